This design comes from an exercise in tuning for small area and a short achievable clock period on the open sky130 flow, not from production work.
Where RTL was checked, it was by simulation tests only, not by an equivalence proof against the original.
The runs stand in the order in which they began. Some may have run side by side, so a run need not build on the results above it, and the first need not be the original design.
Not every run is shown, and edits may drop behaviour that the tests do not exercise.
No functional check of the RTL was part of run 4.

**flow/config.mk**
```make
export PLATFORM = sky130hd
export DESIGN_NAME = QR_decomposition_v2
export DESIGN_NICKNAME = QR_decomposition_v2
export VERILOG_FILES = /design/flow/design.v
export SDC_FILE = /design/flow/constraint.sdc
export NUM_CORES = 4
export LEC_CHECK = 0
export ABC_CLOCK_PERIOD_IN_PS = 18000
export CAP_MARGIN = 20
export CORE_MARGIN = 2
export CORE_UTILIZATION = 35
export SETUP_SLACK_MARGIN = 0.5
export SLEW_MARGIN = 20
```
**flow/constraint.sdc**
```tcl
create_clock -name core_clock -period 27.0 [get_ports {clk}]
set_input_delay 5.4000 -clock core_clock [delete_from_list [all_inputs] [get_ports {clk}]]
set_output_delay 5.4000 -clock core_clock [all_outputs]
set_load 0.01 [all_outputs]
```
**flow/design.v**
```verilog
module QR_decomposition_v2(clk, rst_n,valid, in_1, in_2, in_3, in_4, out_1, out_2, out_3, out_4);
	parameter HOLD = 4;  
	input clk;
	input rst_n;
	input valid;  
	input signed [17-1:0] in_1, in_2, in_3, in_4;
	output signed [17-1:0] out_1, out_2, out_3, out_4;
	reg [2:0] counter;
	always @(posedge clk, negedge rst_n)begin
		if(!rst_n)begin
			counter <= 0;
		end
		else begin
			counter <= (valid)? (counter==3'd7)? 6'd0 : counter+1'b1 : counter;
		end
	end
	reg signed [17-1:0] in_skew_3[1*HOLD-1:0], in_skew_4[2*HOLD-1:0];
	reg signed [17-1:0] DU2[HOLD-1:0], DU3[HOLD-1:0];
	always @(posedge clk, negedge rst_n)begin
		if(!rst_n)begin
			in_skew_3[0] <= 17'd0;
			in_skew_4[0] <= 17'd0;
		end
		else begin
			in_skew_3[0] <= in_3;
			in_skew_4[0] <= in_4;
		end
	end
	generate
		genvar idx;
		for(idx=1; idx<1*HOLD; idx=idx+1)begin : in_skew_3_save
			always @(posedge clk, negedge rst_n)begin
				if(!rst_n)begin
					in_skew_3[idx] <= 17'd0;
				end
				else begin
					in_skew_3[idx] <= in_skew_3[idx-1];
				end
			end
		end
		for(idx=1; idx<2*HOLD; idx=idx+1)begin : in_skew_4_save
			always @(posedge clk, negedge rst_n)begin
				if(!rst_n)begin
					in_skew_4[idx] <= 17'd0;
				end
				else begin
					in_skew_4[idx] <= in_skew_4[idx-1];
				end
			end
		end
	endgenerate
	wire signed [17-1:0] xin_PE[6:1], yin_PE[6:1];
	wire signed [17-1:0] xout_PE[6:1], yout_PE[6:1];
	wire signed [16-1:0] angle_in_PE[6:1], angle_out_PE[6:1];
	reg signed [16-1:0] angle_dff_PE[6:1];
	wire map_flag_in_PE[6:1], map_flag_out_PE[6:1];
	reg map_flag_dff_PE[6:1];
	wire mode_in_PE[6:1], mode_out_PE[6:1];
	wire rote_zero_PE[6:1];
	assign xin_PE[1] = in_1;
	assign yin_PE[1] = in_2;
	assign xin_PE[2] = xout_PE[1];
	assign yin_PE[2] = in_skew_3[1*HOLD-1];
	assign xin_PE[3] = xout_PE[2];
	assign yin_PE[3] = in_skew_4[2*HOLD-1];
	assign mode_in_PE[1] = (counter ==         1'b0)? 1'b0: 1'b1;
	assign mode_in_PE[2] = (counter == ((1*HOLD)%8))? 1'b0: 1'b1;
	assign mode_in_PE[3] = (counter == ((2*HOLD)%8))? 1'b0: 1'b1;
	generate
		for(idx=1;idx<=3;idx=idx+1)begin : first_row_PE
			CORDIC_PE first_row_PE (.clk(clk), .rst_n(rst_n), .mode(mode_in_PE[idx]), .x(xin_PE[idx]), .y(yin_PE[idx]),
				 .angle(angle_in_PE[idx]), .map_flag(map_flag_in_PE[idx]), .rote_zero_in(1'b0),
				 .x_out(xout_PE[idx]), .y_out(yout_PE[idx]), 
				 .angle_out(angle_out_PE[idx]), .map_flag_out(map_flag_out_PE[idx]), .mode_out(mode_out_PE[idx]));
		end
		for (idx=1;idx<=3;idx=idx+1)begin : first_row_angle
			assign angle_in_PE[idx] = (mode_in_PE[idx])? angle_dff_PE[idx] : $signed(0);
		end
		for (idx=1;idx<=3;idx=idx+1)begin : first_row_flag
			assign map_flag_in_PE[idx] = (mode_in_PE[idx])? map_flag_dff_PE[idx] : $signed(0);
		end
		for (idx=1;idx<=3;idx=idx+1)begin : first_row_angle_dff
			always@(posedge clk, negedge rst_n)begin
				if(!rst_n) begin
					angle_dff_PE[idx] <= 16'd0;
				end
				else begin
					angle_dff_PE[idx] <= (mode_out_PE[idx]==1'b1)? angle_dff_PE[idx] : angle_out_PE[idx];
				end
			end
		end
		for (idx=1;idx<=3;idx=idx+1)begin : first_row_flag_dff
			always@(posedge clk, negedge rst_n)begin
				if(!rst_n) begin
				 map_flag_dff_PE[idx] <= 16'd0;
				end
				else begin
				 map_flag_dff_PE[idx] <= (mode_out_PE[idx]==1'b1)? map_flag_dff_PE[idx] : map_flag_out_PE[idx];
				end
			end
		end
	endgenerate
	assign xin_PE[4] = DU2[HOLD-1];
	assign yin_PE[4] = yout_PE[2];
	assign xin_PE[5] = xout_PE[4];
	assign yin_PE[5] = yout_PE[3];
	assign mode_in_PE[4] = (counter == (((2*HOLD+1)%8)))? 1'b0: 1'b1;
	assign mode_in_PE[5] = (counter == (((3*HOLD+1)%8)))? 1'b0: 1'b1;
	assign rote_zero_PE[4] = (counter == ((2*HOLD)%8))? 1'b1: 1'b0;
	assign rote_zero_PE[5] = (counter == ((3*HOLD)%8))? 1'b1: 1'b0;
	always @(posedge clk, negedge rst_n)begin
		if(!rst_n)begin
			DU2[0] <= 17'd0;
		end
		else begin
			DU2[0] <= yout_PE[1];
		end
	end
	generate 
		for(idx=1; idx<HOLD; idx=idx+1)begin : DU2_save
			always @(posedge clk, negedge rst_n)begin
				if(!rst_n)begin
					DU2[idx] <= 17'd0;
				end
				else begin
					DU2[idx] <= DU2[idx-1];
				end
			end
		end
		for(idx=4;idx<=5;idx=idx+1)begin : second_row_PE
			CORDIC_PE second_row_PE (.clk(clk), .rst_n(rst_n), .mode(mode_in_PE[idx]), .x(xin_PE[idx]), .y(yin_PE[idx]),
				 .angle(angle_in_PE[idx]), .map_flag(map_flag_in_PE[idx]), .rote_zero_in(rote_zero_PE[idx]),
				 .x_out(xout_PE[idx]), .y_out(yout_PE[idx]), 
				 .angle_out(angle_out_PE[idx]), .map_flag_out(map_flag_out_PE[idx]), .mode_out(mode_out_PE[idx]));
		end
		for (idx=4;idx<=5;idx=idx+1)begin : second_row_angle
			assign angle_in_PE[idx] = (mode_in_PE[idx])? angle_dff_PE[idx] : $signed(0);
		end
		for (idx=4;idx<=5;idx=idx+1)begin : second_row_flag
			assign map_flag_in_PE[idx] = (mode_in_PE[idx])? map_flag_dff_PE[idx] : $signed(0);
		end
		for (idx=4;idx<=5;idx=idx+1)begin : second_row_angle_dff
			always@(posedge clk, negedge rst_n)begin
				if(!rst_n) begin
					angle_dff_PE[idx] <= 16'd0;
				end
				else begin
					angle_dff_PE[idx] <= (mode_out_PE[idx]==1'b1)? angle_dff_PE[idx] : angle_out_PE[idx];
				end
			end
		end
		for (idx=4;idx<=5;idx=idx+1)begin : second_row_flag_dff
			always@(posedge clk, negedge rst_n)begin
				if(!rst_n) begin
				 map_flag_dff_PE[idx] <= 16'd0;
				end
				else begin
				 map_flag_dff_PE[idx] <= (mode_out_PE[idx]==1'b1)? map_flag_dff_PE[idx] : map_flag_out_PE[idx];
				end
			end
		end
	endgenerate
	assign xin_PE[6] = DU3[HOLD-1];
	assign yin_PE[6] = yout_PE[5];
	assign mode_in_PE[6] =  (counter == ((4*HOLD+2)%8))? 1'b0: 1'b1;
	assign rote_zero_PE[6] = (counter ==  ((4*HOLD+1)%8) || counter == ((4*HOLD)%8))? 1'b1: 1'b0;
	always @(posedge clk, negedge rst_n)begin
		if(!rst_n)begin
			DU3[0] <= 17'd0;
		end
		else begin
			DU3[0] <= yout_PE[4];
		end
	end
	generate 
		for(idx=1; idx<HOLD; idx=idx+1)begin : DU3_save
			always @(posedge clk, negedge rst_n)begin
				if(!rst_n)begin
					DU3[idx] <= 17'd0;
				end
				else begin
					DU3[idx] <= DU3[idx-1];
				end
			end
		end
		for(idx=6;idx<=6;idx=idx+1)begin : third_row_PE
			CORDIC_PE third_row_PE (.clk(clk), .rst_n(rst_n), .mode(mode_in_PE[idx]), .x(xin_PE[idx]), .y(yin_PE[idx]),
				 .angle(angle_in_PE[idx]), .map_flag(map_flag_in_PE[idx]), .rote_zero_in(rote_zero_PE[idx]),
				 .x_out(xout_PE[idx]), .y_out(yout_PE[idx]), 
				 .angle_out(angle_out_PE[idx]), .map_flag_out(map_flag_out_PE[idx]), .mode_out(mode_out_PE[idx]));
		end
		for (idx=6;idx<=6;idx=idx+1)begin : third_row_angle
			assign angle_in_PE[idx] = (mode_in_PE[idx])? angle_dff_PE[idx] : $signed(0);
		end
		for (idx=6;idx<=6;idx=idx+1)begin : third_row_flag
			assign map_flag_in_PE[idx] = (mode_in_PE[idx])? map_flag_dff_PE[idx] : $signed(0);
		end
		for (idx=6;idx<=6;idx=idx+1)begin : third_row_angle_dff
			always@(posedge clk, negedge rst_n)begin
				if(!rst_n) begin
					angle_dff_PE[idx] <= 16'd0;
				end
				else begin
					angle_dff_PE[idx] <= (mode_out_PE[idx]==1'b1)? angle_dff_PE[idx] : angle_out_PE[idx];
				end
			end
		end
		for (idx=6;idx<=6;idx=idx+1)begin : third_row_flag_dff
			always@(posedge clk, negedge rst_n)begin
				if(!rst_n) begin
				 map_flag_dff_PE[idx] <= 16'd0;
				end
				else begin
				 map_flag_dff_PE[idx] <= (mode_out_PE[idx]==1'b1)? map_flag_dff_PE[idx] : map_flag_out_PE[idx];
				end
			end
		end
	endgenerate
	reg signed [17-1:0] out_skew_2[1*HOLD-1:0], out_skew_1[2*HOLD-1:0];
	always @(posedge clk, negedge rst_n)begin
		if(!rst_n)begin
			out_skew_1[0] <= 17'd0;
			out_skew_2[0] <= 17'd0;
		end
		else begin
			out_skew_1[0] <= xout_PE[3];
			out_skew_2[0] <= xout_PE[5];
		end
	end	
	generate 
		for(idx=1; idx<1*HOLD; idx=idx+1)begin : out_skew_2_save
			always @(posedge clk, negedge rst_n)begin
				if(!rst_n)begin
					out_skew_2[idx] <= 17'd0;
				end
				else begin
					out_skew_2[idx] <= out_skew_2[idx-1];
				end
			end
		end
		for(idx=1; idx<2*HOLD; idx=idx+1)begin : out_skew_1_save
			always @(posedge clk, negedge rst_n)begin
				if(!rst_n)begin
					out_skew_1[idx] <= 17'd0;
				end
				else begin
					out_skew_1[idx] <= out_skew_1[idx-1];
				end
			end
		end
	endgenerate
	assign out_1 = out_skew_1[2*HOLD-1];
	assign out_2 = out_skew_2[1*HOLD-1];
	assign out_3 = xout_PE[6]; 
	assign out_4 = yout_PE[6];
endmodule
module CSD(in, out);
input signed [17-1:0] in;
output signed [17-1:0] out;
wire signed [17-1:0] xbuff1, xbuff3, xbuff6, xbuff9, xbuff12, xbuff14;
wire signed [17-1:0] add_buff1, add_buff2, add_buff3, add_buff4;
assign xbuff1 = in >>> 1;
assign xbuff3 = in >>> 3;
assign xbuff6 = in >>> 6;
assign xbuff9 = in >>> 9;
assign xbuff12= in >>> 12;
assign xbuff14= in >>> 14;
assign add_buff1 = xbuff1+xbuff3;
assign add_buff2 = xbuff6+xbuff9;
assign add_buff3 = xbuff12-xbuff14;
assign out = add_buff1 - add_buff2 -add_buff3 ;
endmodule
module CORDIC_PE_Acc(x, y, ang, mode, mu_in, map_in, rote_zero, x_out, y_out, ang_out, mu_out);
parameter SHIFT_STAGE = 0;
parameter signed ELEMENTARY_ANGLE = 16'b0011001001000011;
input signed [17-1:0] x, y;
input signed [16-1:0] ang;
input mode, mu_in, map_in, rote_zero;
output signed [17-1:0] x_out, y_out;
output signed [16-1:0] ang_out;
output mu_out;
wire mu;
assign mu = (rote_zero==1'b0) ? (mode==1'b0)? ((y<0)? 1'b1 : 1'b0) : ((map_in==1'b0)? mu_in : ~mu_in): ((ang<0)? 1'b0:1'b1);
assign mu_out = (rote_zero==1'b0) ? (mode==1'b0)? mu : mu_in : mu;
wire signed [17-1:0] Y_SHIFT, X_SHIFT;
assign X_SHIFT = (x>>>SHIFT_STAGE);
assign Y_SHIFT = (y>>>SHIFT_STAGE);
wire signed [17-1:0] Y_pre_add, X_pre_add;
assign X_pre_add = (mu==1'b1)? X_SHIFT : -(X_SHIFT);
assign Y_pre_add = (mu==1'b0)? Y_SHIFT : -(Y_SHIFT);
wire signed [16-1:0] ang_pre_add;
assign ang_pre_add = (mu==1'b0) ? ELEMENTARY_ANGLE : -(ELEMENTARY_ANGLE);
assign x_out = x + Y_pre_add;
assign y_out = X_pre_add + y;
assign ang_out = (rote_zero==1'b0)? (x|y)? ang + ang_pre_add : $signed(0) : ang+ang_pre_add;
endmodule
module CORDIC_PE(clk, rst_n, mode, x, y, angle, map_flag, rote_zero_in, x_out, y_out, angle_out, map_flag_out, mode_out);
	parameter DISTANCE = 7;  
	parameter DIVIDE = 6; 	 
	input clk, rst_n;
	input mode, map_flag, rote_zero_in;
	input signed [17-1:0] x, y;
	input signed [16-1:0] angle;
	output reg signed [17-1:0] x_out, y_out;
	output reg signed [16-1:0] angle_out;
	output reg map_flag_out;
	output reg mode_out;
		wire mode_in [13-1:0];
		wire map_in [13-1:0];
		wire rote_zero [13-1:0];
		reg mu_data[13-1:0];
		wire mu_in [13-1:0], mu_out[13-1:0];
		reg mode_data [2:0];
		reg map_data [2:0];
		reg rote_zero_data[2:0];
		reg signed [17-1:0] x_data [2:0], y_data [2:0];
		reg signed [16-1:0] angle_data [2:0];
	always @(posedge clk, negedge rst_n)begin
		if(!rst_n) begin
			mode_data[0] <= 1'b0;
			map_data[0] <= 1'b0;
			rote_zero_data[0] <= 1'b0;
			x_data[0] <= 17'd0;
			y_data[0] <= 17'd0;
			angle_data[0] <= 16'd0;
		end
		else begin
			mode_data[0] <= mode;
			map_data[0] <= (mode==1'b0)? (x<0)? 1'b1: 1'b0: map_data[0];
			rote_zero_data[0] <= rote_zero_in;
			x_data[0] <= (!rote_zero_in)? (mode==1'b0)? ((x<0)? -x: x): ((map_data[0]==1'b1)? -x: x): x;
			y_data[0] <= (!rote_zero_in)? (mode==1'b0)? y : ((map_data[0]==1'b1)? -y: y): y;
			angle_data[0] <= (!rote_zero_in)? (mode==1'b0)? 16'd0 : angle : 16'd0;
		end
	end
	always @(posedge clk, negedge rst_n) begin
		if(!rst_n) begin
			mode_data[2] <= 1'b0;
			map_data[2] <= 1'b0;
			rote_zero_data[2] <= 1'b0;
			x_data[2] <= 17'd0;
			y_data[2] <= 17'd0;
			angle_data[2] <= 16'd0;
		end
		else begin
			mode_data[2] <= mode_data[2-1];
			map_data[2] <= map_data[2-1];
			rote_zero_data[2] <= rote_zero_data[2-1];
			x_data[2] <= acc_stage[13-1].x_acc_out;
			y_data[2] <= acc_stage[13-1].y_acc_out;
			angle_data[2] <= acc_stage[13-1].ang_acc_out;
		end
	end
	wire signed [17-1:0] origin_x, origin_y, mapped_x, mapped_y;
	assign origin_x = x_data[2];
	assign origin_y = y_data[2];
	CSD scaling_x(.in(origin_x), .out(mapped_x));
	CSD scaling_y(.in(origin_y), .out(mapped_y));
	always @(posedge clk, negedge rst_n)begin
		if(!rst_n)begin
			x_out <= 17'd0;
			y_out <= 17'd0;
			angle_out <= 16'd0;
			map_flag_out <= 1'b0;
			mode_out <= 1'b1;
		end
		else begin
			x_out <= mapped_x; 
			y_out <= mapped_y;
			angle_out <= (mode_data[2]==1'b0)? (map_data[2])? -angle_data[2] : angle_data[2] : angle_data[2] ;
			map_flag_out <= map_data[2];
			mode_out <= mode_data[2];
		end
	end
	assign mode_in[0] = mode_data[0];
	assign map_in[0] = map_data[0];
	assign rote_zero[0] = rote_zero_data[0];
	parameter [16*13-1:0] elementary_angle = {
	16'b0011001001000011,
	16'b0001110110101100,
	16'b0000111110101101,
	16'b0000011111110101,
	16'b0000001111111110,
	16'b0000000111111111,
	16'b0000000011111111,
	16'b0000000001111111,
	16'b0000000000111111,
	16'b0000000000011111,
	16'b0000000000001111,
	16'b0000000000000111,
	16'b0000000000000011};
		genvar idx;
		generate
			for(idx=0; idx<13; idx=idx+1)begin : acc_stage
				wire signed [17-1:0] x_acc_in, y_acc_in, x_acc_out, y_acc_out;
				wire signed [16-1:0] ang_acc_in, ang_acc_out;
				if(idx == 0) begin : first
					assign x_acc_in = x_data[0];
					assign y_acc_in = y_data[0];
					assign ang_acc_in = angle_data[0];
				end
				else if(((idx%DISTANCE) == 0)) begin : from_reg
					assign x_acc_in = x_data[(idx/DISTANCE)];
					assign y_acc_in = y_data[(idx/DISTANCE)];
					assign ang_acc_in = angle_data[(idx/DISTANCE)];
				end
				else begin : from_prev
					assign x_acc_in = acc_stage[idx-1].x_acc_out;
					assign y_acc_in = acc_stage[idx-1].y_acc_out;
					assign ang_acc_in = acc_stage[idx-1].ang_acc_out;
				end
				CORDIC_PE_Acc #(.ELEMENTARY_ANGLE(elementary_angle[16*(13-idx-1) +: 16]), .SHIFT_STAGE(idx)) 
				  Stage_(.x(x_acc_in), .y(y_acc_in), .ang(ang_acc_in), .mode(mode_in[idx]), .mu_in(mu_in[idx]), .map_in(map_in[idx]), .rote_zero(rote_zero[idx]),
				         .x_out(x_acc_out), .y_out(y_acc_out),.ang_out(ang_acc_out),.mu_out(mu_out[idx]));
			end
			for(idx=0;idx<13;idx=idx+1)begin : mu_data_save
				always @(posedge clk, negedge rst_n)begin
					if(!rst_n) begin
						mu_data[idx] <= 1'b0;
					end
					else begin
						mu_data[idx] <= mu_out[idx];
					end
				end
				assign mu_in[idx] = mu_data[idx];
			end
			for(idx=1; idx<13; idx=idx+1)begin
				if(((idx%DISTANCE) == 0)) begin
					assign mode_in[idx] = mode_data[(idx/DISTANCE)];
					assign map_in[idx] = map_data[(idx/DISTANCE)];
					assign rote_zero[idx] = rote_zero_data[(idx/DISTANCE)];
				end
				else begin
					assign mode_in[idx] = mode_data[((idx-(idx%DISTANCE))/DISTANCE)];
					assign map_in[idx] = map_data[((idx-(idx%DISTANCE))/DISTANCE)];
					assign rote_zero[idx] = rote_zero_data[((idx-(idx%DISTANCE))/DISTANCE)];
				end
			end
			for(idx=0; idx<13; idx=idx+1)begin
				if(!((idx==13-1)&&(DIVIDE==0)))begin
					if((idx)%DISTANCE== (DISTANCE-1)) begin
						always @(posedge clk, negedge rst_n)begin
							if(!rst_n)begin
								mode_data[(idx+1)/DISTANCE] <= 1'b0;
								map_data[(idx+1)/DISTANCE] <= 1'b0;
								rote_zero_data[(idx+1)/DISTANCE] <= 1'b0;
								x_data[(idx+1)/DISTANCE] <= 17'd0;		
								y_data[(idx+1)/DISTANCE] <= 17'd0;		
								angle_data[(idx+1)/DISTANCE] <= 16'd0;		
							end
							else begin
								mode_data[(idx+1)/DISTANCE] <= mode_data[(idx+1)/DISTANCE-1];
								map_data[(idx+1)/DISTANCE] <= map_data[(idx+1)/DISTANCE-1];
								rote_zero_data[(idx+1)/DISTANCE] <= rote_zero_data[(idx+1)/DISTANCE-1];
								x_data[(idx+1)/DISTANCE] <= acc_stage[idx].x_acc_out;
								y_data[(idx+1)/DISTANCE] <= acc_stage[idx].y_acc_out;
								angle_data[(idx+1)/DISTANCE] <= acc_stage[idx].ang_acc_out;
							end
						end
					end
				end
			end
		endgenerate
endmodule
```
**flow/run.sh**
```bash
#!/bin/bash
# synth_recipe.tcl (not shown) runs the flow's synth.tcl, then flattens the netlist and writes it again
# the make line also repeats each setting of config.mk as NAME=value (left out here)
make -C /OpenROAD-flow-scripts/flow DESIGN_CONFIG=/design/flow/config.mk WORK_HOME=/design/flow/orfs CLKGATE_MAP_FILE= SYNTH_SCRIPT=/design/flow/synth_recipe.tcl finish
```
==> results of run 1 <==
final cells by class:
cell class	count	area, µm²
Tap cell	9516	11900
Multi-Input combinational cell	25300	194000
Antenna cell	5	12.5
Timing Repair Buffer	516	4360
Clock buffer	256	5670
Timing Repair inverter	1	5.00
Inverter	3080	11600
Fill cell	72700	439000
Clock inverter	125	1600
Sequential cell	1706	42700
synth_stat cells (57+ instances only):
master / number / area share [%]
inv_1: 3052 / 4.6
a211oi_1: 144 / 0.43
a211o_1: 74 / 0.26
a21oi_1: 2786 / 5.6
a21boi_0: 131 / 0.39
nor3_1: 595 / 1.2
nand2b_1: 345 / 0.87
nor2_1: 2491 / 3.7
or3_1: 324 / 0.81
nor4_1: 191 / 0.48
o21a_1: 211 / 0.64
and3_1: 161 / 0.40
o211ai_1: 121 / 0.36
xor2_1: 1436 / 5.0
nor3b_1: 74 / 0.22
fa_1: 645 / 5.2
ha_1: 3810 / 19
mux2i_1: 102 / 0.41
nand3b_1: 88 / 0.26
a31oi_1: 154 / 0.39
nor2b_1: 280 / 0.70
nand3_1: 368 / 0.74
nand2_1: 1797 / 2.7
mux2_2: 136 / 0.61
clkbuf_1: 423 / 0.64
xnor2_1: 3166 / 11
or4_1: 170 / 0.51
a21o_1: 1011 / 3.0
buf_1: 57 / 0.086
a2111oi_0: 65 / 0.23
dfrtp_1: 1703 / 17
o31ai_1: 281 / 0.85
and2_1: 180 / 0.45
o21bai_1: 1099 / 3.3
or2_2: 141 / 0.35
o21ai_0: 1679 / 3.4
o41ai_1: 76 / 0.27
nand4_1: 104 / 0.26
flip-flops by register name, indices dropped and copies added (netlist names), 26 cells and up:
register and cells:
first_row_PE.first_row_PE.x_out 51, in_skew_4 136, angle_dff_PE 48, second_row_PE.second_row_PE.mu_data 26
second_row_PE.second_row_PE.x_out 34, first_row_PE.first_row_PE.x_data 150, first_row_PE.first_row_PE.y_out 51, out_skew_1 136
third_row_PE.third_row_PE.angle_data 48, DU3 68, third_row_PE.third_row_PE.x_data 50, first_row_PE.first_row_PE.mu_data 39
in_skew_3 68, out_skew_2 68, second_row_PE.second_row_PE.y_out 34, second_row_PE.second_row_PE.angle_data 96
second_row_PE.second_row_PE.y_data 100, third_row_PE.third_row_PE.y_data 50, first_row_PE.first_row_PE.y_data 150, second_row_PE.second_row_PE.angle_out 32
DU2 68, second_row_PE.second_row_PE.x_data 100
metrics by stage:
step / instances / setup slack, ns
finish: 40500 / 2.21
global route: 40500 / 0.481
CTS: 40400 / 0.713
detailed placement: 40000 / 0.554
global placement: 40000 / 0.894
floorplan: 30600 / 0.859
critical path: cells and delay by family, from the launching register on:
| family | cells | cell delay, ns |
|---|---|---|
| AOI/OAI and AO/OA | 71 | 13.48 |
| DFF | 1 | 0.43 |
| xor gates and xnor gates | 12 | 1.91 |
| muxes | 2 | 0.64 |
| adders and majority gates | 7 | 2.75 |
| buffers and inverters | 4 | 0.54 |
| and+or+nand+nor | 23 | 4.83 |
layer usage:
layer	routed length, µm	up-vias
met3	23700	779
met4	14600	4
met2	322000	3747
li1	-	107000
met5	21	-
met1	317000	102000
path summary, 6_finish.rpt:
check / cells after the start / end / slack, ns
hold reg to reg: 0 / in_skew_4[4][6]$_DFF_PN0_ / 0.32
min in group asynchronous: 1 / third_row_PE[6].third_row_PE.y_out[12]$_DFF_PN0_ / 4.35
hold / removal: 0 / in_skew_4[4][6]$_DFF_PN0_ / 0.32
max in group asynchronous: 6 / first_row_PE[3].first_row_PE.mode_data[0]$_DFF_PN0_ / 18.33
setup / recovery: 119 / second_row_PE[5].second_row_PE.y_data[1][16]$_DFF_PN0_ / 2.21
setup reg to reg: 119 / second_row_PE[5].second_row_PE.y_data[1][16]$_DFF_PN0_ / 2.21
kinds of logic after synthesis:
kind of cell               synth area share, %
AOI/OAI and AO/OA                         21.2
xor gates and xnor gates                  16.4
adders and majority gates                 24.3
buffers and inverters                     5.44
DFF                                       17.1
muxes                                     1.06
and+or+nand+nor                           14.5
repair_timing:
action | 4_1_cts | 5_1_grt
buffers inserted | 0 | 64
pin swaps | 0 | 32
gates resized for setup | 1 | 294
gates cloned | 0 | 5
setup endpoints to repair | 1 | 275
endpoints found under the hold margin | 0 | 0
==> results.yml, run 1 <==
synthesis:
  syn_area_per_cell_um2: 8.16
  ys_warn_count: 32
  synth_nets: 35100
  synth-edff-count: 0
  synth_top_flop_cell: "dfrtp_1"
  syn_area_um2: 249000
  synth-seq-cells: 1706
  synth_cell_type_count: 127
  netlist_instances: 30600
  yosysSeqAreaShare_pct: 17.1
  async_flop_share_pct: 100
placement:
  io_buffers: 138
  gp_congestion: 0.909
  hpwl_um: 560000
  placed_cell_area_um2: 263000
timing:
  worst_slew_pin_slew_ns: 1.21
  max_slew_margin_pct: 18.2
  finalMaxSlewViolations: 0
  final-hold-violation-count: 0
  hold_ws_ns: 0.317
  fmax_mhz: 40.3
  rsz0062_at_grt: "no"
  final.setup_skew_ns: 0.114
  min_period_ns: 24.79
  min_period_over_period_pct: 91.8
  fin_setup_tns_ns: 0
  setup_viol: 0
worst_setup_path:
  arrival_ns: 25.55
  end_kind: "flip-flop"
  worst-path-max-fanout: 14
  r2r_start: "second_row_PE[5].second_row_PE.x_data[0][6]$_DFF_PN0_"
  cpPeakStageDelay_ns: 0.59
  cp-start-kind: "flip-flop"
  cp-startpoint: "second_row_PE[5].second_row_PE.x_data[0][6]$_DFF_PN0_"
  path_class: "flip-flop to flip-flop"
  cp_slowest_cell: "or4_4"
  crit_top_cell: "a21oi_1"
  cp.required_ns: 27.76
global_route:
  use_met1_pct: 24.5
  grt_pass1_wl_um: 1090000
  antenna_found_initial: 18
  gr-total-overflow: 0
  top_usage_layer: "met2"
  grt_util_met3_pct: 1.35
  grt_pass1_vias: 208000
  grt_usage_pct: 18.2
  grt_util_met2_pct: 31.8
  grt_max_degree: 156
route:
  drc_errors: 0
  wl_per_cell_um: 16.7
  dr.pass1.iters: 7
  num_vias: 213000
  ant_nets: 0
  drtIter0Drc: 13300
  drt_wl_total_um: 677000
  vias_per_cell: 5.26
clocking:
  path_clk_slew_ns: 0.06
  cts_hold_buf: 0
  cts_buffers: 210
  cts-root-buf: "clkbuf_16"
  cts_buffer_depth: 4
  cts_tree: "yes"
  cts_htree_levels: 4
  clock_latency_ns: 0.98
  clock_sinks: 1706
final_layout:
  layout_commonest_cell: "ha_1"
  drive_gt1_share_pct: 4.49
  area_growth_pct: 9.08
  design_area_um2: 272000
  fin_nets: 35300
  mostFrequentLayoutCells: "ha_1, xnor2_1, inv_1"
  post-route-util_pct: 38.2
floorplan:
  die_w_um: 848
  start_util_pct: 35.1
  core.rowCount: 310
  die_h_um: 848
  placeableCoreArea_um2: 711000
  boundaryPins: 139
  die-area_um2: 719000
job:
  cap_violations: 0
worst_hold_path:
  hp-start: "in_skew_4[3][6]$_DFF_PN0_"
  hold_class: "flip-flop to flip-flop"
run_status:
  outcome: "finished clean"
Power of run 1 is not shown: default switching activity piles up to over one toggle a cycle in this logic, so the estimate is an artifact.
==> inputs of run 2 (changes only) <==
==> flow/design.v (replaced) <==
module QR_decomposition_v2(clk, rst_n,valid, in_1, in_2, in_3, in_4, out_1, out_2, out_3, out_4);
	parameter HOLD = 4;
	input clk;
	input rst_n;
	input valid;
	input signed [17-1:0] in_1, in_2, in_3, in_4;
	output signed [17-1:0] out_1, out_2, out_3, out_4;
	reg [2:0] counter;
	always @(posedge clk, negedge rst_n) begin
		if (!rst_n) counter <= 3'd0;
		else if (valid) counter <= counter + 3'd1;
	end
	reg signed [17-1:0] in_skew_3[1*HOLD-1:0], in_skew_4[2*HOLD-1:0];
	reg signed [17-1:0] DU2[HOLD-1:0], DU3[HOLD-1:0];
	reg signed [17-1:0] out_skew_2[1*HOLD-1:0], out_skew_1[2*HOLD-1:0];
	wire signed [17-1:0] xin_PE[6:1], yin_PE[6:1];
	wire signed [17-1:0] xout_PE[6:1], yout_PE[6:1];
	wire mode_PE[6:1], rz_PE[6:1];
	wire signed [17-1:0] DU2_c, DU3_c, out_skew_1_c, out_skew_2_c;
	CSD csd_du2(.in(DU2[0]), .out(DU2_c));
	CSD csd_du3(.in(DU3[0]), .out(DU3_c));
	CSD csd_os1(.in(out_skew_1[0]), .out(out_skew_1_c));
	CSD csd_os2(.in(out_skew_2[0]), .out(out_skew_2_c));
	integer i;
	always @(posedge clk, negedge rst_n) begin
		if (!rst_n) begin
			for (i = 0; i < HOLD; i = i + 1) begin
				in_skew_3[i] <= 0; DU2[i] <= 0; DU3[i] <= 0; out_skew_2[i] <= 0;
			end
			for (i = 0; i < 2*HOLD; i = i + 1) begin
				in_skew_4[i] <= 0; out_skew_1[i] <= 0;
			end
		end else begin
			in_skew_3[0] <= in_3;
			in_skew_4[0] <= in_4;
			DU2[0] <= yout_PE[1];
			DU3[0] <= yout_PE[4];
			out_skew_1[0] <= xout_PE[3];
			out_skew_2[0] <= xout_PE[5];
			DU2[1] <= DU2_c;
			DU3[1] <= DU3_c;
			out_skew_1[1] <= out_skew_1_c;
			out_skew_2[1] <= out_skew_2_c;
			for (i = 1; i < HOLD; i = i + 1) in_skew_3[i] <= in_skew_3[i-1];
			for (i = 2; i < HOLD; i = i + 1) begin
				DU2[i] <= DU2[i-1]; DU3[i] <= DU3[i-1]; out_skew_2[i] <= out_skew_2[i-1];
			end
			for (i = 1; i < 2*HOLD; i = i + 1) in_skew_4[i] <= in_skew_4[i-1];
			for (i = 2; i < 2*HOLD; i = i + 1) out_skew_1[i] <= out_skew_1[i-1];
		end
	end
	assign xin_PE[1] = in_1;           assign yin_PE[1] = in_2;
	assign xin_PE[2] = xout_PE[1];     assign yin_PE[2] = in_skew_3[HOLD-1];
	assign xin_PE[3] = xout_PE[2];     assign yin_PE[3] = in_skew_4[2*HOLD-1];
	assign xin_PE[4] = DU2[HOLD-1];    assign yin_PE[4] = yout_PE[2];
	assign xin_PE[5] = xout_PE[4];     assign yin_PE[5] = yout_PE[3];
	assign xin_PE[6] = DU3[HOLD-1];    assign yin_PE[6] = yout_PE[5];
	assign mode_PE[1] = (counter != 3'd0);
	assign mode_PE[2] = (counter != 3'd4);
	assign mode_PE[3] = (counter != 3'd0);
	assign mode_PE[4] = (counter != 3'd1);
	assign mode_PE[5] = (counter != 3'd5);
	assign mode_PE[6] = (counter != 3'd2);
	assign rz_PE[1] = 1'b0;
	assign rz_PE[2] = 1'b0;
	assign rz_PE[3] = 1'b0;
	assign rz_PE[4] = (counter == 3'd0);
	assign rz_PE[5] = (counter == 3'd4);
	assign rz_PE[6] = (counter == 3'd0) | (counter == 3'd1);
	localparam [15:0] CUTS_FIRST = 16'b0100010001000010;  
	localparam [15:0] CUTS_MID   = 16'b0100100010001000;  
	localparam [15:0] CUTS_LAST  = 16'b1000100010001000;  
	CORDIC_PE #(.CUTS(CUTS_FIRST), .CSD_X(0), .CSD_Y(0), .CSD_OUT(0)) pe1 (.clk(clk), .rst_n(rst_n),
		.mode(mode_PE[1]), .rz(rz_PE[1]), .x(xin_PE[1]), .y(yin_PE[1]), .x_out(xout_PE[1]), .y_out(yout_PE[1]));
	CORDIC_PE #(.CUTS(CUTS_MID), .CSD_X(1), .CSD_Y(0), .CSD_OUT(0)) pe2 (.clk(clk), .rst_n(rst_n),
		.mode(mode_PE[2]), .rz(rz_PE[2]), .x(xin_PE[2]), .y(yin_PE[2]), .x_out(xout_PE[2]), .y_out(yout_PE[2]));
	CORDIC_PE #(.CUTS(CUTS_MID), .CSD_X(1), .CSD_Y(0), .CSD_OUT(0)) pe3 (.clk(clk), .rst_n(rst_n),
		.mode(mode_PE[3]), .rz(rz_PE[3]), .x(xin_PE[3]), .y(yin_PE[3]), .x_out(xout_PE[3]), .y_out(yout_PE[3]));
	CORDIC_PE #(.CUTS(CUTS_MID), .CSD_X(0), .CSD_Y(1), .CSD_OUT(0)) pe4 (.clk(clk), .rst_n(rst_n),
		.mode(mode_PE[4]), .rz(rz_PE[4]), .x(xin_PE[4]), .y(yin_PE[4]), .x_out(xout_PE[4]), .y_out(yout_PE[4]));
	CORDIC_PE #(.CUTS(CUTS_MID), .CSD_X(1), .CSD_Y(1), .CSD_OUT(0)) pe5 (.clk(clk), .rst_n(rst_n),
		.mode(mode_PE[5]), .rz(rz_PE[5]), .x(xin_PE[5]), .y(yin_PE[5]), .x_out(xout_PE[5]), .y_out(yout_PE[5]));
	CORDIC_PE #(.CUTS(CUTS_LAST), .CSD_X(0), .CSD_Y(1), .CSD_OUT(1)) pe6 (.clk(clk), .rst_n(rst_n),
		.mode(mode_PE[6]), .rz(rz_PE[6]), .x(xin_PE[6]), .y(yin_PE[6]), .x_out(xout_PE[6]), .y_out(yout_PE[6]));
	assign out_1 = out_skew_1[2*HOLD-1];
	assign out_2 = out_skew_2[HOLD-1];
	assign out_3 = xout_PE[6];
	assign out_4 = yout_PE[6];
endmodule
module CSD(in, out);
input signed [17-1:0] in;
output signed [17-1:0] out;
wire signed [17-1:0] xbuff1, xbuff3, xbuff6, xbuff9, xbuff12, xbuff14;
wire signed [17-1:0] add_buff1, add_buff2, add_buff3, add_buff4;
assign xbuff1 = in >>> 1;
assign xbuff3 = in >>> 3;
assign xbuff6 = in >>> 6;
assign xbuff9 = in >>> 9;
assign xbuff12= in >>> 12;
assign xbuff14= in >>> 14;
assign add_buff1 = xbuff1+xbuff3;
assign add_buff2 = xbuff6+xbuff9;
assign add_buff3 = xbuff12-xbuff14;
assign out = add_buff1 - add_buff2 -add_buff3 ;
endmodule
module CORDIC_PE_Acc(x, y, mu, x_out, y_out);
parameter SHIFT_STAGE = 0;
input signed [17-1:0] x, y;
input mu;
output signed [17-1:0] x_out, y_out;
wire signed [17-1:0] X_SHIFT = x >>> SHIFT_STAGE;
wire signed [17-1:0] Y_SHIFT = y >>> SHIFT_STAGE;
CSA_add add_x(.a(x), .b(Y_SHIFT ^ {17{mu}}), .ci(mu), .s(x_out));
CSA_add add_y(.a(y), .b(X_SHIFT ^ {17{!mu}}), .ci(!mu), .s(y_out));
endmodule
module CSA_add(a, b, ci, s);
input [17-1:0] a, b;
input ci;
output [17-1:0] s;
wire [17-1:0] p0 = a ^ b;
wire [17-1:0] g0 = a & b;
genvar l, j;
generate
	for (l = 0; l <= 5; l = l + 1) begin : lv
		wire [17-1:0] g, p;
		if (l == 0) begin : init
			assign g = {g0[17-1:1], g0[0] | (p0[0] & ci)};
			assign p = p0;
		end else begin : tree
			for (j = 0; j < 17; j = j + 1) begin : b
				if ((j >> (l-1)) & 1) begin : comb
					assign g[j] = lv[l-1].g[j] | (lv[l-1].p[j] & lv[l-1].g[((j >> (l-1)) << (l-1)) - 1]);
					assign p[j] = lv[l-1].p[j] & lv[l-1].p[((j >> (l-1)) << (l-1)) - 1];
				end else begin : keep
					assign g[j] = lv[l-1].g[j];
					assign p[j] = lv[l-1].p[j];
				end
			end
		end
	end
endgenerate
assign s = p0 ^ {lv[5].g[17-2:0], ci};
endmodule
module CORDIC_PE(clk, rst_n, mode, rz, x, y, x_out, y_out);
	parameter [15:0] CUTS = 16'b0100100010001000;
	parameter CSD_X = 0;    
	parameter CSD_Y = 0;    
	parameter CSD_OUT = 0;  
	localparam [12:0] RZ_MU = 13'b1000011010001;
	input clk, rst_n;
	input mode, rz;
	input signed [17-1:0] x, y;
	output signed [17-1:0] x_out, y_out;
	reg map_s;
	reg [12:0] mu_s;
	genvar e;
	generate
		for (e = 0; e < 16; e = e + 1) begin : el
			wire signed [17-1:0] xi, yi;
			wire mi, ri, pi;
			wire signed [17-1:0] xo, yo;
			if (e == 0) begin : head
				assign xi = x;
				assign yi = y;
				assign mi = mode;
				assign ri = rz;
				assign pi = map_s;
			end else begin : link
				assign xi = el[e-1].xq;
				assign yi = el[e-1].yq;
				assign mi = el[e-1].mq;
				assign ri = el[e-1].rq;
				assign pi = el[e-1].pq;
			end
			if (e == 0 || e == 15) begin : csd
				if ((e == 0) ? CSD_X : CSD_OUT) begin : cx
					CSD scaling_x(.in(xi), .out(xo));
				end else begin : nx
					assign xo = xi;
				end
				if ((e == 0) ? CSD_Y : CSD_OUT) begin : cy
					CSD scaling_y(.in(yi), .out(yo));
				end else begin : ny
					assign yo = yi;
				end
			end else if (e == 1) begin : entry
				wire nx = !ri & (mi ? pi : xi[17-1]);
				wire ny = !ri & mi & pi;
				assign xo = (xi ^ {17{nx}}) + nx;
				assign yo = (yi ^ {17{ny}}) + ny;
				always @(posedge clk, negedge rst_n) begin
					if (!rst_n) map_s <= 1'b0;
					else if (!mi) map_s <= xi[17-1];
				end
			end else begin : rot
				wire mu = ri ? RZ_MU[e-2] : (!mi ? yi[17-1] : (pi ^ mu_s[e-2]));
				CORDIC_PE_Acc #(.SHIFT_STAGE(e-2)) stage_(.x(xi), .y(yi), .mu(mu), .x_out(xo), .y_out(yo));
				always @(posedge clk, negedge rst_n) begin
					if (!rst_n) mu_s[e-2] <= 1'b0;
					else if (ri | !mi) mu_s[e-2] <= mu;
				end
			end
			wire signed [17-1:0] xq, yq;
			wire mq, rq, pq;
			if (CUTS[e]) begin : cut
				reg signed [17-1:0] xr, yr;
				reg mr, rr, pr;
				always @(posedge clk, negedge rst_n) begin
					if (!rst_n) begin
						xr <= 0; yr <= 0; mr <= 1'b0; rr <= 1'b0; pr <= 1'b0;
					end else begin
						xr <= xo; yr <= yo; mr <= mi; rr <= ri; pr <= pi;
					end
				end
				assign xq = xr; assign yq = yr; assign mq = mr; assign rq = rr; assign pq = pr;
			end else begin : pass
				assign xq = xo; assign yq = yo; assign mq = mi; assign rq = ri; assign pq = pi;
			end
		end
	endgenerate
	assign x_out = el[15].xq;
	assign y_out = el[15].yq;
endmodule
==> flow/flow/run.sh (new file) <==
#!/bin/bash
# Layout flow: the standard flow, except that Yosys does not extract
# full/half adder cells before ABC, so ABC maps each register-to-register
# cone of the CORDIC adder chains as a whole. Registers are unchanged.
set -euo pipefail
sed 's/CLKGATE_MAP_FILE= /CLKGATE_MAP_FILE= ADDER_MAP_FILE= /' standard.sh > standard_noadders.sh
grep -q 'ADDER_MAP_FILE= ' standard_noadders.sh
bash standard_noadders.sh > flow_make.log 2>&1
==> flow/standard.sh (new file) <==
#!/bin/bash
# synth_recipe.tcl (not shown) runs the flow's synth.tcl, then flattens the netlist and writes it again
# the make line also repeats each setting of config.mk as NAME=value (left out here)
make -C /OpenROAD-flow-scripts/flow DESIGN_CONFIG=/design/flow/config.mk WORK_HOME=/design/flow/orfs CLKGATE_MAP_FILE= SYNTH_SCRIPT=/design/flow/synth_recipe.tcl "${@:-finish}"
--- a/flow/config.mk
+++ b/flow/config.mk
@@ -7,2 +7,3 @@
 export LEC_CHECK = 0
+export ABC_AREA = 1
 export ABC_CLOCK_PERIOD_IN_PS = 18000
removed: flow/run.sh
==> run 2 against run 1 <==
Effect of this change:
- setup slack better by 14 ns
- sequential share of layout area is 1.1 points higher
- area after synthesis is 18% lower
- synthesized cell count up 24%
- global-route usage rose by 1.1 points
- maximum frequency rose by 120%
- register-to-register slack better by 14 ns
- hold slack got worse by 0.0043 ns
- non-clock buffer count is 302 lower
- clock skew is 0.021 ns lower
- largest cell class unchanged
==> results.yml, run 2 <==
global_route:
  grt_pass1_wl_um: 971000
  grt_max_degree: 136
  grt_pass1_vias: 199000
  gr-total-overflow: 0
  grt_usage_pct: 19.2
  antenna_found_initial: 9
worst_hold_path:
  hold_class: "flip-flop to flip-flop"
placement:
  place_ws_ns: 15.97
  hpwl_um: 485000
  io_buffers: 138
  gp_congestion: 0.893
clocking:
  cts-root-buf: "clkbuf_16"
  cts_resized: 0
  postCtsSetupRepairBufs: 0
  cts_htree_levels: 4
  cts_buffers: 189
  cts_buffer_depth: 4
  cts_hold_buf: 0
  clock_sinks: 1475
  cts_tree: "yes"
  clock_latency_ns: 0.97
  path_clk_slew_ns: 0.07
synthesis:
  synth-edff-count: 0
  synth_compound_area_share_pct: 7.42
  synth_mux_area_share_pct: 0.0220
  syn_area_per_cell_um2: 5.42
  synth_area_leaders: "nand2_1, dfrtp_1, inv_1"
  synth_cell_type_count: 82
  yosysTopAreaCellShare_pct: 29.6
  synth-simple-area-share_pct: 50.4
  synth-xor-area-share_pct: 12.4
  yosys.area_share.adder_pct: 0.139
  ys_warn_count: 18
  netlist_top_cells_count: "nand2_1, inv_1, nand3_1"
  yosysTopAreaCell: "nand2_1"
  syn_area_um2: 205000
  synth_most_common_cell: "nand2_1"
  yosysSeqAreaShare_pct: 18.0
  synth-seq-cells: 1475
  synth_top_family_by_area: "simple AND/OR/NAND/NOR gates"
  synth_nets: 37900
  async_flop_share_pct: 100
  netlist_instances: 37800
  synth_top_flop_cell: "dfrtp_1"
timing:
  finalMaxSlewViolations: 0
  min_period_over_period_pct: 41.0
  max_slew_margin_pct: 32.8
  final-hold-violation-count: 0
  rsz0062_at_grt: "no"
  fin_setup_tns_ns: 0
  setup_ws_ns: 15.93
  setup_viol: 0
  worst_slew_pin_slew_ns: 1.00
  fmax_mhz: 90.3
  final.setup_skew_ns: 0.0933
  min_period_ns: 11.07
run_status:
  outcome: "finished clean"
route:
  drtIter0Drc: 13500
  vias_per_cell: 4.78
  num_vias: 218000
  ant_nets: 0
  drt_wl_total_um: 590000
  drc_errors: 0
  wl_per_cell_um: 12.9
  dr.pass1.iters: 7
final_layout:
  drive_gt1_share_pct: 3.83
  multi_input_area_um2: 144000
  largest-register: "in_skew_4"
  layout_commonest_cell: "nand2_1"
  mostFrequentLayoutCells: "nand2_1, inv_1, nand3_1"
  fin_nets: 37800
  regArea_um2: 36900
  area_growth_pct: 7.50
  reg_top3: "in_skew_4 x136, out_skew_1 x135"
  largest_reg_flops: 136
  n_fill_cell: 64300
job:
  cap_violations: 0
floorplan:
  die-area_um2: 591000
  die_h_um: 769
  die_w_um: 769
  boundaryPins: 139
  placeableCoreArea_um2: 582000
  start_util_pct: 35.2
  core.rowCount: 280
worst_setup_path:
  cp-start-kind: "flip-flop"
  end_kind: "flip-flop"
  cp.required_ns: 27.85
  crit_top_cell: "nand2_1"
  worst-path-max-fanout: 37
  cpPeakStageDelay_ns: 0.65
  arrival_ns: 11.92
  path_class: "flip-flop to flip-flop"
  cp_slowest_cell: "dfrtp_1"
## run 2: cell count changes after synthesis, sizes merged, moves of 645 or more
cell / before / now
a21o: 1011 / 53
a21oi: 2786 / 979
fa: 645 / 0
ha: 3810 / 0
inv: 3070 / 5519
nand2: 1798 / 16341
nand3: 369 / 4047
o21ai: 1699 / 874
o21bai: 1099 / 57
xnor2: 3174 / 603
xor2: 1438 / 2297
## run 2: final timing paths
path	slack, ns	depth (start not counted)	endpoint	start
worst max register to register	15.93	70	pe1.el[6].cut.yr[15]$_DFF_PN0_	pe3.el[3].cut.mr$_DFF_PN0_
worst max-delay path	15.93	70	pe1.el[6].cut.yr[15]$_DFF_PN0_	pe3.el[3].cut.mr$_DFF_PN0_
max in group asynchronous	17.83	7	pe3.el[14].cut.xr[2]$_DFF_PN0_	rst_n
worst min-delay path	0.31	0	DU2[0][8]$_DFF_PN0_	pe1.el[14].cut.yr[8]$_DFF_PN0_
min in group asynchronous	4.48	1	pe5.el[11].cut.yr[6]$_DFF_PN0_	rst_n
worst min register to register	0.31	0	DU2[0][8]$_DFF_PN0_	pe1.el[14].cut.yr[8]$_DFF_PN0_
## run 2: layout make-up
type	count	area share, %
antenna	2	0.00227
clock buffer	227	2.32
clock inverter	118	0.638
inverter	5537	9.44
multi-input combinational	30300	65.5
sequential	1475	16.8
tap	7755	4.41
timing repair buffer	214	0.904
## run 2: metrics by stage
stage	utilization (%)	hold slack, ns	instance area, µm²	cells
6_report	37.8	0.313	220000	45600
5_1_grt	37.8	0.303	220000	45600
4_1_cts	37.8	0.305	220000	45600
3_3_place_gp	36.7	0.332	214000	45300
3_5_place_dp	36.7	0.335	214000	45300
2_1_floorplan	-	0.331	205000	37800
## run 2: cell families (layout without fill, tap and decap cells)
logic type | after synthesis | in the layout
flip-flops | 1475 | 1475
XOR/XNOR | 2900 | 2900
adder cells (fa/ha/maj) | 28 | 28
AND/OR/NAND/NOR | 24800 | 24800
buffers and inverters | 6001 | 6096
multiplexers | 4 | 4
other | 0 | 2
AO/OA/AOI/OAI | 2612 | 2612
## run 2: layer usage
| metal | wire (µm) | share of wire [%] | vias to the layer above | track usage (%) |
|---|---|---|---|---|
| met2 | 277000 | 47 | 3376 | 34.3 |
| met5 | 12 | 0.0020 | - | 0 |
| li1 | - | - | 117000 | - |
| met3 | 18500 | 3.1 | 653 | 1.24 |
| met4 | 13100 | 2.2 | 2 | 4.13 |
| met1 | 281000 | 48 | 97600 | 25.5 |
## run 2: worst max-delay path, delay by kind of cell, from the launching register on
family / cells / cell delay [ns]
AO/OA/AOI/OAI: 4 / 0.82
AND/OR/NAND/NOR: 61 / 8.41
flip-flops: 1 / 0.65
buffers and inverters: 5 / 0.98
Power of run 2 is left out for the same reason.
==> inputs of run 3 (changes only) <==
==> flow/run.sh (new file) <==
#!/bin/bash
# synth_recipe.tcl (not shown) runs the flow's synth.tcl, then flattens the netlist and writes it again
# the make line also repeats each setting of config.mk as NAME=value (left out here)
make -C /OpenROAD-flow-scripts/flow DESIGN_CONFIG=/design/flow/config.mk WORK_HOME=/design/flow/orfs CLKGATE_MAP_FILE= SYNTH_SCRIPT=/design/flow/synth_recipe.tcl finish
removed: flow/flow/run.sh
removed: flow/standard.sh
==> run 3 against run 2 <==
Effect of this change:
- still clean
- flip-flop and latch count unchanged
- wire length decreased by 39%
- global-route usage decreased by 4.7 points
- core utilization rose by 0.48 points
- first-iteration DRC count is 67% lower
- count of clock-buffer cells in the layout decreased by 4
- critical endpoint is now pe1.el[6].cut.xr[16]$_DFF_PN0_
==> results.yml, run 3 <==
timing:
  final.setup_skew_ns: 0.0757
  fmax_mhz: 66.4
  setup_ws_ns: 11.93
  min_period_ns: 15.07
  min_period_over_period_pct: 55.8
  hold_ws_ns: 0.320
  finalMaxSlewViolations: 0
  setup_viol: 0
  worst_slew_pin_slew_ns: 1.09
  rsz0062_at_grt: "no"
  final-hold-violation-count: 0
  max_slew_margin_pct: 27.0
  fin_setup_tns_ns: 0
worst_hold_path:
  hp-start: "pe3.el[14].cut.xr[14]$_DFF_PN0_"
  hold_end: "out_skew_1[0][14]$_DFF_PN0_"
  hold_class: "flip-flop to flip-flop"
  holdPathStages: 0
final_layout:
  area_growth_pct: 8.97
  largest-register: "in_skew_4"
  largest_reg_flops: 136
  multi_input_area_um2: 121000
  layout_commonest_cell: "inv_1"
  mostFrequentLayoutCells: "inv_1, xor2_1, nand2_1"
  n_fill_cell: 49600
  drive_gt1_share_pct: 3.00
  reg_top3: "in_skew_4 x136, out_skew_1 x135"
  fin_nets: 23900
  regArea_um2: 36900
route:
  num_vias: 123000
  drc_errors: 0
  drtIter0Drc: 4464
  vias_per_cell: 4.58
  wl_per_cell_um: 13.4
  ant_nets: 0
  drt_wl_total_um: 361000
  dr.pass1.iters: 7
synthesis:
  yosys.area_share.adder_pct: 30.9
  synth_compound_area_share_pct: 8.88
  synth-xor-area-share_pct: 19.4
  synth_most_common_cell: "inv_1"
  synth-edff-count: 0
  yosysTopAreaCellShare_pct: 21.3
  synth_top_family_by_area: "adder cells"
  yosysTopAreaCell: "dfrtp_1"
  ys_warn_count: 18
  synth-seq-cells: 1475
  synth_cell_type_count: 65
  synth_nets: 23700
  syn_area_um2: 173000
  synth-simple-area-share_pct: 10.7
  netlist_instances: 20000
  synth_top_flop_cell: "dfrtp_1"
  synth_mux_area_share_pct: 0.127
  async_flop_share_pct: 100
  syn_area_per_cell_um2: 8.68
  synth_area_leaders: "dfrtp_1, ha_1, xor2_1"
  netlist_top_cells_count: "inv_1, xor2_1, nand2_1"
  yosysSeqAreaShare_pct: 21.3
floorplan:
  die_h_um: 708
  start_util_pct: 35.1
  placeableCoreArea_um2: 494000
  die-area_um2: 501000
  boundaryPins: 139
  core.rowCount: 258
  die_w_um: 708
worst_setup_path:
  r2r_start: "pe1.el[1].cut.pr$_DFF_PN0_"
  cp.required_ns: 27.82
  arrival_ns: 15.89
  cpPeakStageDelay_ns: 0.58
  cp_slowest_cell: "nand2_2"
  reg2reg_depth: 91
  rrSetupSlack_ns: 11.93
  path_class: "flip-flop to flip-flop"
  timing.rr.end: "pe1.el[6].cut.xr[16]$_DFF_PN0_"
  end_kind: "flip-flop"
  crit_top_cell: "nand2_1"
  cp-start-kind: "flip-flop"
  worst-path-max-fanout: 32
clocking:
  clock_latency_ns: 0.93
  cts_htree_levels: 4
  path_clk_slew_ns: 0.06
  postCtsSetupRepairBufs: 0
  cts_hold_buf: 0
  cts-root-buf: "clkbuf_16"
  clock_sinks: 1475
  cts_resized: 0
  cts_tree: "yes"
  cts_buffers: 176
  cts_buffer_depth: 4
job:
  cap_violations: 0
placement:
  gp_congestion: 0.857
  io_buffers: 138
  hpwl_um: 307000
  place_ws_ns: 11.98
global_route:
  grt_pass1_vias: 126000
  grt_max_degree: 143
  antenna_found_initial: 3
  grt_pass1_wl_um: 613000
  grt_usage_pct: 14.5
  gr-total-overflow: 0
run_status:
  outcome: "finished clean"
==> run 3: worst max-delay path by stage <==
stage	from	end	cells after the start
final	pe1.el[1].cut.pr$_DFF_PN0_	pe1.el[6].cut.xr[16]$_DFF_PN0_	91
after global routing	pe1.el[1].cut.pr$_DFF_PN0_	pe1.el[6].cut.yr[16]$_DFF_PN0_	93
after CTS	pe1.el[1].cut.pr$_DFF_PN0_	pe1.el[6].cut.xr[16]$_DFF_PN0_	93
after global placement	pe1.el[1].cut.pr$_DFF_PN0_	pe1.el[6].cut.yr[16]$_DFF_PN0_	93
after floorplan	pe3.el[3].cut.mr$_DFF_PN0_	pe1.el[6].cut.yr[16]$_DFF_PN0_	87
after detailed placement	pe6.el[11].cut.pr$_DFF_PN0_	pe6.el[15].cut.yr[15]$_DFF_PN0_	72
==> run 3: cell families after synthesis <==
group / after synthesis
DFF: 1475
adders and majority gates: 3639
AOI/OAI and AO/OA: 2710
buffers and inverters: 3957
and+or+nand+nor: 4347
muxes: 21
xor gates and xnor gates: 3833
==> run 3: critical path, delay by kind of cell, from the launching register on <==
kind                       cells  cell delay, ns
xor gates and xnor gates       1            0.15
adders and majority gates      5            2.42
DFF                            1            0.39
AOI/OAI and AO/OA             22            4.40
buffers and inverters         11            2.20
and+or+nand+nor               52            5.26
==> run 3: cell type report <==
class                           instances  area share (%)
Multi-Input combinational cell      14600            64.2
Sequential cell                      1475            19.5
Inverter                             3795            7.54
Tap cell                             6500            4.30
Clock buffer                          223            2.55
Timing Repair Buffer                  227            1.11
Clock inverter                         96           0.715
Antenna cell                            2         0.00265
==> run 3: through the flow <==
stage          std cells  area [µm²]  util, %
4_1_cts            26900      189000     38.3
3_5_place_dp       26500      183000     37.0
2_1_floorplan      20000      173000        -
6_report           26900      189000     38.3
5_1_grt            26900      189000     38.3
3_3_place_gp       26500      183000     37.0
==> run 3: per-layer routing <==
layer | wire, µm | track usage [%] | vias up
met3 | 8510 | 1.32 | 415
met1 | 163000 | 18.2 | 57800
met2 | 181000 | 26.8 | 1040
li1 | - | - | 63800
met4 | 7840 | 3.15 | 2
met5 | 11 | 0 | -
Power of run 3 is left out for the same reason.
==> inputs of run 4 (changes only) <==
--- a/flow/design.v
+++ b/flow/design.v
@@ -69,3 +69,3 @@
 	assign rz_PE[6] = (counter == 3'd0) | (counter == 3'd1);
-	localparam [15:0] CUTS_FIRST = 16'b0100010001000010;  
+	localparam [15:0] CUTS_FIRST = 16'b0100010001000100;  
 	localparam [15:0] CUTS_MID   = 16'b0100100010001000;  
@@ -119,21 +119,46 @@
 output [17-1:0] s;
-wire [17-1:0] p0 = a ^ b;
-wire [17-1:0] g0 = a & b;
-genvar l, j;
+wire [17-1:0] p = a ^ b;
+wire [17-1:0] g = a & b;
+wire [17:0] g0 = {g, ci};
+wire [17:0] p0 = {p, 1'b0};
+wire [17:0] g1, p1, g2, p2, g3, p3, g4, p4, d1, d2, d3;
+genvar i;
 generate
-	for (l = 0; l <= 5; l = l + 1) begin : lv
-		wire [17-1:0] g, p;
-		if (l == 0) begin : init
-			assign g = {g0[17-1:1], g0[0] | (p0[0] & ci)};
-			assign p = p0;
-		end else begin : tree
-			for (j = 0; j < 17; j = j + 1) begin : b
-				if ((j >> (l-1)) & 1) begin : comb
-					assign g[j] = lv[l-1].g[j] | (lv[l-1].p[j] & lv[l-1].g[((j >> (l-1)) << (l-1)) - 1]);
-					assign p[j] = lv[l-1].p[j] & lv[l-1].p[((j >> (l-1)) << (l-1)) - 1];
-				end else begin : keep
-					assign g[j] = lv[l-1].g[j];
-					assign p[j] = lv[l-1].p[j];
-				end
-			end
+	for (i = 0; i < 18; i = i + 1) begin : up
+		if (i % 2 == 1) begin : l1
+			assign g1[i] = g0[i] | (p0[i] & g0[i-1]); assign p1[i] = p0[i] & p0[i-1];
+		end else begin : k1
+			assign g1[i] = g0[i]; assign p1[i] = p0[i];
+		end
+		if (i % 4 == 3) begin : l2
+			assign g2[i] = g1[i] | (p1[i] & g1[i-2]); assign p2[i] = p1[i] & p1[i-2];
+		end else begin : k2
+			assign g2[i] = g1[i]; assign p2[i] = p1[i];
+		end
+		if (i % 8 == 7) begin : l3
+			assign g3[i] = g2[i] | (p2[i] & g2[i-4]); assign p3[i] = p2[i] & p2[i-4];
+		end else begin : k3
+			assign g3[i] = g2[i]; assign p3[i] = p2[i];
+		end
+		if (i % 16 == 15) begin : l4
+			assign g4[i] = g3[i] | (p3[i] & g3[i-8]); assign p4[i] = p3[i] & p3[i-8];
+		end else begin : k4
+			assign g4[i] = g3[i]; assign p4[i] = p3[i];
+		end
+		if (i == 11) begin : m1
+			assign d1[i] = g4[i] | (p4[i] & g4[7]);
+		end else if (i == 17) begin : m1b
+			assign d1[i] = g4[i] | (p4[i] & g4[15]);
+		end else begin : n1
+			assign d1[i] = g4[i];
+		end
+		if (i % 4 == 1 && i >= 5) begin : m2
+			assign d2[i] = d1[i] | (p1[i] & d1[i-2]);
+		end else begin : n2
+			assign d2[i] = d1[i];
+		end
+		if (i % 2 == 0 && i >= 2) begin : m3
+			assign d3[i] = d2[i] | (p0[i] & d2[i-1]);
+		end else begin : n3
+			assign d3[i] = d2[i];
 		end
@@ -141,3 +166,3 @@
 endgenerate
-assign s = p0 ^ {lv[5].g[17-2:0], ci};
+assign s = p ^ d3[17-1:0];
 endmodule
==> flow/flow/run.sh (new file) <==
#!/bin/bash
# Layout flow: the standard flow with two changes.
# - Yosys does not extract full/half adder cells before ABC, so ABC maps each
#   register-to-register cone of the CORDIC adder chains as a whole.
#   Registers are unchanged.
# - Timing repair (floorplan, CTS, global route) aims for more setup slack
#   than the 0.5 ns the design's settings ask for; the clock and the
#   constraints are the design's.
set -euo pipefail
MARGIN=18.5
sed -e 's/CLKGATE_MAP_FILE= /CLKGATE_MAP_FILE= ADDER_MAP_FILE= /' \
    -e "s/SETUP_SLACK_MARGIN=[0-9.]*/SETUP_SLACK_MARGIN=$MARGIN/" standard.sh > standard_mod.sh
grep -q 'ADDER_MAP_FILE= ' standard_mod.sh
grep -q "SETUP_SLACK_MARGIN=$MARGIN" standard_mod.sh
bash standard_mod.sh > flow_make.log 2>&1
==> flow/standard.sh (new file) <==
#!/bin/bash
# synth_recipe.tcl (not shown) runs the flow's synth.tcl, then flattens the netlist and writes it again
# the make line also repeats each setting of config.mk as NAME=value (left out here)
make -C /OpenROAD-flow-scripts/flow DESIGN_CONFIG=/design/flow/config.mk WORK_HOME=/design/flow/orfs CLKGATE_MAP_FILE= SYNTH_SCRIPT=/design/flow/synth_recipe.tcl "${@:-finish}"
removed: flow/run.sh
==> run 4 against run 3 <==
Effect of this change:
- now fails the layout checks on max-capacitance violations, max-slew violations
- flip-flop and latch count shrank 1
- setup slack gained 4.4 ns
- clock skew shrank 0.0041 ns
- area after synthesis grew 15%
- design area grew 25%
- die area grew 15%
- maximum frequency grew 41%
- global-route usage grew 4.1 points
- register-to-register slack gained 6.8 ns
- sequential share of layout area shrank 3.9 points
- highest routed layer is now met4
==> results.yml, run 4 <==
run_status:
  outcome: "finished with violations"
  so_faults: "max-capacitance violations, max-slew violations"
worst_setup_path:
  cp.required_ns: 27.79
  end_kind: "flip-flop"
  cp_top_family: "buffers and inverters"
  path_class: "input port to flip-flop"
  crit_top_cell: "buf_4"
  arrival_ns: 11.48
  worst-path-max-fanout: 3
  cp_slowest_cell: "clkdlybuf4s50_1"
  rrSetupSlack_ns: 18.77
  cpPeakStageDelay_ns: 0.47
  cp-start-kind: "input port"
  crit_buf_inv: 36
synthesis:
  synth_most_common_cell: "nand2_1"
  yosysSeqAreaShare_pct: 18.4
  yosysTopAreaCellShare_pct: 28.2
  synth_compound_area_share_pct: 7.04
  syn_area_um2: 200000
  yosysTopAreaCell: "nand2_1"
  synth_top_flop_cell: "dfrtp_1"
  synth_cell_type_count: 93
  synth_top_family_by_area: "simple AND/OR/NAND/NOR gates"
  ys_warn_count: 18
  netlist_top_cells_count: "nand2_1, inv_1, nand3_1"
  syn_area_per_cell_um2: 5.61
  synth-simple-area-share_pct: 49.1
  synth-edff-count: 0
  synth_mux_area_share_pct: 0.0163
  yosys.area_share.adder_pct: 0.118
  async_flop_share_pct: 100
  netlist_instances: 35700
  synth_area_leaders: "nand2_1, dfrtp_1, xor2_1"
  synth-seq-cells: 1474
  synth-xor-area-share_pct: 13.5
  synth_nets: 35800
route:
  dr.pass1.iters: 10
  num_vias: 215000
  drtIter0Drc: 12700
  drc_errors: 0
  ant_nets: 0
  drt_wl_total_um: 591000
  wl_per_cell_um: 13.3
  vias_per_cell: 4.82
placement:
  io_buffers: 138
  hpwl_um: 450000
  gp_congestion: 0.898
  place_ws_ns: 14.32
  place_inst: 42900
final_layout:
  mostFrequentLayoutCells: "nand2_1, inv_1, nand3_1"
  drive_gt1_share_pct: 14.2
  post-route-util_pct: 41.6
  multi_input_area_um2: 152000
  reg_top3: "in_skew_4 x136, out_skew_1 x135"
  n_fill_cell: 60600
  layout_commonest_cell: "nand2_1"
  largest_reg_flops: 136
  area_growth_pct: 18.3
  largest-register: "in_skew_4"
  layout.cells.non_filler: 44600
  regArea_um2: 37000
  fin_nets: 37000
job:
  cap_violations: 2
timing:
  worst_slew_pin_slew_ns: 1.63
  min_period_ns: 10.68
  rsz0062_at_grt: "yes"
  fin_setup_tns_ns: 0
  setup_viol: 0
  setup_ws_ns: 16.32
  final-hold-violation-count: 0
  finalMaxSlewViolations: 10
  final.setup_skew_ns: 0.0716
  min_period_over_period_pct: 39.6
  fmax_mhz: 93.6
  max_slew_margin_pct: -9.64
clocking:
  cts_buffer_depth: 4
  cts_hold_buf: 0
  clock_latency_ns: 0.93
  cts_buffers: 184
  cts_htree_levels: 4
  cts_tree: "yes"
  path_clk_slew_ns: 0.06
  clock_sinks: 1474
  cts-root-buf: "clkbuf_16"
floorplan:
  core.rowCount: 277
  die-area_um2: 578000
  die_w_um: 760
  boundaryPins: 139
  placeableCoreArea_um2: 569000
  start_util_pct: 35.1
  die_h_um: 760
global_route:
  gr-total-overflow: 0
  grt_max_degree: 179
  grt_pass1_wl_um: 922000
  grt_pass1_vias: 191000
  grt_usage_pct: 18.6
  antenna_found_initial: 5
worst_hold_path:
  hold_class: "flip-flop to flip-flop"
## run 4: changes by cell type in the layout (fill, tap and decap cells not counted), moves of 396 or more
cell / previous run / this run
xnor2_1: 1196 / 503
nor2_1: 506 / 1882
nand3_1: 806 / 3481
or2_2: 128 / 524
ha_1: 2557 / 0
fa_1: 1082 / 0
nand2_2: 24 / 1025
a21oi_1: 1410 / 553
nand2_1: 2596 / 14276
inv_1: 3768 / 4966
buf_4: 84 / 1004
## run 4: timing repair
action | CTS | global route
gates cloned | 40 | 119
setup endpoints to repair | 905 | 861
setup buffers | 252 | 889
hold endpoints to repair | 0 | 0
resized for setup | 367 | 2531
pin swaps | 94 | 667
## run 4: final cells by class
| class | count | share of cell area (%) |
|---|---|---|
| Antenna cell | 5 | 0.00529 |
| Clock buffer | 229 | 2.15 |
| Clock inverter | 102 | 0.507 |
| Inverter | 5256 | 8.52 |
| Multi-Input combinational cell | 28600 | 64.1 |
| Sequential cell | 1474 | 15.6 |
| Tap cell | 7533 | 3.98 |
| Timing Repair Buffer | 1354 | 5.08 |
| Timing Repair inverter | 8 | 0.0312 |
## run 4: per-stage QoR
stage	area (µm²)	hold slack [ns]
after floorplan	200000	0.331
after global placement	208000	0.331
after detailed placement	208000	0.335
after CTS	218000	0.332
after global routing	237000	0.344
final	237000	0.320
## run 4: path summary, 6_finish.rpt
path | from | endpoint | cells after the start
max | in_2[6] | pe1.el[2].cut.yr[11]$_DFF_PN0_ | 49
max reg2reg | pe6.el[11].cut.pr$_DFF_PN0_ | pe6.el[15].cut.yr[15]$_DFF_PN0_ | 72
min in group asynchronous | rst_n | pe5.mu_s[9]$_DFFE_PN0P_ | 1
max in group asynchronous | rst_n | pe1.el[6].cut.xr[5]$_DFF_PN0_ | 7
min | DU3[1][10]$_DFF_PN0_ | DU3[2][10]$_DFF_PN0_ | 0
min reg2reg | DU3[1][10]$_DFF_PN0_ | DU3[2][10]$_DFF_PN0_ | 0
## run 4: kinds of logic (layout without fill, tap and decap cells)
kind of cell / after synthesis / after routing
and+or+nand+nor: 23100 / 23200
other: 0 / 5
AOI/OAI and AO/OA: 2339 / 2339
xor gates and xnor gates: 3061 / 3061
adders and majority gates: 23 / 23
buffers and inverters: 5727 / 6949
muxes: 3 / 3
DFF: 1474 / 1474
## run 4: worst register-to-register path: cells and delay by family (launching register included)
family | cells | cell delay, ns
AND/OR/NAND/NOR | 59 | 6.08
buffers and inverters | 10 | 1.16
flip-flops | 1 | 0.42
AO/OA/AOI/OAI | 3 | 0.50
## run 4: metal layers
metal	global-route usage (%)	part of all wire (%)	routed length, µm
met3	1.38	3.9	23100
met2	33.2	48	284000
met4	4.46	2.6	15300
met1	24.3	45	269000
met5	0	0	0
Power of run 4 is left out for the same reason.
==> inputs of run 5 (changes only) <==
==> flow/design.v (replaced) <==
module QR_decomposition_v2(clk, rst_n,valid, in_1, in_2, in_3, in_4, out_1, out_2, out_3, out_4);
	parameter HOLD = 4;
	input clk;
	input rst_n;
	input valid;
	input signed [17-1:0] in_1, in_2, in_3, in_4;
	output signed [17-1:0] out_1, out_2, out_3, out_4;
	reg [2:0] counter;
	always @(posedge clk, negedge rst_n) begin
		if (!rst_n) counter <= 3'd0;
		else if (valid) counter <= counter + 3'd1;
	end
	reg signed [17-1:0] in_skew_3[1*HOLD-1:0], in_skew_4[2*HOLD-1:0];
	reg signed [17-1:0] DU2[HOLD-1:0], DU3[HOLD-1:0];
	reg signed [17-1:0] out_skew_2[1*HOLD-1:0], out_skew_1[2*HOLD-1:0];
	wire signed [17-1:0] xin_PE[6:1], yin_PE[6:1];
	wire signed [17-1:0] xout_PE[6:1], yout_PE[6:1];
	wire mode_PE[6:1], rz_PE[6:1];
	wire signed [17-1:0] DU2_c, DU3_c, out_skew_1_c, out_skew_2_c;
	wire mu_PE1;
	reg signed [17-1:0] DU2_x;
	reg DU2_mu;
	wire signed [17-1:0] DU2_r;
	CORDIC_PE_Acc #(.SHIFT_STAGE(12)) du2_rot12(.x(DU2_x), .y(DU2[0]), .mu(DU2_mu), .x_out(), .y_out(DU2_r));
	CSD csd_du2(.in(DU2_r), .out(DU2_c));
	CSD csd_du3(.in(DU3[0]), .out(DU3_c));
	CSD csd_os1(.in(out_skew_1[0]), .out(out_skew_1_c));
	CSD csd_os2(.in(out_skew_2[0]), .out(out_skew_2_c));
	reg [6:0] alive;
	always @(posedge clk, negedge rst_n) begin
		if (!rst_n) alive <= 7'd0;
		else alive <= {alive[5:0], 1'b1};
	end
	integer i;
	always @(posedge clk) begin
		in_skew_3[0] <= in_3;
		in_skew_4[0] <= in_4;
		DU2[0] <= yout_PE[1];
		DU2_x <= xout_PE[1];
		DU2_mu <= mu_PE1;
		DU3[0] <= yout_PE[4];
		out_skew_1[0] <= xout_PE[3];
		out_skew_2[0] <= xout_PE[5];
		DU2[1] <= DU2_c;
		DU3[1] <= DU3_c;
		out_skew_1[1] <= out_skew_1_c;
		out_skew_2[1] <= out_skew_2_c;
		for (i = 1; i < HOLD-1; i = i + 1) in_skew_3[i] <= in_skew_3[i-1];
		for (i = 2; i < HOLD-1; i = i + 1) begin
			DU2[i] <= DU2[i-1]; DU3[i] <= DU3[i-1]; out_skew_2[i] <= out_skew_2[i-1];
		end
		for (i = 1; i < 2*HOLD-1; i = i + 1) in_skew_4[i] <= in_skew_4[i-1];
		for (i = 2; i < 2*HOLD-1; i = i + 1) out_skew_1[i] <= out_skew_1[i-1];
	end
	always @(posedge clk, negedge rst_n) begin
		if (!rst_n) begin
			in_skew_3[HOLD-1] <= 0; DU2[HOLD-1] <= 0; DU3[HOLD-1] <= 0; out_skew_2[HOLD-1] <= 0;
			in_skew_4[2*HOLD-1] <= 0; out_skew_1[2*HOLD-1] <= 0;
		end else begin
			in_skew_3[HOLD-1]    <= alive[HOLD-2]   ? in_skew_3[HOLD-2]    : 0;
			DU2[HOLD-1]          <= alive[HOLD-2]   ? DU2[HOLD-2]          : 0;
			DU3[HOLD-1]          <= alive[HOLD-2]   ? DU3[HOLD-2]          : 0;
			out_skew_2[HOLD-1]   <= alive[HOLD-2]   ? out_skew_2[HOLD-2]   : 0;
			in_skew_4[2*HOLD-1]  <= alive[2*HOLD-2] ? in_skew_4[2*HOLD-2]  : 0;
			out_skew_1[2*HOLD-1] <= alive[2*HOLD-2] ? out_skew_1[2*HOLD-2] : 0;
		end
	end
	assign xin_PE[1] = in_1;           assign yin_PE[1] = in_2;
	assign xin_PE[2] = xout_PE[1];     assign yin_PE[2] = in_skew_3[HOLD-1];
	assign xin_PE[3] = xout_PE[2];     assign yin_PE[3] = in_skew_4[2*HOLD-1];
	assign xin_PE[4] = DU2[HOLD-1];    assign yin_PE[4] = yout_PE[2];
	assign xin_PE[5] = xout_PE[4];     assign yin_PE[5] = yout_PE[3];
	assign xin_PE[6] = DU3[HOLD-1];    assign yin_PE[6] = yout_PE[5];
	assign mode_PE[1] = (counter != 3'd0);
	assign mode_PE[2] = (counter != 3'd4);
	assign mode_PE[3] = (counter != 3'd0);
	assign mode_PE[4] = (counter != 3'd1);
	assign mode_PE[5] = (counter != 3'd5);
	assign mode_PE[6] = (counter != 3'd2);
	assign rz_PE[1] = 1'b0;
	assign rz_PE[2] = 1'b0;
	assign rz_PE[3] = 1'b0;
	assign rz_PE[4] = (counter == 3'd0);
	assign rz_PE[5] = (counter == 3'd4);
	assign rz_PE[6] = (counter == 3'd0) | (counter == 3'd1);
	localparam [16:0] CUTS_FIRST = (17'd1 << 2) | (17'd1 << 6) | (17'd1 << 10) | (17'd1 << 15);
	localparam [16:0] CUTS_MID   = (17'd1 << 4) | (17'd1 << 8) | (17'd1 << 12) | (17'd1 << 15);
	localparam [16:0] CUTS_LAST  = (17'd1 << 4) | (17'd1 << 8) | (17'd1 << 12) | (17'd1 << 16);
	CORDIC_PE #(.CUTS(CUTS_FIRST), .DEFER12(1)) pe1 (.clk(clk), .rst_n(rst_n),
		.mode(mode_PE[1]), .rz(rz_PE[1]), .x(xin_PE[1]), .y(yin_PE[1]), .y_aux(17'd0), .mu_aux(1'b0),
		.x_out(xout_PE[1]), .y_out(yout_PE[1]), .mu_out(mu_PE1));
	CORDIC_PE #(.CUTS(CUTS_MID), .IN_ROT12(1), .CSD_X(1)) pe2 (.clk(clk), .rst_n(rst_n),
		.mode(mode_PE[2]), .rz(rz_PE[2]), .x(xin_PE[2]), .y(yin_PE[2]), .y_aux(yout_PE[1]), .mu_aux(mu_PE1),
		.x_out(xout_PE[2]), .y_out(yout_PE[2]), .mu_out());
	CORDIC_PE #(.CUTS(CUTS_MID), .CSD_X(1)) pe3 (.clk(clk), .rst_n(rst_n),
		.mode(mode_PE[3]), .rz(rz_PE[3]), .x(xin_PE[3]), .y(yin_PE[3]), .y_aux(17'd0), .mu_aux(1'b0),
		.x_out(xout_PE[3]), .y_out(yout_PE[3]), .mu_out());
	CORDIC_PE #(.CUTS(CUTS_MID), .CSD_Y(1)) pe4 (.clk(clk), .rst_n(rst_n),
		.mode(mode_PE[4]), .rz(rz_PE[4]), .x(xin_PE[4]), .y(yin_PE[4]), .y_aux(17'd0), .mu_aux(1'b0),
		.x_out(xout_PE[4]), .y_out(yout_PE[4]), .mu_out());
	CORDIC_PE #(.CUTS(CUTS_MID), .CSD_X(1), .CSD_Y(1)) pe5 (.clk(clk), .rst_n(rst_n),
		.mode(mode_PE[5]), .rz(rz_PE[5]), .x(xin_PE[5]), .y(yin_PE[5]), .y_aux(17'd0), .mu_aux(1'b0),
		.x_out(xout_PE[5]), .y_out(yout_PE[5]), .mu_out());
	CORDIC_PE #(.CUTS(CUTS_LAST), .CSD_Y(1), .CSD_OUT(1)) pe6 (.clk(clk), .rst_n(rst_n),
		.mode(mode_PE[6]), .rz(rz_PE[6]), .x(xin_PE[6]), .y(yin_PE[6]), .y_aux(17'd0), .mu_aux(1'b0),
		.x_out(xout_PE[6]), .y_out(yout_PE[6]), .mu_out());
	assign out_1 = out_skew_1[2*HOLD-1];
	assign out_2 = out_skew_2[HOLD-1];
	assign out_3 = xout_PE[6];
	assign out_4 = yout_PE[6];
endmodule
module CSD(in, out);
input signed [17-1:0] in;
output signed [17-1:0] out;
wire s = in[16];
wire s1 = in[1] ^ in[3];
wire c2 = in[1] & in[3];
wire s3 = in[2] ^ in[4] ^ ~in[7];
wire c4 = (in[2] & in[4]) | (in[2] & ~in[7]) | (in[4] & ~in[7]);
wire s5 = in[3] ^ in[5] ^ ~in[8];
wire c6 = (in[3] & in[5]) | (in[3] & ~in[8]) | (in[5] & ~in[8]);
wire s7 = in[4] ^ in[6];
wire c8 = in[4] & in[6];
wire s9 = ~in[6] ^ ~in[9] ^ ~in[12];
wire c10 = (~in[6] & ~in[9]) | (~in[6] & ~in[12]) | (~in[9] & ~in[12]);
wire s11 = ~in[10] ^ ~in[13] ^ in[15];
wire c12 = (~in[10] & ~in[13]) | (~in[10] & in[15]) | (~in[13] & in[15]);
wire s13 = 1'b1 ^ s3;
wire c14 = 1'b1 & s3;
wire s15 = ~in[11] ^ ~in[14] ^ ~s;
wire c16 = (~in[11] & ~in[14]) | (~in[11] & ~s) | (~in[14] & ~s);
wire s17 = 1'b1 ^ s5 ^ c4;
wire c18 = (1'b1 & s5) | (1'b1 & c4) | (s5 & c4);
wire s19 = ~in[9] ^ ~in[12] ^ ~in[15];
wire c20 = (~in[9] & ~in[12]) | (~in[9] & ~in[15]) | (~in[12] & ~in[15]);
wire s21 = 1'b1 ^ s7 ^ c6;
wire c22 = (1'b1 & s7) | (1'b1 & c6) | (s7 & c6);
wire s23 = in[5] ^ in[7] ^ ~in[10];
wire c24 = (in[5] & in[7]) | (in[5] & ~in[10]) | (in[7] & ~in[10]);
wire s25 = ~in[13] ^ s ^ c8;
wire c26 = (~in[13] & s) | (~in[13] & c8) | (s & c8);
wire s27 = in[6] ^ in[8] ^ ~in[11];
wire c28 = (in[6] & in[8]) | (in[6] & ~in[11]) | (in[8] & ~in[11]);
wire s29 = ~in[14] ^ 1'b1;
wire c30 = ~in[14] & 1'b1;
wire s31 = in[7] ^ in[9] ^ ~in[12];
wire c32 = (in[7] & in[9]) | (in[7] & ~in[12]) | (in[9] & ~in[12]);
wire s33 = ~in[15] ^ 1'b1;
wire c34 = ~in[15] & 1'b1;
wire s35 = in[8] ^ in[10] ^ ~in[13];
wire c36 = (in[8] & in[10]) | (in[8] & ~in[13]) | (in[10] & ~in[13]);
wire s37 = in[9] ^ in[11];
wire c38 = in[9] & in[11];
wire s39 = in[10] ^ in[12];
wire c40 = in[10] & in[12];
wire s41 = in[14] ^ 1'b1;
wire c42 = in[14] & 1'b1;
wire s43 = c2 ^ s11 ^ s13;
wire c44 = (c2 & s11) | (c2 & s13) | (s11 & s13);
wire s45 = s15 ^ s17 ^ c12;
wire c46 = (s15 & s17) | (s15 & c12) | (s17 & c12);
wire s47 = s19 ^ s21 ^ c16;
wire c48 = (s19 & s21) | (s19 & c16) | (s21 & c16);
wire s49 = s23 ^ s25 ^ c20;
wire c50 = (s23 & s25) | (s23 & c20) | (s25 & c20);
wire s51 = s27 ^ s29 ^ c24;
wire c52 = (s27 & s29) | (s27 & c24) | (s29 & c24);
wire s53 = s31 ^ s33 ^ c28;
wire c54 = (s31 & s33) | (s31 & c28) | (s33 & c28);
wire s55 = s ^ s35 ^ c32;
wire c56 = (s & s35) | (s & c32) | (s35 & c32);
wire s57 = ~in[14] ^ 1'b1 ^ s37;
wire c58 = (~in[14] & 1'b1) | (~in[14] & s37) | (1'b1 & s37);
wire s59 = ~in[15] ^ 1'b1 ^ s39;
wire c60 = (~in[15] & 1'b1) | (~in[15] & s39) | (1'b1 & s39);
wire s61 = in[11] ^ in[13] ^ s;
wire c62 = (in[11] & in[13]) | (in[11] & s) | (in[13] & s);
wire s63 = in[12] ^ in[14];
wire c64 = in[12] & in[14];
wire s65 = in[13] ^ in[15];
wire c66 = in[13] & in[15];
wire s67 = s1 ^ s9;
wire c68 = s1 & s9;
wire s69 = c10 ^ s43 ^ c42;
wire c70 = (c10 & s43) | (c10 & c42) | (s43 & c42);
wire s71 = c14 ^ s45 ^ c44;
wire c72 = (c14 & s45) | (c14 & c44) | (s45 & c44);
wire s73 = c18 ^ s47 ^ c46;
wire c74 = (c18 & s47) | (c18 & c46) | (s47 & c46);
wire s75 = c22 ^ s49 ^ c48;
wire c76 = (c22 & s49) | (c22 & c48) | (s49 & c48);
wire s77 = c26 ^ s51 ^ c50;
wire c78 = (c26 & s51) | (c26 & c50) | (s51 & c50);
wire s79 = c30 ^ s53 ^ c52;
wire c80 = (c30 & s53) | (c30 & c52) | (s53 & c52);
wire s81 = c34 ^ s55 ^ c54;
wire c82 = (c34 & s55) | (c34 & c54) | (s55 & c54);
wire s83 = c36 ^ s57 ^ c56;
wire c84 = (c36 & s57) | (c36 & c56) | (s57 & c56);
wire s85 = c38 ^ s59 ^ c58;
wire c86 = (c38 & s59) | (c38 & c58) | (s59 & c58);
wire s87 = c40 ^ s61 ^ c60;
wire c88 = (c40 & s61) | (c40 & c60) | (s61 & c60);
wire s89 = 1'b1 ^ s63 ^ c62;
wire c90 = (1'b1 & s63) | (1'b1 & c62) | (s63 & c62);
wire s91 = 1'b1 ^ s65 ^ c64;
wire c92 = (1'b1 & s65) | (1'b1 & c64) | (s65 & c64);
wire s93 = in[14] ^ ~s ^ c66;
wire c94 = (in[14] & ~s) | (in[14] & c66) | (~s & c66);
wire s95 = in[15] ^ 1'b1;
wire c96 = in[15] & 1'b1;
wire [16:0] ra = {1'b1, ~s, s95, s93, s91, s89, s87, s85, s83, s81, s79, s77, s75, s73, s71, s69, s41};
wire [16:0] rb = {1'b0, c96, c94, c92, c90, c88, c86, c84, c82, c80, c78, c76, c74, c72, c70, c68, s67};
CSA_add final_add(.a(ra), .b(rb), .ci(1'b0), .s(out));
endmodule
module CORDIC_PE_Acc(x, y, mu, x_out, y_out);
parameter SHIFT_STAGE = 0;
input signed [17-1:0] x, y;
input mu;
output signed [17-1:0] x_out, y_out;
wire signed [17-1:0] X_SHIFT = x >>> SHIFT_STAGE;
wire signed [17-1:0] Y_SHIFT = y >>> SHIFT_STAGE;
CSA_add add_x(.a(x), .b(Y_SHIFT ^ {17{mu}}), .ci(mu), .s(x_out));
CSA_add add_y(.a(y), .b(X_SHIFT ^ {17{!mu}}), .ci(!mu), .s(y_out));
endmodule
module CSA_add(a, b, ci, s);
input [17-1:0] a, b;
input ci;
output [17-1:0] s;
wire [17-1:0] p = a ^ b;
wire [17-1:0] g = a & b;
wire [17:0] g0 = {g, ci};
wire [17:0] p0 = {p, 1'b0};
wire [17:0] g1, p1, g2, p2, g3, p3, g4, p4, d1, d2, d3;
genvar i;
generate
	for (i = 0; i < 18; i = i + 1) begin : up
		if (i % 2 == 1) begin : l1
			assign g1[i] = g0[i] | (p0[i] & g0[i-1]); assign p1[i] = p0[i] & p0[i-1];
		end else begin : k1
			assign g1[i] = g0[i]; assign p1[i] = p0[i];
		end
		if (i % 4 == 3) begin : l2
			assign g2[i] = g1[i] | (p1[i] & g1[i-2]); assign p2[i] = p1[i] & p1[i-2];
		end else begin : k2
			assign g2[i] = g1[i]; assign p2[i] = p1[i];
		end
		if (i % 8 == 7) begin : l3
			assign g3[i] = g2[i] | (p2[i] & g2[i-4]); assign p3[i] = p2[i] & p2[i-4];
		end else begin : k3
			assign g3[i] = g2[i]; assign p3[i] = p2[i];
		end
		if (i % 16 == 15) begin : l4
			assign g4[i] = g3[i] | (p3[i] & g3[i-8]); assign p4[i] = p3[i] & p3[i-8];
		end else begin : k4
			assign g4[i] = g3[i]; assign p4[i] = p3[i];
		end
		if (i == 11) begin : m1
			assign d1[i] = g4[i] | (p4[i] & g4[7]);
		end else if (i == 17) begin : m1b
			assign d1[i] = g4[i] | (p4[i] & g4[15]);
		end else begin : n1
			assign d1[i] = g4[i];
		end
		if (i % 4 == 1 && i >= 5) begin : m2
			assign d2[i] = d1[i] | (p1[i] & d1[i-2]);
		end else begin : n2
			assign d2[i] = d1[i];
		end
		if (i % 2 == 0 && i >= 2) begin : m3
			assign d3[i] = d2[i] | (p0[i] & d2[i-1]);
		end else begin : n3
			assign d3[i] = d2[i];
		end
	end
endgenerate
assign s = p ^ d3[17-1:0];
endmodule
module CORDIC_PE(clk, rst_n, mode, rz, x, y, y_aux, mu_aux, x_out, y_out, mu_out);
	parameter [16:0] CUTS = 17'b0_1001_0001_0001_0000;
	parameter IN_ROT12 = 0;
	parameter CSD_X = 0;
	parameter CSD_Y = 0;
	parameter DEFER12 = 0;
	parameter CSD_OUT = 0;
	localparam [12:0] RZ_MU = 13'b1000011010001;
	input clk, rst_n;
	input mode, rz;
	input signed [17-1:0] x, y;
	input signed [17-1:0] y_aux;  
	input mu_aux;                            
	output signed [17-1:0] x_out, y_out;
	output mu_out;
	reg map_s;
	reg [12:0] mu_s;
	genvar e;
	generate
		for (e = 0; e < 17; e = e + 1) begin : el
			wire signed [17-1:0] xi, yi;
			wire mi, ri, pi;
			wire [2:0] ki;
			wire signed [17-1:0] xo, yo;
			wire [2:0] ko;
			if (e == 0) begin : head
				assign xi = x;
				assign yi = y;
				assign mi = mode;
				assign ri = rz;
				assign pi = map_s;
				assign ki = 3'b000;
			end else begin : link
				assign xi = el[e-1].xq;
				assign yi = el[e-1].yq;
				assign mi = el[e-1].mq;
				assign ri = el[e-1].rq;
				assign pi = el[e-1].pq;
				assign ki = el[e-1].kq;
			end
			if (e == 0) begin : rot12_in
				if (IN_ROT12) begin : r
					CORDIC_PE_Acc #(.SHIFT_STAGE(12)) stage_(.x(xi), .y(y_aux), .mu(mu_aux), .x_out(xo), .y_out());
				end else begin : n
					assign xo = xi;
				end
				assign yo = yi;
				assign ko = ki;
			end else if (e == 1 || e == 16) begin : csd
				if ((e == 1) ? CSD_X : CSD_OUT) begin : cx
					CSD scaling_x(.in(xi), .out(xo));
				end else begin : nx
					assign xo = xi;
				end
				if ((e == 1) ? CSD_Y : CSD_OUT) begin : cy
					CSD scaling_y(.in(yi), .out(yo));
				end else begin : ny
					assign yo = yi;
				end
				assign ko = ki;
			end else if (e == 2) begin : entry1
				wire nx = !ri & (mi ? pi : xi[17-1]);
				wire ny = !ri & mi & pi;
				wire m = ri ? RZ_MU[0] : (!mi ? yi[17-1] : (pi ^ mu_s[0]));
				assign xo = xi;
				assign yo = yi;
				assign ko = {m, ny, nx};
				always @(posedge clk, negedge rst_n) begin
					if (!rst_n) begin
						map_s <= 1'b0;
						mu_s[0] <= 1'b0;
					end else begin
						if (!mi) map_s <= xi[17-1];
						if (ri | !mi) mu_s[0] <= m;
					end
				end
			end else if (e == 3) begin : entry2
				wire nx = ki[0], ny = ki[1], m = ki[2];
				wire cx1 = nx, cx2 = ny ^ m;
				wire cy1 = ny, cy2 = nx ^ !m;
				wire [17-1:0] ax = xi ^ {17{cx1}};
				wire [17-1:0] bx = yi ^ {17{cx2}};
				wire [17-1:0] ay = yi ^ {17{cy1}};
				wire [17-1:0] by = xi ^ {17{cy2}};
				CSA_add add_x(.a(ax ^ bx), .b({ax[17-2:0] & bx[17-2:0], cx1}), .ci(cx2), .s(xo));
				CSA_add add_y(.a(ay ^ by), .b({ay[17-2:0] & by[17-2:0], cy1}), .ci(cy2), .s(yo));
				assign ko = ki;
			end else begin : rot
				wire mu = ri ? RZ_MU[e-3] : (!mi ? yi[17-1] : (pi ^ mu_s[e-3]));
				if (DEFER12 && e == 15) begin : dir_only
					assign xo = xi;
					assign yo = yi;
					assign ko = {2'b00, mu};
				end else begin : full
					CORDIC_PE_Acc #(.SHIFT_STAGE(e-3)) stage_(.x(xi), .y(yi), .mu(mu), .x_out(xo), .y_out(yo));
					assign ko = ki;
				end
				always @(posedge clk, negedge rst_n) begin
					if (!rst_n) mu_s[e-3] <= 1'b0;
					else if (ri | !mi) mu_s[e-3] <= mu;
				end
			end
			wire signed [17-1:0] xq, yq;
			wire mq, rq, pq;
			wire [2:0] kq;
			if (CUTS[e]) begin : cut
				reg signed [17-1:0] xr, yr;
				reg mr, rr, pr;
				reg [2:0] kr;
				always @(posedge clk, negedge rst_n) begin
					if (!rst_n) begin
						xr <= 0; yr <= 0; mr <= 1'b0; rr <= 1'b0; pr <= 1'b0; kr <= 3'b000;
					end else begin
						xr <= xo; yr <= yo; mr <= mi; rr <= ri; pr <= pi; kr <= ko;
					end
				end
				assign xq = xr; assign yq = yr; assign mq = mr; assign rq = rr; assign pq = pr; assign kq = kr;
			end else begin : pass
				assign xq = xo; assign yq = yo; assign mq = mi; assign rq = ri; assign pq = pi; assign kq = ko;
			end
		end
	endgenerate
	assign x_out = el[16].xq;
	assign y_out = el[16].yq;
	assign mu_out = el[16].kq[0];
endmodule
--- a/flow/flow/run.sh
+++ b/flow/flow/run.sh
@@ -5,3 +5,4 @@
 #   Registers are unchanged.
-# - Timing repair (floorplan, CTS, global route) aims for more setup slack
+# - Timing repair (floorplan, CTS, global route) aims for more setup slack,
+#   without gate cloning,
 #   than the 0.5 ns the design's settings ask for; the clock and the
@@ -9,3 +10,3 @@
 set -euo pipefail
-MARGIN=18.5
+MARGIN=19
 sed -e 's/CLKGATE_MAP_FILE= /CLKGATE_MAP_FILE= ADDER_MAP_FILE= /' \
@@ -14,2 +15,2 @@
 grep -q "SETUP_SLACK_MARGIN=$MARGIN" standard_mod.sh
-bash standard_mod.sh > flow_make.log 2>&1
+SKIP_GATE_CLONING=1 bash standard_mod.sh > flow_make.log 2>&1
--- a/flow/config.mk
+++ b/flow/config.mk
@@ -9,3 +9,3 @@
 export ABC_CLOCK_PERIOD_IN_PS = 18000
-export CAP_MARGIN = 20
+export CAP_MARGIN = 30
 export CORE_MARGIN = 2
@@ -13,2 +13,2 @@
 export SETUP_SLACK_MARGIN = 0.5
-export SLEW_MARGIN = 20
+export SLEW_MARGIN = 30
==> run 5 against run 4 <==
Effect of this change:
- now clean on timing, DRC and antenna
- wire length fell by 2.9%
- setup slack improved by 3.1 ns
- first-iteration DRC count fell by 3.3%
- global-route usage rose by 0.067 points
- via count fell by 3.5%
- sequential share of layout area fell by 0.18 points
- critical path depth rose by 16
- die area fell by 2.4%
- critical endpoint is now pe4.el[12].cut.yr[10]$_DFF_PN0_
- largest cell class unchanged
==> results.yml, run 5 <==
worst_setup_path:
  setup.worst_path.end: "pe4.el[12].cut.yr[10]$_DFF_PN0_"
  cp-startpoint: "pe4.el[8].cut.mr$_DFF_PN0_"
  end_kind: "flip-flop"
  cp_slowest_cell: "dfrtp_2"
  crit_cells: 65
  worst-path-max-fanout: 8
  timing.rr.end: "pe4.el[12].cut.yr[10]$_DFF_PN0_"
  path_class: "flip-flop to flip-flop"
  cp_top_family: "simple AND/OR/NAND/NOR gates"
  crit_top_cell: "nand2_1"
  crit_buf_inv: 8
  cp-start-kind: "flip-flop"
  r2r_start: "pe4.el[8].cut.mr$_DFF_PN0_"
  rrSetupSlack_ns: 19.37
  arrival_ns: 8.42
  cpPeakStageDelay_ns: 0.46
  cp.required_ns: 27.80
  reg2reg_depth: 65
global_route:
  grt_pass1_vias: 184000
  grt_max_degree: 149
  antenna_found_initial: 10
  gr-total-overflow: 0
  grt_pass1_wl_um: 893000
  grt_usage_pct: 18.7
timing:
  max_slew_margin_pct: 28.3
  worst_slew_pin_slew_ns: 1.07
  min_period_ns: 7.63
  final.setup_skew_ns: 0.0846
  fin_setup_tns_ns: 0
  final-hold-violation-count: 0
  fmax_mhz: 131
  rsz0062_at_grt: "yes"
  finalMaxSlewViolations: 0
  min_period_over_period_pct: 28.2
  setup_viol: 0
final_layout:
  layout.cells.non_filler: 43600
  area_growth_pct: 17.0
  fin_nets: 36000
  mostFrequentLayoutCells: "nand2_1, inv_1, nand3_1"
  layout_commonest_cell: "nand2_1"
  reg_top3: "in_skew_4 x136, out_skew_1 x135"
  largest-register: "in_skew_4"
  largest_reg_flops: 136
  drive_gt1_share_pct: 14.2
synthesis:
  synth_area_leaders: "nand2_1, dfrtp_1, xor2_1"
  yosysTopAreaCell: "nand2_1"
  netlist_instances: 34800
  synth-edff-count: 0
  netlist_top_cells_count: "nand2_1, inv_1, nand3_1"
  ys_warn_count: 19
  synth_most_common_cell: "nand2_1"
  yosysSeqAreaShare_pct: 18.0
  syn_area_um2: 195000
  syn_area_per_cell_um2: 5.60
  synth-seq-cells: 1494
  async_flop_share_pct: 70.2
  synth_nets: 34900
  yosysTopAreaCellShare_pct: 28.1
  synth_cell_type_count: 98
  synth_top_flop_cell: "dfrtp_1"
worst_hold_path:
  hold_class: "flip-flop to flip-flop"
  holdPathStages: 0
floorplan:
  die_h_um: 751
  die-area_um2: 564000
  placeableCoreArea_um2: 556000
  die_w_um: 751
  start_util_pct: 35.1
  boundaryPins: 139
  core.rowCount: 274
route:
  wl_per_cell_um: 13.2
  drt_wl_total_um: 574000
  ant_nets: 0
  drtIter0Drc: 12300
  dr.pass1.iters: 18
  drc_errors: 0
  vias_per_cell: 4.76
  num_vias: 207000
run_status:
  outcome: "finished clean"
clocking:
  cts-root-buf: "clkbuf_16"
  cts_htree_levels: 4
  cts_hold_buf: 0
  cts_buffers: 190
  clock_latency_ns: 0.97
  cts_tree: "yes"
  path_clk_slew_ns: 0.06
  clock_sinks: 1494
  cts_buffer_depth: 4
placement:
  io_buffers: 138
  place_inst: 42000
  gp_congestion: 0.899
  hpwl_um: 446000
job:
  cap_violations: 0
[run 5: what timing repair did]
item | CTS | global route
pin swaps | 49 | 580
setup endpoints to repair | 694 | 788
gates resized for setup | 278 | 2219
setup buffers | 115 | 1037
[run 5: area by class of cell]
cell class / instances / area (µm²)
Timing Repair Buffer: 1342 / 12100
Tap cell: 7452 / 9320
Clock inverter: 106 / 1220
Sequential cell: 1494 / 35300
Clock buffer: 246 / 5380
Fill cell: 59400 / 328000
Multi-Input combinational cell: 27800 / 145000
Inverter: 5154 / 19600
Antenna cell: 5 / 12.5
[run 5: cells by family after synthesis]
kind of cell	share of synthesized area [%]
muxes	0.0231
and+or+nand+nor	49.2
xor gates and xnor gates	13.9
DFF	18.0
AOI/OAI and AO/OA	7.05
buffers and inverters	11.8
other	0.00192
adders and majority gates	0.0519
[run 5: worst register-to-register path: cells and delay by family, from the launching register on]
| kind | cells | cell delay [ns] |
|---|---|---|
| XOR/XNOR | 1 | 0.18 |
| flip-flops | 1 | 0.46 |
| AO/OA/AOI/OAI | 5 | 0.94 |
| AND/OR/NAND/NOR | 51 | 4.73 |
| buffers and inverters | 8 | 1.17 |
[run 5: how the worst min path moves through the flow]
stage	end	slack (ns)	start
6_report	DU2[0][3]$_DFF_P_	0.30	pe1.el[15].cut.yr[3]$_DFF_PN0_
5_1_grt	DU2[0][3]$_DFF_P_	0.31	pe1.el[15].cut.yr[3]$_DFF_PN0_
4_1_cts	out_skew_1[5][6]$_DFF_P_	0.30	out_skew_1[4][6]$_DFF_P_
3_5_place_dp	out_skew_1[6][11]$_DFF_P_	0.31	out_skew_1[5][11]$_DFF_P_
3_3_place_gp	out_skew_2[2][11]$_DFF_P_	0.31	out_skew_2[1][11]$_DFF_P_
2_1_floorplan	DU2[2][0]$_DFF_P_	0.31	DU2[1][0]$_DFF_P_
[run 5: through the flow]
stage | hold slack (ns) | worst slack, ns | util, % | area, µm²
after CTS | 0.299 | 19.00 | 38.1 | 212000
after detailed placement | 0.312 | 16.84 | 36.4 | 203000
after floorplan | 0.310 | 20.73 | - | 195000
final | 0.305 | 19.37 | 41.1 | 228000
after global placement | 0.310 | 16.62 | 36.4 | 203000
after global routing | 0.307 | 18.80 | 41.1 | 228000
[run 5: per-layer routing]
layer | global-route usage (%) | part of all wire (%) | up-vias | wire, µm
met5 | 0 | 0 | - | 0
met4 | 3.54 | 2.0 | 0 | 11500
met3 | 1.39 | 3.6 | 635 | 20900
met2 | 33.5 | 48 | 3442 | 274000
met1 | 24.6 | 47 | 93900 | 267000
li1 | - | - | 109000 | -
Power of run 5 is left out for the same reason.
==> inputs of run 6 (changes only) <==
--- a/flow/config.mk
+++ b/flow/config.mk
@@ -11,3 +11,4 @@
 export CORE_MARGIN = 2
-export CORE_UTILIZATION = 35
+export CORE_UTILIZATION = 55
+export PLACE_DENSITY = 0.72
 export SETUP_SLACK_MARGIN = 0.5
==> run 6 against run 5 <==
Effect of this change:
- core utilization grew 22 points
- wire length is 5.2% lower
- die area down 36%
- critical endpoint is now pe5.el[8].cut.yr[10]$_DFF_PN0_
- count of clock-buffer cells in the layout fell by 27
- non-clock buffer count shrank 164
- first-iteration DRC count increased by 15%
- critical path depth down 5
- via count up 0.73%
- flip-flop and latch count unchanged
- sequential share of layout area rose by 0.47 points
- register-to-register slack worse by 0.13 ns
==> results.yml, run 6 <==
run_status:
  outcome: "finished clean"
clocking:
  cts-root-buf: "clkbuf_16"
  cts_htree_levels: 4
  clock_latency_ns: 0.93
  cts_buffer_depth: 4
  cts_buffers: 176
  cts_tree: "yes"
  clock_sinks: 1494
  path_clk_slew_ns: 0.06
global_route:
  antenna_found_initial: 8
  gr-total-overflow: 0
  grt_pass1_wl_um: 853000
  grt_pass1_vias: 184000
  grt_usage_pct: 27.8
  grt_max_degree: 157
route:
  drtIter0Drc: 14200
  dr.pass1.iters: 8
  wl_per_cell_um: 13.4
  drc_errors: 0
  ant_nets: 0
  vias_per_cell: 5.14
  num_vias: 209000
  drt_wl_total_um: 544000
worst_setup_path:
  worst-path-max-fanout: 8
  end_kind: "flip-flop"
  cp_slowest_cell: "dfrtp_2"
  crit_buf_inv: 8
  arrival_ns: 8.61
  cpPeakStageDelay_ns: 0.50
  cp-start-kind: "flip-flop"
  crit_top_cell: "nand2_1"
  cp_top_family: "simple AND/OR/NAND/NOR gates"
  cp.required_ns: 27.85
  path_class: "flip-flop to flip-flop"
final_layout:
  reg_top3: "in_skew_4 x136, out_skew_1 x135"
  area_growth_pct: 13.5
  mostFrequentLayoutCells: "nand2_1, inv_1, nand3_1"
  drive_gt1_share_pct: 13.0
  largest_reg_flops: 136
  regArea_um2: 35300
  fin_nets: 35800
  n_fill_cell: 34200
  multi_input_area_um2: 144000
  design_area_um2: 222000
  largest-register: "in_skew_4"
  layout_commonest_cell: "nand2_1"
synthesis:
  synth_top_flop_cell: "dfrtp_1"
  netlist_top_cells_count: "nand2_1, inv_1, nand3_1"
  syn_area_um2: 195000
  yosysSeqAreaShare_pct: 18.0
  netlist_instances: 34800
  syn_area_per_cell_um2: 5.60
  synth_area_leaders: "nand2_1, dfrtp_1, xor2_1"
  async_flop_share_pct: 70.2
  ys_warn_count: 19
  synth_cell_type_count: 98
  synth-edff-count: 0
  synth_nets: 34900
  yosysTopAreaCell: "nand2_1"
  synth_most_common_cell: "nand2_1"
  yosysTopAreaCellShare_pct: 28.1
  synth-seq-cells: 1494
timing:
  setup_viol: 0
  min_period_ns: 7.76
  rsz0062_at_grt: "yes"
  fmax_mhz: 129
  final-hold-violation-count: 0
  setup_ws_ns: 19.24
  finalMaxSlewViolations: 0
  max_slew_margin_pct: 23.8
  fin_setup_tns_ns: 0
  worst_slew_pin_slew_ns: 1.14
  final.setup_skew_ns: 0.0613
  min_period_over_period_pct: 28.7
worst_hold_path:
  hold_class: "flip-flop to flip-flop"
placement:
  io_buffers: 138
  place_ws_ns: 17.10
  hpwl_um: 418000
  placed_cell_area_um2: 199000
  gp_congestion: 0.919
floorplan:
  core.rowCount: 218
  boundaryPins: 139
  start_util_pct: 55.3
  die-area_um2: 360000
  placeableCoreArea_um2: 353000
  die_w_um: 600
  die_h_um: 600
job:
  cap_violations: 0
## run 6: cell counts after synthesis
No cell type changed its count.
## run 6: stage by stage
stage	utilization [%]	cells	hold WS (ns)
3_5_place_dp	56.5	39300	0.312
2_1_floorplan	-	34800	0.310
3_3_place_gp	56.5	39300	0.310
4_1_cts	58.8	39700	0.307
6_report	62.8	40600	0.318
5_1_grt	62.8	40600	0.328
## run 6: timing repair
action                     4_1_cts  5_1_grt
resized for setup              247     1829
hold buffers                     0        0
setup endpoints to repair      738      769
buffers inserted                82      910
pin swaps                       43      442
## run 6: final cells by class
type	count	area share, %
clock buffers	219	2.19
flip-flops and latches	1494	15.9
diodes	3	0.00339
repair buffers	1178	4.82
well taps	4730	2.67
clock inverters	104	0.594
multi-input cells	27800	65.0
inverters	5154	8.85
## run 6: worst paths after layout
path,start,to,slack [ns],cells after the start
max in group asynchronous,rst_n,in_skew_3[3][0]$_DFF_PN0_,19.65,6
setup reg to reg,pe5.el[4].cut.pr$_DFF_PN0_,pe5.el[8].cut.yr[10]$_DFF_PN0_,19.24,60
setup / recovery,pe5.el[4].cut.pr$_DFF_PN0_,pe5.el[8].cut.yr[10]$_DFF_PN0_,19.24,60
hold reg to reg,pe3.el[15].cut.xr[16]$_DFF_PN0_,out_skew_1[0][16]$_DFF_P_,0.32,0
hold / removal,pe3.el[15].cut.xr[16]$_DFF_PN0_,out_skew_1[0][16]$_DFF_P_,0.32,0
min in group asynchronous,rst_n,pe6.el[4].cut.pr$_DFF_PN0_,4.54,1
## run 6: worst reg2reg max path: cells and delay by family, from the launching register on
family / cells / cell delay, ns
buffers and inverters: 8 / 1.12
DFF: 1 / 0.50
xor gates and xnor gates: 1 / 0.18
AOI/OAI and AO/OA: 8 / 1.52
and+or+nand+nor: 43 / 4.40
## run 6: routing by layer
metal / vias to the layer above / share of wire [%] / GRT usage, %
li1: 109000 / - / -
met5: - / 0 / 0
met3: 957 / 4.3 / 1.93
met1: 94500 / 44 / 34.6
met2: 4381 / 49 / 51.3
met4: 0 / 3.1 / 7.83
## run 6: cells by family (layout without fill, tap and decap cells)
| group | after synthesis | after routing | share of synthesized area (%) |
|---|---|---|---|
| buffers and inverters | 5596 | 6655 | 11.8 |
| adder cells (fa/ha/maj) | 10 | 10 | 0.0519 |
| multiplexers | 4 | 4 | 0.0231 |
| other | 1 | 4 | 0.00192 |
| AND/OR/NAND/NOR | 22400 | 22400 | 49.2 |
| XOR/XNOR | 3022 | 3022 | 13.9 |
| flip-flops | 1494 | 1494 | 18.0 |
| AO/OA/AOI/OAI | 2294 | 2294 | 7.05 |
Power of run 6 is left out for the same reason.
==> inputs of run 7 (changes only) <==
==> flow/flow/run.sh (replaced) <==
#!/bin/bash
# Layout flow: the standard flow with these changes.
# - Yosys does not extract full/half adder cells before ABC, so ABC maps each
#   register-to-register cone of the CORDIC adder chains as a whole.
#   Registers are unchanged.
# - Timing repair aims for more setup slack than the 0.5 ns the design's
#   settings ask for, without gate cloning: 19.5 ns up to and including clock
#   tree synthesis, 18.8 ns after global routing. The clock and the
#   constraints are the design's.
set -euo pipefail
make_script() {
  sed -e 's/CLKGATE_MAP_FILE= /CLKGATE_MAP_FILE= ADDER_MAP_FILE= /' \
      -e "s/SETUP_SLACK_MARGIN=[0-9.]*/SETUP_SLACK_MARGIN=$1/" standard.sh > "$2"
  grep -q 'ADDER_MAP_FILE= ' "$2"
  grep -q "SETUP_SLACK_MARGIN=$1" "$2"
}
make_script 19.5 standard_cts.sh
make_script 18.8 standard_rest.sh
SKIP_GATE_CLONING=1 bash standard_cts.sh cts > flow_make_cts.log 2>&1
SKIP_GATE_CLONING=1 bash standard_rest.sh > flow_make.log 2>&1
--- a/flow/config.mk
+++ b/flow/config.mk
@@ -11,4 +11,3 @@
 export CORE_MARGIN = 2
-export CORE_UTILIZATION = 55
-export PLACE_DENSITY = 0.72
+export CORE_UTILIZATION = 35
 export SETUP_SLACK_MARGIN = 0.5
==> run 7 against run 6 <==
Effect of this change:
- flip-flop and latch count is the same
- setup slack better by 0.18 ns
- cell count grew 6.2%
- core utilization is 23 points lower
- wire length up 3.5%
- design area fell by 0.15%
- global-route usage is 8.8 points lower
- die area is 57% higher
- first-iteration DRC count shrank 14%
- clock skew grew 0.023 ns
- area after synthesis unchanged
==> results.yml, run 7 <==
clocking:
  clock_latency_ns: 0.97
  cts_hold_buf: 0
  cts_htree_levels: 4
  cts-root-buf: "clkbuf_16"
  cts_buffer_depth: 4
  cts_tree: "yes"
  clock_sinks: 1494
  cts_buffers: 190
  path_clk_slew_ns: 0.06
timing:
  fin_setup_tns_ns: 0
  min_period_ns: 7.58
  min_period_over_period_pct: 28.1
  setup_viol: 0
  fmax_mhz: 132
  final-hold-violation-count: 0
  finalMaxSlewViolations: 0
  hold_ws_ns: 0.304
  rsz0062_at_grt: "yes"
  final.setup_skew_ns: 0.0845
  worst_slew_pin_slew_ns: 1.03
  max_slew_margin_pct: 30.9
floorplan:
  die_h_um: 751
  core.rowCount: 274
  die_w_um: 751
  placeableCoreArea_um2: 556000
  boundaryPins: 139
  start_util_pct: 35.1
  die-area_um2: 564000
run_status:
  outcome: "finished clean"
route:
  drc_errors: 0
  wl_per_cell_um: 13.0
  drt_wl_total_um: 563000
  dr.pass1.iters: 9
  drtIter0Drc: 12100
  vias_per_cell: 4.75
  ant_nets: 0
  num_vias: 205000
worst_setup_path:
  cp.required_ns: 27.86
  cp-start-kind: "flip-flop"
  arrival_ns: 8.44
  end_kind: "flip-flop"
  worst-path-max-fanout: 13
  cp_slowest_cell: "dfrtp_2"
  cpPeakStageDelay_ns: 0.51
  path_class: "flip-flop to flip-flop"
global_route:
  gr-total-overflow: 0
  grt_max_degree: 149
  grt_usage_pct: 19.1
  grt_pass1_wl_um: 911000
  antenna_found_initial: 10
  grt_pass1_vias: 187000
final_layout:
  drive_gt1_share_pct: 11.2
  n_fill_cell: 59900
  layout_commonest_cell: "nand2_1"
  largest_reg_flops: 136
  multi_input_area_um2: 142000
  largest-register: "in_skew_4"
  regArea_um2: 35200
  fin_nets: 35600
  mostFrequentLayoutCells: "nand2_1, inv_1, nand3_1"
  area_growth_pct: 13.4
  reg_top3: "in_skew_4 x136, out_skew_1 x135"
synthesis:
  syn_area_per_cell_um2: 5.60
  synth-edff-count: 0
  synth_nets: 34900
  yosysTopAreaCellShare_pct: 28.1
  async_flop_share_pct: 70.2
  netlist_top_cells_count: "nand2_1, inv_1, nand3_1"
  synth_top_flop_cell: "dfrtp_1"
  synth-seq-cells: 1494
  synth_most_common_cell: "nand2_1"
  yosysTopAreaCell: "nand2_1"
  synth_area_leaders: "nand2_1, dfrtp_1, xor2_1"
  synth_cell_type_count: 98
  netlist_instances: 34800
  yosysSeqAreaShare_pct: 18.0
  syn_area_um2: 195000
  ys_warn_count: 19
placement:
  gp_congestion: 0.899
  io_buffers: 138
  hpwl_um: 446000
job:
  cap_violations: 0
worst_hold_path:
  hold_class: "flip-flop to flip-flop"
==> run 7: cell counts after synthesis <==
No cell type changed its count.
==> run 7: per-layer routing <==
| layer | vias up | track usage [%] | wire length (µm) |
|---|---|---|---|
| met2 | 3385 | 34.2 | 266000 |
| met4 | 0 | 3.80 | 11900 |
| met5 | - | 0 | 0 |
| met1 | 92500 | 25.0 | 263000 |
| met3 | 618 | 1.48 | 21200 |
| li1 | 109000 | - | - |
==> run 7: final timing paths <==
check                                          startpoint                        endpoint  slack, ns  cells past startpoint
setup / recovery               pe3.el[4].cut.pr$_DFF_PN0_  pe3.el[8].cut.yr[16]$_DFF_PN0_      19.42                     62
hold / removal             pe1.el[15].cut.yr[3]$_DFF_PN0_               DU2[0][3]$_DFF_P_       0.30                      0
setup reg to reg               pe3.el[4].cut.pr$_DFF_PN0_  pe3.el[8].cut.yr[16]$_DFF_PN0_      19.42                     62
hold reg to reg            pe1.el[15].cut.yr[3]$_DFF_PN0_               DU2[0][3]$_DFF_P_       0.30                      0
max in group asynchronous                           rst_n      in_skew_3[3][11]$_DFF_PN0_      19.64                      5
min in group asynchronous                           rst_n  pe6.el[8].cut.yr[11]$_DFF_PN0_       4.44                      1
==> run 7: per-stage QoR <==
step	area, µm²	setup WS, ns	utilization [%]	std cells
floorplan	195000	20.73	-	34800
global placement	203000	16.62	36.4	42000
detailed placement	203000	16.84	36.4	42000
CTS	217000	19.50	39.0	42900
global route	221000	18.72	39.8	43200
finish	221000	19.42	39.8	43200
==> run 7: critical path, delay by kind of cell, from the launching register on <==
kind,cells,cell delay (ns)
buffers and inverters,7,1.16
XOR/XNOR,2,0.30
AO/OA/AOI/OAI,4,0.74
flip-flops,1,0.51
AND/OR/NAND/NOR,49,4.73
==> run 7: area by class of cell <==
| class | instances | area share [%] |
|---|---|---|
| Multi-Input combinational cell | 27800 | 64.0 |
| Sequential cell | 1494 | 15.9 |
| Inverter | 5154 | 8.83 |
| Tap cell | 7452 | 4.21 |
| Timing Repair Buffer | 965 | 4.01 |
| Clock buffer | 246 | 2.43 |
| Clock inverter | 106 | 0.550 |
| Antenna cell | 3 | 0.00339 |
==> run 7: cells by family (layout without fill, tap and decap cells) <==
family | count (synthesis) | count (layout) | share of synthesized area (%)
XOR/XNOR | 3022 | 3022 | 13.9
AND/OR/NAND/NOR | 22400 | 22400 | 49.2
flip-flops | 1494 | 1494 | 18.0
other | 1 | 4 | 0.00192
AO/OA/AOI/OAI | 2294 | 2294 | 7.05
adder cells (fa/ha/maj) | 10 | 10 | 0.0519
buffers and inverters | 5596 | 6471 | 11.8
multiplexers | 4 | 4 | 0.0231
==> run 7: repair_timing <==
action	in CTS	in global routing
gates resized for setup	717	616
buffers inserted	489	287
pin swaps	182	196
endpoints found under the setup margin	896	371
Power of run 7 is left out for the same reason.

==> what the ideal ports hide <==
No port has a modelled driver above. Below, the same layouts with a new extraction and two added sets of constraints.
Step 1 (the two cells are an assumption about what drives the block):
set clk [get_ports {clk}]
set_driving_cell -lib_cell sky130_fd_sc_hd__clkbuf_16 $clk
set_driving_cell -lib_cell sky130_fd_sc_hd__buf_2 [delete_from_list [all_inputs] $clk]
Step 2 also shifts input and output timing later by t, the mid clock arrival at the registers, as if the neighbouring blocks saw the same clock.
a / b / c = ideal ports / drivers / drivers and shift; a / b = the first two.
| run | t, ns | setup WS [ns] | worst hold slack (ns) | clock arrival spread, ns | worst data-port slew with drivers (ns) |
|---|---|---|---|---|---|
| run 1 | 1.060 | 2.212 / 2.212 / 2.212 | 0.317 / 0.317 / 0.317 | 0.132 / 0.133 | 0.17 |
| run 2 | 1.027 | 15.932 / 15.932 / 15.932 | 0.313 / 0.313 / 0.313 | 0.136 / 0.136 | 0.26 |
| run 3 | 0.995 | 11.932 / 11.932 / 11.932 | 0.320 / 0.320 / 0.320 | 0.104 / 0.104 | 0.30 |
| run 4 | 1.016 | 16.315 / 16.396 / 15.380 | 0.320 / 0.320 / 0.320 | 0.087 / 0.086 | 0.35 |
| run 5 | 1.048 | 19.375 / 19.375 / 18.578 | 0.305 / 0.305 / 0.305 | 0.104 / 0.105 | 0.22 |
| run 6 | 0.997 | 19.241 / 19.241 / 18.688 | 0.318 / 0.318 / 0.318 | 0.071 / 0.071 | 0.20 |
| run 7 | 1.042 | 19.420 / 19.420 / 18.596 | 0.304 / 0.304 / 0.304 | 0.104 / 0.103 | 0.26 |
The setup slack of run 4, which loses most, moves by +0.081 ns with the drivers and by -0.935 ns with both steps. The worst setup slack also covers recovery checks on asynchronous resets.
